Background: an optimization exercise with open tools, aiming at small area. Do not read the settings as production practice.
RTL that was checked went through simulation tests only; none was proved equivalent to the original.
Runs are listed by start time; runs that overlapped did not see each other's results, and the first one shown may already differ from the original design.
Not every run is shown, and edits may drop behaviour that the tests do not exercise.
The RTL of run 5 was laid out without a check of its function.
In runs 11 and 12 the design's own scripts or RTL, not TritonCTS, make the clock network.
The flow treats the clock pin as an ideal source. Dropping or thinning the clock tree relies on that and would not hold on a real chip.
Power and IR drop assume default switching activity.

--- design.v ---
module simple_480p (
    input  wire logic clk_pix,    
    input  wire logic rst,        
    output      logic [9:0] sx,   
    output      logic [9:0] sy,   
    output      logic hsync,      
    output      logic vsync,      
    output      logic de          
    );
    parameter HA_END = 639;            
    parameter HS_STA = HA_END + 16;    
    parameter HS_END = HS_STA + 96;    
    parameter LINE   = 799;            
    parameter VA_END = 479;            
    parameter VS_STA = VA_END + 10;    
    parameter VS_END = VS_STA + 2;     
    parameter SCREEN = 524;            
    always_comb begin
        hsync = ~(sx >= HS_STA && sx < HS_END);   
        vsync = ~(sy >= VS_STA && sy < VS_END);   
        de = (sx <= HA_END && sy <= VA_END);
    end
    always_ff @(posedge clk_pix) begin
        if (sx == LINE) begin   
            sx <= 0;
            sy <= (sy == SCREEN) ? 0 : sy + 1;   
        end else begin
            sx <= sx + 1;
        end
        if (rst) begin
            sx <= 0;
            sy <= 0;
        end
    end
endmodule
`default_nettype none
`timescale 1ns / 1ps
module top_bounce #(parameter CORDW=10) (   
    input  wire logic clk_pix,          
    input  wire logic rst,              
    input  wire logic [CORDW-1:0] init_q1x,   
    input  wire logic [CORDW-1:0] init_q1y,
    input  wire logic [CORDW-1:0] init_q2x,   
    input  wire logic [CORDW-1:0] init_q2y,
    input  wire logic [CORDW-1:0] init_q3x,   
    input  wire logic [CORDW-1:0] init_q3y,
    input  wire logic [5:0] init_dir,   
    output      logic [CORDW-1:0] sx,   
    output      logic [CORDW-1:0] sy,   
    output      logic de,               
    output      logic [7:0] sdl_r,      
    output      logic [7:0] sdl_g,      
    output      logic [7:0] sdl_b       
    );
    simple_480p display_inst (
        .clk_pix,
        .rst,
        .sx,
        .sy,
        .hsync(),
        .vsync(),
        .de
    );
    localparam H_RES = 640;
    localparam V_RES = 480;
    logic animate;   
    always_comb animate = (sy == V_RES && sx == 0);
    localparam Q1_SIZE = 100;    
    localparam Q2_SIZE = 150;    
    localparam Q3_SIZE = 200;    
    logic [CORDW-1:0] q1x, q1y;  
    logic [CORDW-1:0] q2x, q2y;  
    logic [CORDW-1:0] q3x, q3y;  
    logic q1dx, q1dy;            
    logic q2dx, q2dy;            
    logic q3dx, q3dy;            
    localparam [CORDW-1:0] q1s = 2;   
    localparam [CORDW-1:0] q2s = 1;   
    localparam [CORDW-1:0] q3s = 1;   
    always_ff @(posedge clk_pix) begin
        if (animate) begin
            if (q1x >= H_RES - (Q1_SIZE + q1s)) begin   
                q1dx <= 1;
                q1x <= q1x - q1s;
            end else if (q1x < q1s) begin   
                q1dx <= 0;
                q1x <= q1x + q1s;
            end else q1x <= (q1dx) ? q1x - q1s : q1x + q1s;
            if (q1y >= V_RES - (Q1_SIZE + q1s)) begin   
                q1dy <= 1;
                q1y <= q1y - q1s;
            end else if (q1y < q1s) begin   
                q1dy <= 0;
                q1y <= q1y + q1s;
            end else q1y <= (q1dy) ? q1y - q1s : q1y + q1s;
            if (q2x >= H_RES - (Q2_SIZE + q2s)) begin
                q2dx <= 1;
                q2x <= q2x - q2s;
            end else if (q2x < q2s) begin
                q2dx <= 0;
                q2x <= q2x + q2s;
            end else q2x <= (q2dx) ? q2x - q2s : q2x + q2s;
            if (q2y >= V_RES - (Q2_SIZE + q2s)) begin
                q2dy <= 1;
                q2y <= q2y - q2s;
            end else if (q2y < q2s) begin
                q2dy <= 0;
                q2y <= q2y + q2s;
            end else q2y <= (q2dy) ? q2y - q2s : q2y + q2s;
            if (q3x >= H_RES - (Q3_SIZE + q3s)) begin
                q3dx <= 1;
                q3x <= q3x - q3s;
            end else if (q3x < q3s) begin
                q3dx <= 0;
                q3x <= q3x + q3s;
            end else q3x <= (q3dx) ? q3x - q3s : q3x + q3s;
            if (q3y >= V_RES - (Q3_SIZE + q3s)) begin
                q3dy <= 1;
                q3y <= q3y - q3s;
            end else if (q3y < q3s) begin
                q3dy <= 0;
                q3y <= q3y + q3s;
            end else q3y <= (q3dy) ? q3y - q3s : q3y + q3s;
        end
        if (rst) begin
            q1x <= init_q1x;
            q1y <= init_q1y;
            q2x <= init_q2x;
            q2y <= init_q2y;
            q3x <= init_q3x;
            q3y <= init_q3y;
            {q3dy, q3dx, q2dy, q2dx, q1dy, q1dx} <= init_dir;
        end
    end
    logic q1_draw, q2_draw, q3_draw;
    always_comb begin
        q1_draw = (sx >= q1x) && (sx < q1x + Q1_SIZE)
              && (sy >= q1y) && (sy < q1y + Q1_SIZE);
        q2_draw = (sx >= q2x) && (sx < q2x + Q2_SIZE)
              && (sy >= q2y) && (sy < q2y + Q2_SIZE);
        q3_draw = (sx >= q3x) && (sx < q3x + Q3_SIZE)
              && (sy >= q3y) && (sy < q3y + Q3_SIZE);
    end
    always_ff @(posedge clk_pix) begin
        sdl_r <= (de && q1_draw) ? 8'hFF : 8'h00;
        sdl_g <= (de && q2_draw) ? 8'hFF : 8'h00;
        sdl_b <= (de && q3_draw) ? 8'hFF : 8'h00;
    end
endmodule
--- run.sh ---
#!/bin/bash
# synth_recipe.tcl (not shown) runs the flow's synth.tcl, then flattens the netlist and writes it again
# the make line also repeats each setting of config.mk as NAME=value (left out here)
make -C /OpenROAD-flow-scripts/flow DESIGN_CONFIG=/design/flow/config.mk WORK_HOME=/design/flow/orfs CLKGATE_MAP_FILE= SYNTH_SCRIPT=/design/flow/synth_recipe.tcl finish
--- constraint.sdc ---
create_clock -name core_clock -period 10.0 [get_ports {clk_pix}]
set_input_delay 2.0000 -clock core_clock [delete_from_list [all_inputs] [get_ports {clk_pix}]]
set_output_delay 2.0000 -clock core_clock [all_outputs]
set_load 0.01 [all_outputs]
--- config.mk ---
export PLATFORM = sky130hd
export DESIGN_NAME = top_bounce
export DESIGN_NICKNAME = top_bounce
export VERILOG_FILES = /design/flow/design.v
export SDC_FILE = /design/flow/constraint.sdc
export NUM_CORES = 4
export LEC_CHECK = 0
export CAP_MARGIN = 20
export CORE_MARGIN = 2
export CORE_UTILIZATION = 40
export SLEW_MARGIN = 20
==> key figures, run 1 <==
Run status
  • Run status: finished clean

Final layout
  • Fraction of layout cells with a size suffix above 1: 0.03763
  • Layout Nets: 1322
  • Antenna Cells: 0
  • Most common cell after layout, fill and taps aside: ha_1
  • Most frequent cells in the layout: 143 x ha_1, 111 x clkdlybuf4s50_1, 103 x nand2_1
  • Fill count: 2236
  • Area delta synth->final: 15.89%

GRT
  • First-pass GRT wire length: 36450 µm
  • Initial antenna violation count: 0
  • Total GRT Usage: 0.1863
  • Pin count of the biggest net entering global routing: 92
  • Vias in the first global route: 7304
  • GR Overflow Total: 0

Pwr
  • Pwr Density: 103.8 nW/µm²
  • Pleak: 4.414 nW
  • Design Power: 1.097 mW
  • VDD IR max: 0.00007312 V

Clock network
  • Latest clock arrival within the worst-skew pair: 360 ps
  • Setup Buffers After CTS: 0
  • CTS Buf Count: 9
  • Clock Sinks: 89
  • Clk buf depth: 2
  • CTS root buffer: clkbuf_16
  • CTS tree: done
  • PostCTS Resize Cnt: 0
  • CTS Hold Bufs: 0
  • Clock slew seen by the registers of the worst setup and hold paths: 70 ps
  • Max H-tree Level: 3

Timing
  • RSZ-0062 raised after global routing: false
  • Minimum clock period: 4106 ps
  • Final hold violations: 0
  • Final Cycle Share: 0.4106
  • Total negative slack: 0 ps
  • Final setup viols: 0
  • Fmax: 243.6 MHz
  • Slew headroom: 0.4379
  • Clock Skew: 5.939 ps
  • Worst slew pin tran: 843.1 ps
  • Final count of pins violating max slew: 0

Detailed routing
  • Iteration-0 DRC Markers: 367
  • Vias: 7505
  • DR vias/cell: 5.357
  • Pre-antenna DRT Iters: 5
  • WL per Instance: 15.86 µm
  • Antenna Nets Post-Route: 0
  • # DRC: 0
  • Drt total wl: 22210 µm

Place
  • Port bufs: 112
  • Hpwl dp: 16730 µm
  • Routability cong.: 0.8228

Worst setup path
  • Crit path DAT: 2110 ps
  • Critical Path RT: 8000 ps
  • CP Capture Type: output port
  • CP Max Fanout: 13
  • R2R Setup Slk: 6700 ps
  • Critical path class: reg -> out
  • CP startpoint kind: flip-flop

Die
  • Die area: 24010 µm²
  • Core ar.: 22500 µm²
  • Die width: 155.0 µm
  • Starting Density: 0.4051
  • Core Rows: 55
  • Top Ports: 113
  • Die height: 155.0 µm

Synthesis
  • Post-synth EDFFs: 66
  • Largest family of logic cells by synthesized area: adder cells
  • Share of Yosys cell area claimed by the top area cell type: 0.2174
  • Syn. warnings: 2
  • Xor and xnor area share after synthesis: 0.09607
  • Mapped Nets: 1257
  • #FFs+latches synth: 89
  • Synth Flop Type: edfxtp_1
  • Mux cell area share after synthesis: 0.04708
  • Top post-synthesis cells by area: edfxtp_1 22%, ha_1 20%, xnor2_1 8.0%, dfxtp_1 5.1%, o21ai_0 5.0%
  • Seq/Total Area, Yosys: 0.2679
  • Simple-Gate Fraction of Synth Area: 0.1618
  • FFs w/ async S/R, synth: 0
  • Syn avg cell area: 8.715 µm²
  • Synth Area in Adders: 0.1963
  • Yosys top cell by area: edfxtp_1
  • Mapped Area: 9116 µm²
  • Synth Area in Compound Gates: 0.1647
  • Post-Synthesis Cells: 1046
  • Unique masters post-synth: 70

Min path
  • Min-Delay Path Class: reg -> reg

Job
  • Max-Cap Viols: 0
-- logic make-up after synthesis --
kind of cell | count (synthesis)
fa+ha+maj | 143
xor+xnor | 100
compound gates | 242
buf+inv | 134
flops | 89
mux | 42
simple gates | 296
-- flip-flops by register name (all words and copies together), names as in the netlist, 10 cells and up --
signal and cells:
display_inst.sx 10, q3y 10, q3x 10, q1y 10, q1x 10, q2y 10
q2x 10, display_inst.sy 10
-- metrics by stage --
stage                     cell area [µm²]  utilization  worst slack (ps)  cells  hold slack (ps)
after floorplan                      9116            -              5586   1046            487.8
after global placement              10280       0.4570              6042   1385            498.7
after detailed placement            10280       0.4570              6004   1385            502.3
after CTS                           10570       0.4695              5866   1401            522.0
after global routing                10570       0.4695              5737   1401            590.8
final                               10570       0.4695              5894   1401            510.9
-- where the power goes --
group | switching, mW | internal (mW)
Combinational | 0.147 | 0.139
Clock | 0.157 | 0.183
Sequential | 0.0426 | 0.429
-- synth_stat cells (all sizes together) (5+ instances only) --
cell type / count
a211oi: 7
a21o: 13
mux2: 7
nor4: 8
nand2b: 10
xnor2: 83
ha: 143
o21ai: 97
xor2: 17
dfxtp: 23
buf: 26
nor2b: 9
o21a: 13
nand2: 103
clkbuf: 34
edfxtp: 66
o211ai: 5
inv: 73
and3: 13
a21oi: 50
nand3: 26
or3: 8
o21bai: 9
mux2i: 35
a2111oi: 5
nor3: 21
a31oi: 10
nand4: 23
nor2: 46
-- routing by layer --
| metal | track usage | up-vias | routed length (µm) |
|---|---|---|---|
| met1 | 0.2461 | 3467 | 10700 |
| met4 | 0.04277 | 0 | 330 |
| met5 | 0 | - | 0 |
| met3 | 0.03398 | 24 | 844 |
| met2 | 0.3168 | 130 | 10340 |
| li1 | - | 3884 | - |
-- critical path, cell delays in order, from the launching register on --
cell             delay, ps
dfxtp_1                660
nand4_1                240
and3b_1                330
clkdlybuf4s50_1        510
-- worst paths after layout --
| check | cells after the start | end | start |
|---|---|---|---|
| worst max register to register | 6 | q2y[8] | display_inst.sx[6] |
| worst min register to register | 1 | display_inst.sx[0] | display_inst.sx[0] |
| worst min-delay path | 1 | display_inst.sx[0] | display_inst.sx[0] |
| worst max-delay path | 3 | de | display_inst.sy[5] |
-- layout make-up --
type                       instances  area (µm²)  share of cell area
clock buffer                      12       256.5             0.02428
clock inverter                     4       25.02            0.002369
inverter                          74       277.8             0.02629
multi-input combinational        823        6073              0.5748
sequential                        89        2442              0.2312
tap                              285       356.6             0.03375
timing repair buffer             114        1134              0.1073
==> inputs of run 2 (changes only) <==
==> design.v (replaced) <==
module simple_480p (
    input  wire logic clk_pix,    
    input  wire logic rst,        
    output      logic [9:0] sx,   
    output      logic [9:0] sy,   
    output      logic hsync,      
    output      logic vsync,      
    output      logic de          
    );
    parameter HA_END = 639;            
    parameter HS_STA = HA_END + 16;    
    parameter HS_END = HS_STA + 96;    
    parameter LINE   = 799;            
    parameter VA_END = 479;            
    parameter VS_STA = VA_END + 10;    
    parameter VS_END = VS_STA + 2;     
    parameter SCREEN = 524;            
    always_comb begin
        hsync = ~(sx >= HS_STA && sx < HS_END);   
        vsync = ~(sy >= VS_STA && sy < VS_END);   
        de = (sx <= HA_END && sy <= VA_END);
    end
    always_ff @(posedge clk_pix) begin
        if (sx == LINE) begin   
            sx <= 0;
            sy <= (sy == SCREEN) ? 0 : sy + 1;   
        end else begin
            sx <= sx + 1;
        end
        if (rst) begin
            sx <= 0;
            sy <= 0;
        end
    end
endmodule
`default_nettype none
`timescale 1ns / 1ps
module top_bounce #(parameter CORDW=10) (   
    input  wire logic clk_pix,          
    input  wire logic rst,              
    input  wire logic [CORDW-1:0] init_q1x,   
    input  wire logic [CORDW-1:0] init_q1y,
    input  wire logic [CORDW-1:0] init_q2x,   
    input  wire logic [CORDW-1:0] init_q2y,
    input  wire logic [CORDW-1:0] init_q3x,   
    input  wire logic [CORDW-1:0] init_q3y,
    input  wire logic [5:0] init_dir,   
    output      logic [CORDW-1:0] sx,   
    output      logic [CORDW-1:0] sy,   
    output      logic de,               
    output      logic [7:0] sdl_r,      
    output      logic [7:0] sdl_g,      
    output      logic [7:0] sdl_b       
    );
    logic last_x, last_y;
    always_comb begin
        last_x = (sx == 799);
        last_y = (sy == 524);
        de = (sx <= 639 && sy <= 479);
    end
    always_ff @(posedge clk_pix) begin
        if (last_x) begin
            sx <= 0;
            sy <= last_y ? 10'd0 : sy + 10'd1;
        end else begin
            sx <= sx + 10'd1;
        end
        if (rst) begin
            sx <= 0;
            sy <= 0;
        end
    end
    logic [9:0] c1x, c2x, c3x, c1y, c2y, c3y;
    logic q1dx, q1dy, q2dx, q2dy, q3dx, q3dy;
    logic eval;
    always_comb eval = last_y && (sx == 0);
    logic h1x, l1x, h2x, l2x, h3x, l3x, h1y, l1y, h2y, l2y, h3y, l3y;
    always_comb begin
        h1x = (c1x >= 538); l1x = (c1x < 2);
        h2x = (c2x >= 489); l2x = (c2x == 0);
        h3x = (c3x >= 439); l3x = (c3x == 0);
        h1y = (c1y >= 379); l1y = (c1y < 3);
        h2y = (c2y >= 330); l2y = (c2y < 2);
        h3y = (c3y >= 280); l3y = (c3y < 2);
    end
    logic hold1x, hold2x, hold3x, ext1y, ext2y, ext3y;
    always_comb begin
        hold1x = last_y && (q1dx ? (sx < 798) : (sx < 2));
        hold2x = last_y && (q2dx ? (sx < 799) : (sx < 1));
        hold3x = last_y && (q3dx ? (sx < 799) : (sx < 1));
        ext1y  = last_y && (q1dy ? (sx < 2) : (sx < 523));
        ext2y  = last_y && (q2dy ? (sx < 1) : (sx < 524));
        ext3y  = last_y && (q3dy ? (sx < 1) : (sx < 524));
    end
    function automatic [9:0] decx(input [9:0] c);
        decx = (c == 0) ? 10'd799 : c - 10'd1;
    endfunction
    function automatic [9:0] decy(input [9:0] c);
        decy = (c == 0) ? 10'd524 : c - 10'd1;
    endfunction
    always_ff @(posedge clk_pix) begin
        if (!hold1x) c1x <= decx(c1x);
        if (!hold2x) c2x <= decx(c2x);
        if (!hold3x) c3x <= decx(c3x);
        if (last_x || ext1y) c1y <= decy(c1y);
        if (last_x || ext2y) c2y <= decy(c2y);
        if (last_x || ext3y) c3y <= decy(c3y);
        if (eval) begin
            q1dx <= h1x | (~l1x & q1dx);
            q2dx <= h2x | (~l2x & q2dx);
            q3dx <= h3x | (~l3x & q3dx);
            q1dy <= h1y | (~l1y & q1dy);
            q2dy <= h2y | (~l2y & q2dy);
            q3dy <= h3y | (~l3y & q3dy);
        end
        if (rst) begin
            c1x <= init_q1x;
            c1y <= {1'b0, init_q1y[8:0]};
            c2x <= {1'b0, init_q2x[8:0]};
            c2y <= {1'b0, init_q2y[8:0]};
            c3x <= {1'b0, init_q3x[8:0]};
            c3y <= {1'b0, init_q3y[8:0]};
            {q3dy, q3dx, q2dy, q2dx, q1dy, q1dx} <= init_dir;
        end
    end
    logic q1_draw, q2_draw, q3_draw;
    always_comb begin
        q1_draw = (c1x == 0 || c1x >= 701) && (c1y == 0 || c1y >= 426);
        q2_draw = (c2x == 0 || c2x >= 651) && (c2y == 0 || c2y >= 376);
        q3_draw = (c3x == 0 || c3x >= 601) && (c3y == 0 || c3y >= 326);
    end
    logic r, g, b;
    always_ff @(posedge clk_pix) begin
        r <= de && q1_draw;
        g <= de && q2_draw;
        b <= de && q3_draw;
    end
    always_comb begin
        sdl_r = {8{r}};
        sdl_g = {8{g}};
        sdl_b = {8{b}};
    end
endmodule
==> run 2 against run 1 <==
Compared with the run above:
- clock power increased by 6.5%
- hold slack got worse by 7.3 ps
- fmax decreased by 13%
==> key figures, run 2 <==
Detailed routing
  • Met1 WL: 6231 µm (-42%)
  • Routed length on met3: 613 µm (-27%)
  • Drt total wl: 13400 µm (-40%)
  • Vias: 4638 (-38%)
  • DR vias/cell: 5.381 (+0.44%)
  • # DRC: 0 (unchanged)
  • Antenna Nets Post-Route: 0 (unchanged)
  • Top sig layer: met4
  • Met2 wire len: 6404 µm (-38%)
  • WL per Instance: 15.54 µm (-2.0%)
  • Iteration-0 DRC Markers: 257 (-30%)
  • Pre-antenna DRT Iters: 4 (-1)

Final layout
  • Fraction of layout cells with a size suffix above 1: 0.04985 (+0.01222)
  • Cell Count, Final, Fillers Out: 862 (-38%)
  • Post-layout instance area: 6965 µm² (-34%)
  • Fill count: 1279 (-43%)
  • Antenna Cells: 0 (unchanged)
  • Area delta synth->final: 23.63%
  • Final core occ: 0.5038 (+0.03425)
  • Most frequent cells in the layout: 106 x clkdlybuf4s50_1, 68 x nand2_1, 61 x edfxtp_1
  • Layout Nets: 765 (-42%)
  • Most common cell after layout, fill and taps aside: clkdlybuf4s50_1

Worst setup path
  • R2R Setup Slk: 7440 ps (+740 ps)
  • Worst path bufs/invs: 4 (+3)
  • CP Capture Type: flip-flop
  • CP Max Fanout: 95 (+82)
  • End of the worst register-to-register path: c2y[7]
  • Critical Path RT: 10060 ps (+2060 ps)
  • Top Family by Delay on Critical Path: buffers and inverters
  • Crit path max-delay cell type: clkinv_1
  • CP startpoint kind: input port
  • Worst-path cell chain: buf_2 -> buf_4 -> clkinv_1 -> o211ai_1 -> buf_4
  • CP max stage delay: 980 ps (+320 ps)
  • Crit path DAT: 4760 ps (+2650 ps)
  • Reg2Reg Depth: 6 (unchanged)
  • Crit Reg-Reg Startpoint: c2y[0]
  • Critical path class: in -> reg
  • Cell repeated most along the worst path: buf_4

Clock network
  • CTS Buf Count: 9 (unchanged)
  • Clock slew seen by the registers of the worst setup and hold paths: 70 ps (about the same)
  • Setup Buffers After CTS: 0 (unchanged)
  • Clk buf depth: 2 (unchanged)
  • Latest clock arrival within the worst-skew pair: 350 ps (about the same)
  • Max H-tree Level: 3 (unchanged)
  • CTS tree: done
  • PostCTS Resize Cnt: 0 (unchanged)
  • Clock Sinks: 89 (unchanged)
  • CTS Hold Bufs: 0 (unchanged)
  • CTS root buffer: clkbuf_16

Synthesis
  • Simple-Gate Fraction of Synth Area: 0.1925 (+0.03072)
  • Mapped Nets: 690 (-45%)
  • Top post-synthesis cells by area: edfxtp_1 33%, dfxtp_1 9.9%, nand2_1 4.5%, ha_1 4.4%, xnor2_1 4.0%
  • Synth Flop Type: edfxtp_1
  • FFs w/ async S/R, synth: 0 (unchanged)
  • Synth Area in Compound Gates: 0.1857 (+0.02095)
  • Largest family of logic cells by synthesized area: simple AND/OR/NAND/NOR gates
  • Synth cell count leaders: 68 x nand2_1, 61 x edfxtp_1, 54 x nor2_1
  • Top-count cell post-synth: nand2_1
  • Post-Synthesis Cells: 602 (-42%)
  • Unique masters post-synth: 65 (-7.1%)
  • Share of Yosys cell area claimed by the top area cell type: 0.3251 (+0.1077)
  • Mux cell area share after synthesis: 0 (-0.04708)
  • #FFs+latches synth: 89 (unchanged)
  • Xor and xnor area share after synthesis: 0.07773 (-0.01835)
  • Synth Area in Adders: 0.04441 (-0.1519)
  • Yosys top cell by area: edfxtp_1
  • Post-synth EDFFs: 61 (-7.6%)
  • Syn avg cell area: 9.359 µm² (+7.4%)
  • Mapped Area: 5634 µm² (-38%)
  • Seq/Total Area, Yosys: 0.4246 (+0.1567)
  • Syn. warnings: 1 (-1)

Timing
  • Slew headroom: 0.3654 (-0.07259)
  • Worst slew pin tran: 944.1 ps (+101.0 ps)
  • Final hold violations: 0 (unchanged)
  • RSZ-0062 raised after global routing: false
  • Total negative slack: 0 ps (unchanged)
  • Minimum clock period: 4698 ps (+592.2 ps)
  • Final setup viols: 0 (unchanged)
  • Clock Skew: 8.000 ps (+2.060 ps)
  • Final Cycle Share: 0.4698 (+0.05922)
  • Final count of pins violating max slew: 0 (unchanged)
  • Fmax: 212.9 MHz (-13%)

Die
  • Die width: 122.7 µm (-21%)
  • Die area: 15050 µm² (-37%)
  • Top Ports: 113 (unchanged)
  • Die height: 122.7 µm (-21%)
  • Core Rows: 43 (-22%)
  • Core ar.: 13830 µm² (-39%)
  • Starting Density: 0.4075 (+0.002359)

Pwr
  • Pleak: 2.497 nW (-43%)
  • Gate power share: 0.143 (-0.117)
  • VDD IR max: 0.0001120 V (+53%)
  • Switch Pwr: 238.5 µW (-31%)
  • Net Sw Frac: 0.2483 (-0.06756)
  • Pint: 722.3 µW (-3.7%)
  • Sequential power share: 0.482 (+0.052)
  • Pwr Density: 138.0 nW/µm² (+33%)
  • Clock share of power: 0.375 (+0.066)

Place
  • Hpwl dp: 9537 µm (-43%)
  • Routability cong.: 0.8406 (+2.2%)
  • Cell Area, Placed: 6626 µm² (-36%)
  • Placed Instances: 845 (-39%)
  • Port bufs: 107 (-4.5%)

Min path
  • Hold EP: sx[0]
  • Hold Startpoint: sx[0]
  • Min-Delay Path Class: reg -> reg
  • Hold Path Depth: 1 (unchanged)

GRT
  • First-pass GRT wire length: 21650 µm (-41%)
  • Vias in the first global route: 4489 (-39%)
  • Initial antenna violation count: 0 (unchanged)
  • GR Overflow Total: 0 (unchanged)
  • Total GRT Usage: 0.1824 (-0.003829)
  • Pin count of the biggest net entering global routing: 96 (+4.3%)

Job
  • Max-Cap Viols: 0 (unchanged)

Run status
  • Run status: finished clean
## run 2: cell families after synthesis
kind of cell / count (synthesis)
AOI/OAI and AO/OA: 150
xor gates and xnor gates: 50
adders and majority gates: 20
buffers and inverters: 74
DFF: 89
and+or+nand+nor: 219
## run 2: stage by stage
step	hold WS, ps	total power [mW]	worst slack (ps)
final	503.6	0.9609	5302
after global routing	545.9	1.005	4999
after CTS	503.1	0.9710	5186
after floorplan	486.6	0.5517	6732
after detailed placement	486.3	0.6070	4809
after global placement	480.5	0.6040	4902
## run 2: final cells by class
| type | instances | area [µm²] | area share |
|---|---|---|---|
| Inverter | 27 | 101.3 | 0.01455 |
| Tap cell | 180 | 225.2 | 0.03233 |
| Multi-Input combinational cell | 439 | 2825 | 0.4056 |
| Sequential cell | 89 | 2392 | 0.3435 |
| Clock buffer | 16 | 325.3 | 0.04670 |
| Timing Repair Buffer | 111 | 1096 | 0.1574 |
## run 2: per-layer routing
layer  vias to the layer above  global-route usage
met3                         9             0.04693
met4                         0             0.05101
li1                       2333                   -
met5                         -                   0
met1                      2199              0.2359
met2                        97              0.3015
## run 2: power by group through the flow
stage,Combinational [mW],Sequential [mW],Clock (mW)
floorplan,0.0931,0.459,0
global route,0.154,0.469,0.383
detailed placement,0.137,0.470,0
global placement,0.135,0.469,0
finish,0.137,0.463,0.361
CTS,0.139,0.462,0.370
## run 2: worst max-delay path by stage
stage | from | to | slack, ps | depth (start not counted)
floorplan | sy[7] | de | 6730 | 4
CTS | rst | c1x[7] | 5190 | 4
finish | rst | c1x[3] | 5300 | 5
global placement | rst | c1x[2] | 4900 | 4
global route | rst | c1x[3] | 5000 | 5
detailed placement | rst | c1x[2] | 4810 | 4
==> inputs of run 3 (changes only) <==
--- a/design.v
+++ b/design.v
@@ -59,12 +59,8 @@
         de = (sx <= 639 && sy <= 479);
     end
     always_ff @(posedge clk_pix) begin
-        if (last_x) begin
-            sx <= 0;
-            sy <= last_y ? 10'd0 : sy + 10'd1;
-        end else begin
-            sx <= sx + 10'd1;
-        end
+        sx <= last_x ? 10'd0 : sx + 10'd1;
+        sy <= (last_x && last_y) ? 10'd0 : sy + {9'd0, last_x};
         if (rst) begin
             sx <= 0;
             sy <= 0;
@@ -92,19 +88,24 @@
         ext2y  = last_y && (q2dy ? (sx < 1) : (sx < 524));
         ext3y  = last_y && (q3dy ? (sx < 1) : (sx < 524));
     end
-    function automatic [9:0] decx(input [9:0] c);
-        decx = (c == 0) ? 10'd799 : c - 10'd1;
+    function automatic [9:0] decx(input [9:0] c, input en);
+        decx = c - {9'd0, en};
+        if (en && c == 0) decx[7:5] = 3'b000;    
     endfunction
-    function automatic [9:0] decy(input [9:0] c);
-        decy = (c == 0) ? 10'd524 : c - 10'd1;
+    function automatic [9:0] decy(input [9:0] c, input en);
+        decy = c - {9'd0, en};
+        if (en && c == 0) begin                  
+            decy[8:4] = 5'b00000;
+            decy[1:0] = 2'b00;
+        end
     endfunction
     always_ff @(posedge clk_pix) begin
-        if (!hold1x) c1x <= decx(c1x);
-        if (!hold2x) c2x <= decx(c2x);
-        if (!hold3x) c3x <= decx(c3x);
-        if (last_x || ext1y) c1y <= decy(c1y);
-        if (last_x || ext2y) c2y <= decy(c2y);
-        if (last_x || ext3y) c3y <= decy(c3y);
+        c1x <= decx(c1x, !hold1x);
+        c2x <= decx(c2x, !hold2x);
+        c3x <= decx(c3x, !hold3x);
+        c1y <= decy(c1y, last_x || ext1y);
+        c2y <= decy(c2y, last_x || ext2y);
+        c3y <= decy(c3y, last_x || ext3y);
         if (eval) begin
             q1dx <= h1x | (~l1x & q1dx);
             q2dx <= h2x | (~l2x & q2dx);
==> run 3 against run 2 <==
Compared with the run above:
- critical endpoint is now de
- synthesized cell count decreased by 1.3%
- critical path depth decreased by 1
- clock-buffer cell count decreased by 2
- largest power group unchanged
- largest cell class unchanged
- sequential cell count unchanged
- highest routed layer unchanged
- still clean
- sequential power decreased by 7.1%
- critical path type is now reg -> out
- non-clock buffer count decreased by 3
- register-to-register slack got worse by 580 ps
- first-iteration DRC count decreased by 42%
- wire length decreased by 19%
==> key figures, run 3 <==
Final layout
  • Most common cell after layout, fill and taps aside: clkdlybuf4s50_1
  • Final core occ: 0.5217 (+0.01794)
  • Most frequent cells in the layout: 106 x clkdlybuf4s50_1, 83 x dfxtp_1, 73 x nor2_1
  • Fraction of layout cells with a size suffix above 1: 0.05325 (+0.003401)
  • Fill count: 1168 (-8.7%)
  • Area delta synth->final: 25.87%
  • Layout Nets: 757 (-1.0%)
  • Antenna Cells: 0 (unchanged)

Synthesis
  • Yosys top cell by area: dfxtp_1
  • Syn avg cell area: 8.451 µm² (-9.7%)
  • Top-count cell post-synth: dfxtp_1
  • Unique masters post-synth: 64 (-1.5%)
  • FFs w/ async S/R, synth: 0 (unchanged)
  • Synth cell count leaders: 83 x dfxtp_1, 73 x nor2_1, 59 x nand2_1
  • Post-Synthesis Cells: 594 (-1.3%)
  • #FFs+latches synth: 89 (unchanged)
  • Mapped Nets: 679 (-1.6%)
  • Synth Flop Type: dfxtp_1
  • Top post-synthesis cells by area: dfxtp_1 33%, xnor2_1 6.8%, nor2_1 5.5%, nand2_1 4.4%, ha_1 4.2%
  • Share of Yosys cell area claimed by the top area cell type: 0.3310 (+0.005890)
  • Syn. warnings: 1 (unchanged)
  • Seq/Total Area, Yosys: 0.3669 (-0.05771)
  • Post-synth EDFFs: 6 (-90%)
  • Mapped Area: 5020 µm² (-11%)

Pwr
  • Clock share of power: 0.353 (-0.022)
  • Net Sw Frac: 0.2657 (+0.01747)
  • Sequential power share: 0.485 (+0.003)
  • Pwr Density: 140.3 nW/µm² (+1.7%)
  • Switch Pwr: 235.6 µW (-1.2%)
  • Pint: 651.0 µW (-9.9%)
  • Pleak: 2.423 nW (-3.0%)
  • VDD IR max: 0.00007494 V (-33%)
  • Design Power: 886.6 µW (-7.7%)
  • Gate power share: 0.162 (+0.019)

GRT
  • Vias in the first global route: 3918 (-13%)
  • Pin count of the biggest net entering global routing: 87 (-9.4%)
  • Initial antenna violation count: 0 (unchanged)
  • First-pass GRT wire length: 17920 µm (-17%)
  • Total GRT Usage: 0.1668 (-0.01565)
  • GR Overflow Total: 0 (unchanged)

Detailed routing
  • Iteration-0 DRC Markers: 148 (-42%)
  • Pre-antenna DRT Iters: 4 (unchanged)
  • # DRC: 0 (unchanged)
  • DR vias/cell: 5.027 (-6.6%)
  • Antenna Nets Post-Route: 0 (unchanged)
  • Vias: 4243 (-8.5%)
  • WL per Instance: 12.80 µm (-18%)
  • Drt total wl: 10800 µm (-19%)

Clock network
  • Clock slew seen by the registers of the worst setup and hold paths: 60 ps (about the same)
  • Clk buf depth: 2 (unchanged)
  • PostCTS Resize Cnt: 0 (unchanged)
  • CTS root buffer: clkbuf_16
  • Latest clock arrival within the worst-skew pair: 350 ps (about the same)
  • CTS tree: done
  • Max H-tree Level: 3 (unchanged)
  • Clock Sinks: 89 (unchanged)
  • CTS Buf Count: 9 (unchanged)
  • Setup Buffers After CTS: 0 (unchanged)
  • CTS Hold Bufs: 0 (unchanged)

Min path
  • Min-Delay Path Class: reg -> reg

Die
  • Top Ports: 113 (unchanged)
  • Starting Density: 0.4145 (+0.006988)
  • Die width: 116.0 µm (-5.4%)
  • Core ar.: 12110 µm² (-12%)
  • Core Rows: 40 (-7.0%)
  • Die height: 116.0 µm (-5.4%)
  • Die area: 13460 µm² (-11%)

Job
  • Max-Cap Viols: 0 (unchanged)

Worst setup path
  • Critical path class: reg -> out
  • CP Capture Type: output port
  • CP startpoint kind: flip-flop
  • CP Max Fanout: 8 (-92%)
  • Critical Path RT: 8000 ps (-2060 ps)
  • Crit path DAT: 1880 ps (-2880 ps)

Timing
  • Final setup viols: 0 (unchanged)
  • Clock Skew: 11.38 ps (+3.377 ps)
  • Total negative slack: 0 ps (unchanged)
  • Worst slew pin tran: 894.2 ps (-49.89 ps)
  • Final hold violations: 0 (unchanged)
  • Fmax: 257.9 MHz (+21%)
  • RSZ-0062 raised after global routing: false
  • Minimum clock period: 3877 ps (-820.4 ps)
  • Final Cycle Share: 0.3877 (-0.08204)
  • Slew headroom: 0.4038 (+0.03850)
  • Final count of pins violating max slew: 0 (unchanged)

Place
  • Hpwl dp: 8090 µm (-15%)
  • Port bufs: 107 (unchanged)
  • Routability cong.: 0.8167 (-2.8%)

Run status
  • Run status: finished clean
[run 3: changes by cell type after synthesis, moves of 13 or more]
cell and change:
mux2i_1 +19, edfxtp_1 -55, o31ai_1 -18, nor2_1 +19
xnor2_1 +13, dfxtp_1 +55
[run 3: worst paths after layout]
check / cells after the start / end / from / slack (ps)
setup / recovery: 4 / de / sx[8] / 6120
hold / removal: 2 / sy[9] / sy[9] / 520
setup reg to reg: 11 / c2y[6] / sx[1] / 6860
hold reg to reg: 2 / sy[9] / sy[9] / 520
[run 3: power groups by stage]
stage | sequential (mW) | clock (mW) | combinational, mW
CTS | 0.430 | 0.321 | 0.145
finish | 0.430 | 0.313 | 0.143
detailed placement | 0.437 | 0 | 0.144
floorplan | 0.427 | 0 | 0.102
global placement | 0.437 | 0 | 0.142
global route | 0.436 | 0.335 | 0.162
[run 3: per-layer routing]
| metal | vias to the layer above | GRT usage | part of all wire |
|---|---|---|---|
| met4 | 0 | 0.07460 | 0.018 |
| met2 | 105 | 0.2698 | 0.44 |
| met5 | - | 0 | 0 |
| met3 | 11 | 0.02772 | 0.049 |
| met1 | 1925 | 0.2193 | 0.49 |
| li1 | 2202 | - | - |
[run 3: critical path: stages, from the launching register on]
cell and delay (ps):
dfxtp_1 390, o21ai_0 190, nand3b_1 250, inv_1 160, clkdlybuf4s50_1 550
[run 3: cell type report]
class                      count  area, µm²  area share
clock buffer                  14      264.0     0.04178
clock inverter                 1      5.005   0.0007921
timing repair buffer         108       1076      0.1703
tap                          168      210.2     0.03327
sequential                    89       1842      0.2915
inverter                      27      101.3     0.01604
multi-input combinational    437       2820      0.4463
[run 3: kinds of logic (layout without fill, tap and decap cells)]
group | after synthesis | count (layout) | synth area share
compound gates | 112 | 112 | 0.1510
xor+xnor | 62 | 62 | 0.1082
fa+ha+maj | 17 | 17 | 0.04237
buf+inv | 68 | 150 | 0.07128
flops | 89 | 89 | 0.3669
mux | 20 | 20 | 0.04013
simple gates | 226 | 226 | 0.2201
[run 3: per-stage QoR]
stage / std cells / setup WS (ps) / hold slack (ps) / instance area [µm²]
6_report: 844 / 6123 / 519.4 / 6319
5_1_grt: 844 / 6017 / 569.2 / 6319
4_1_cts: 844 / 6112 / 522.5 / 6319
3_5_place_dp: 829 / 6256 / 513.2 / 6050
3_3_place_gp: 829 / 6278 / 506.5 / 6050
2_1_floorplan: 594 / 6780 / 480.7 / 5020
==> inputs of run 4 (changes only) <==
--- a/config.mk
+++ b/config.mk
@@ -8,4 +8,5 @@
 export CAP_MARGIN = 20
 export CORE_MARGIN = 2
 export CORE_UTILIZATION = 40
+export CTS_BUF_LIST = sky130_fd_sc_hd__clkbuf_8
 export SLEW_MARGIN = 20
==> run 4 against run 3 <==
Compared with the run above:
- sequential cell count unchanged
- clock power down 29%
- core utilization down 0.84 points
- die area unchanged
- sequential power about the same
- combinational power about the same
- first-iteration DRC count up 10%
- total power down 10%
- synthesized area unchanged
- clock skew down 1.6 ps
- worst setup slack worse by 36 ps
- register-to-register slack worse by 20 ps
- critical path type unchanged
- critical endpoint unchanged
==> key figures, run 4 <==
Clock network
  • Latest clock arrival within the worst-skew pair: 370 ps (+20 ps)
  • Setup Buffers After CTS: 0 (unchanged)
  • PostCTS Resize Cnt: 0 (unchanged)
  • CTS root buffer: clkbuf_8
  • Clock slew seen by the registers of the worst setup and hold paths: 70 ps (about the same)
  • Max H-tree Level: 3 (unchanged)
  • Clk buf depth: 2 (unchanged)
  • CTS tree: done
  • Clock Sinks: 89 (unchanged)
  • CTS Hold Bufs: 0 (unchanged)
  • CTS Buf Count: 9 (unchanged)

Worst setup path
  • CP startpoint kind: flip-flop
  • Crit path max-delay cell type: clkdlybuf4s50_1
  • Crit Reg-Reg Startpoint: sx[1]
  • Critical Path RT: 8000 ps (about the same)
  • Crit path DAT: 1910 ps (+30 ps)
  • Worst path bufs/invs: 2 (unchanged)
  • CP Capture Type: output port
  • CP Max Fanout: 8 (unchanged)
  • Worst-path cell chain: o21ai_0 -> nand3b_1 -> inv_1 -> clkdlybuf4s50_1
  • End of the worst register-to-register path: c2y[6]
  • Reg2Reg Depth: 11 (unchanged)
  • Top Family by Delay on Critical Path: buffers and inverters
  • CP max stage delay: 550 ps (about the same)
  • Critical path class: reg -> out
  • R2R Setup Slk: 6840 ps (-20 ps)

Synthesis
  • Mapped Area: 5020 µm² (unchanged)
  • FFs w/ async S/R, synth: 0 (unchanged)
  • Share of Yosys cell area claimed by the top area cell type: 0.3310 (unchanged)
  • Syn. warnings: 1 (unchanged)
  • Mapped Nets: 679 (unchanged)
  • Top-count cell post-synth: dfxtp_1
  • Yosys top cell by area: dfxtp_1
  • Post-synth EDFFs: 6 (unchanged)
  • Synth cell count leaders: 83 x dfxtp_1, 73 x nor2_1, 59 x nand2_1
  • Top post-synthesis cells by area: dfxtp_1 33%, xnor2_1 6.8%, nor2_1 5.5%, nand2_1 4.4%, ha_1 4.2%
  • #FFs+latches synth: 89 (unchanged)
  • Unique masters post-synth: 64 (unchanged)
  • Seq/Total Area, Yosys: 0.3669 (unchanged)
  • Post-Synthesis Cells: 594 (unchanged)
  • Syn avg cell area: 8.451 µm² (unchanged)
  • Synth Flop Type: dfxtp_1

Final layout
  • Antenna Cells: 0 (unchanged)
  • Layout Nets: 757 (unchanged)
  • Most frequent cells in the layout: 106 x clkdlybuf4s50_1, 83 x dfxtp_1, 73 x nor2_1
  • Area delta synth->final: 23.85%
  • Fraction of layout cells with a size suffix above 1: 0.05325 (unchanged)
  • Most common cell after layout, fill and taps aside: clkdlybuf4s50_1

Timing
  • RSZ-0062 raised after global routing: false
  • Slew headroom: 0.4027 (-0.001168)
  • Final count of pins violating max slew: 0 (unchanged)
  • Final setup viols: 0 (unchanged)
  • Final Cycle Share: 0.3914 (+0.003640)
  • Clock Skew: 9.817 ps (-1.560 ps)
  • Minimum clock period: 3914 ps (+36.40 ps)
  • Final hold violations: 0 (unchanged)
  • Min Hold Slack: 522.2 ps (+2.712 ps)
  • Total negative slack: 0 ps (unchanged)
  • Worst slew pin tran: 896.0 ps (+1.753 ps)
  • Fmax: 255.5 MHz (-0.93%)

Detailed routing
  • # DRC: 0 (unchanged)
  • Pre-antenna DRT Iters: 4 (unchanged)
  • DR vias/cell: 5.036 (+0.16%)
  • Antenna Nets Post-Route: 0 (unchanged)
  • Drt total wl: 10800 µm (unchanged)
  • Vias: 4250 (+0.16%)
  • Iteration-0 DRC Markers: 163 (+10%)
  • WL per Instance: 12.80 µm (unchanged)

Min path
  • Hold EP: sy[9]
  • Hold Startpoint: sy[9]
  • Min-Delay Path Class: reg -> reg
  • Hold Path Depth: 2 (unchanged)

Pwr
  • Net Sw Frac: 0.2830 (+0.01731)
  • Pleak: 2.389 nW (-1.4%)
  • Pint: 569.5 µW (-13%)
  • VDD IR max: 0.00006876 V (-8.2%)
  • Sequential power share: 0.541 (+0.056)
  • Design Power: 794.4 µW (-10%)
  • Gate power share: 0.180 (+0.018)
  • Pwr Density: 127.8 nW/µm² (-8.9%)
  • Clock share of power: 0.279 (-0.074)
  • Switch Pwr: 224.8 µW (-4.6%)

Die
  • Die width: 116.0 µm (unchanged)
  • Core ar.: 12110 µm² (unchanged)
  • Top Ports: 113 (unchanged)
  • Die area: 13460 µm² (unchanged)
  • Starting Density: 0.4145 (unchanged)
  • Die height: 116.0 µm (unchanged)
  • Core Rows: 40 (unchanged)

Place
  • Routability cong.: 0.8167 (unchanged)
  • Port bufs: 107 (unchanged)
  • Hpwl dp: 8090 µm (unchanged)

GRT
  • Initial antenna violation count: 0 (unchanged)
  • GR Overflow Total: 0 (unchanged)
  • First-pass GRT wire length: 17850 µm (-0.39%)
  • Pin count of the biggest net entering global routing: 87 (unchanged)
  • Total GRT Usage: 0.1657 (-0.001116)
  • Vias in the first global route: 3907 (-0.28%)

Job
  • Max-Cap Viols: 0 (unchanged)

Run status
  • Run status: finished clean
[run 4: cell counts after synthesis]
No cell type changed its count.
[run 4: how the worst max path moves through the flow]
stage / startpoint / to / slack, ps / depth (start not counted)
after floorplan: rst / q3dy / 6780 / 4
after global placement: rst / c3y[1] / 6280 / 5
after detailed placement: rst / c3y[5] / 6260 / 5
after CTS: sx[8] / de / 6070 / 4
after global routing: sx[8] / de / 5980 / 4
final: sx[8] / de / 6090 / 4
[run 4: worst register-to-register path, stage by stage, from the launching register on]
cell and delay, ps:
dfxtp_1 520, ha_1 350, nand4_1 150, or3_4 400, inv_2 120, or2_2 150, ha_1 170, nor4b_1 650
nand2_1 140, xor2_1 170, o21ai_0 80, nor2b_1 160
[run 4: final cells by class]
| class | instances | area [µm²] |
|---|---|---|
| tap | 168 | 210.2 |
| sequential | 89 | 1842 |
| timing repair buffer | 108 | 1076 |
| clock inverter | 4 | 16.27 |
| multi-input combinational | 437 | 2820 |
| clock buffer | 11 | 151.4 |
| inverter | 27 | 101.3 |
| fill | 1183 | 5894 |
[run 4: power groups by stage]
stage / clock, mW / sequential, mW / combinational, mW
final: 0.222 / 0.429 / 0.143
after global routing: 0.243 / 0.436 / 0.161
after CTS: 0.231 / 0.429 / 0.145
after detailed placement: 0 / 0.437 / 0.144
after global placement: 0 / 0.437 / 0.142
after floorplan: 0 / 0.427 / 0.102
[run 4: logic make-up after synthesis]
family | count (synthesis) | synth area share
AO/OA/AOI/OAI | 112 | 0.1510
XOR/XNOR | 62 | 0.1082
adder cells (fa/ha/maj) | 17 | 0.04237
buffers and inverters | 68 | 0.07128
flip-flops | 89 | 0.3669
multiplexers | 20 | 0.04013
AND/OR/NAND/NOR | 226 | 0.2201
[run 4: per-layer routing]
| metal | GRT usage | share of wire | up-vias |
|---|---|---|---|
| li1 | - | - | 2199 |
| met1 | 0.2182 | 0.49 | 1939 |
| met2 | 0.2694 | 0.45 | 101 |
| met3 | 0.02615 | 0.049 | 11 |
| met4 | 0.07222 | 0.019 | 0 |
| met5 | 0 | 0 | - |
[run 4: per-stage QoR]
stage               instance area (µm²)  cells  setup slack [ps]    util
floorplan                          5020    594              6780       -
global placement                   6050    829              6278  0.4995
detailed placement                 6050    829              6256  0.4995
CTS                                6217    844              6075  0.5133
global route                       6217    844              5983  0.5133
finish                             6217    844              6086  0.5133
==> inputs of run 5 (changes only) <==
--- a/design.v
+++ b/design.v
@@ -54,9 +54,9 @@
     );
     logic last_x, last_y;
     always_comb begin
-        last_x = (sx == 799);
-        last_y = (sy == 524);
-        de = (sx <= 639 && sy <= 479);
+        last_x = sx[9] & sx[8] & (&sx[4:0]);               
+        last_y = sy[9] & sy[3] & sy[2];                    
+        de = ~(sx[9] & (sx[8] | sx[7])) & ~(sy[9] | (&sy[8:5]));
     end
     always_ff @(posedge clk_pix) begin
         sx <= last_x ? 10'd0 : sx + 10'd1;
@@ -70,14 +70,25 @@
     logic q1dx, q1dy, q2dx, q2dy, q3dx, q3dy;
     logic eval;
     always_comb eval = last_y && (sx == 0);
+    logic z1x, z2x, z3x, z1y, z2y, z3y;
+    always_comb begin
+        z1x = (c1x == 0); z2x = (c2x == 0); z3x = (c3x == 0);
+        z1y = (c1y == 0); z2y = (c2y == 0); z3y = (c3y == 0);
+    end
     logic h1x, l1x, h2x, l2x, h3x, l3x, h1y, l1y, h2y, l2y, h3y, l3y;
     always_comb begin
-        h1x = (c1x >= 538); l1x = (c1x < 2);
-        h2x = (c2x >= 489); l2x = (c2x == 0);
-        h3x = (c3x >= 439); l3x = (c3x == 0);
-        h1y = (c1y >= 379); l1y = (c1y < 3);
-        h2y = (c2y >= 330); l2y = (c2y < 2);
-        h3y = (c3y >= 280); l3y = (c3y < 2);
+        h1x = c1x[9] & c1x[4] & c1x[3] & (c1x[2] | c1x[1]);           
+        l1x = ~|c1x[9:1];                                              
+        h2x = (&c2x[8:5]) & c2x[3] & (c2x[1] | c2x[0]);                
+        l2x = z2x;                                                     
+        h3x = c3x[8] & c3x[7] & c3x[5] & c3x[4] & (c3x[3] | (&c3x[2:0]));  
+        l3x = z3x;                                                     
+        h1y = c1y[8] & c1y[6] & c1y[5] & c1y[4] & c1y[3] & (c1y[2] | (c1y[1] & c1y[0]));  
+        l1y = ~|c1y[8:2] & ~(c1y[1] & c1y[0]);                         
+        h2y = c2y[8] & c2y[6] & c2y[3] & c2y[1];                       
+        l2y = ~|c2y[8:1];                                              
+        h3y = c3y[8] & c3y[4] & c3y[3];                                
+        l3y = ~|c3y[8:1];                                              
     end
     logic hold1x, hold2x, hold3x, ext1y, ext2y, ext3y;
     always_comb begin
@@ -126,9 +137,9 @@
     end
     logic q1_draw, q2_draw, q3_draw;
     always_comb begin
-        q1_draw = (c1x == 0 || c1x >= 701) && (c1y == 0 || c1y >= 426);
-        q2_draw = (c2x == 0 || c2x >= 651) && (c2y == 0 || c2y >= 376);
-        q3_draw = (c3x == 0 || c3x >= 601) && (c3y == 0 || c3y >= 326);
+        q1_draw = (z1x || c1x >= 701) && (z1y || c1y >= 426);
+        q2_draw = (z2x || c2x >= 651) && (z2y || c2y >= 376);
+        q3_draw = (z3x || c3x >= 601) && (z3y || c3y >= 326);
     end
     logic r, g, b;
     always_ff @(posedge clk_pix) begin
==> flow/run.sh (new file) <==
#!/bin/bash
set -euo pipefail
W=$PWD
export FLOW_WORK=$W
bash standard.sh \
  SYNTH_SCRIPT=$W/flow/synth_area.tcl \
  MY_ABC_SCRIPT=$W/flow/area.abc \
  FLOW_WORK=$W \
  ADDER_MAP_FILE= \
  "BUFFER_PORTS_ARGS=-buffer_cell sky130_fd_sc_hd__buf_1" \
  finish > $W/standard.log 2>&1
==> flow/area.abc (new file) <==
strash
dc2
balance
rewrite
refactor
balance
rewrite
rewrite -z
balance
refactor -z
rewrite -z
balance
strash
dc2
balance
rewrite
refactor
balance
rewrite
rewrite -z
balance
refactor -z
rewrite -z
balance
&get -n
&st
&synch2
&nf -R 1000
&put
==> flow/synth_area.tcl (new file) <==
proc abc {args} {
  set i [lsearch $args -script]
  if {$i >= 0 && [info exists ::env(MY_ABC_SCRIPT)]} {
    lset args [expr {$i + 1}] $::env(MY_ABC_SCRIPT)
  }
  yosys abc {*}$args
}
source $::env(FLOW_WORK)/synth_recipe.tcl
==> standard.sh (new file) <==
#!/bin/bash
# synth_recipe.tcl (not shown) runs the flow's synth.tcl, then flattens the netlist and writes it again
# the make line also repeats each setting of config.mk as NAME=value (left out here)
make -C /OpenROAD-flow-scripts/flow DESIGN_CONFIG=/design/flow/config.mk WORK_HOME=/design/flow/orfs CLKGATE_MAP_FILE= SYNTH_SCRIPT=/design/flow/synth_recipe.tcl "${@:-finish}"
removed: run.sh
==> run 5 against run 4 <==
Compared with the run above:
- synthesized area down 14%
- non-clock buffer count unchanged
- clock power up 45%
- sequential cell count unchanged
- critical path type unchanged
- critical endpoint unchanged
==> key figures, run 5 <==
Synthesis
  • Mapped Nets: 588 (-13%)
  • Synth cell count leaders: 83 x dfxtp_1, 73 x nand2_1, 71 x o21ai_0
  • FFs w/ async S/R, synth: 0 (unchanged)
  • Unique masters post-synth: 38 (-41%)
  • Top post-synthesis cells by area: dfxtp_1 39%, o21ai_0 8.3%, nand2_1 6.4%, xnor2_1 5.3%, buf_4 4.2%
  • Seq/Total Area, Yosys: 0.4285 (+0.06163)
  • Yosys top cell by area: dfxtp_1
  • #FFs+latches synth: 89 (unchanged)
  • Post-Synthesis Cells: 520 (-12%)
  • Mapped Area: 4298 µm² (-14%)
  • Syn avg cell area: 8.265 µm² (-2.2%)
  • Share of Yosys cell area claimed by the top area cell type: 0.3866 (+0.05560)
  • Top-count cell post-synth: dfxtp_1
  • Syn. warnings: 1 (unchanged)
  • Post-synth EDFFs: 6 (unchanged)
  • Synth Flop Type: dfxtp_1

Timing
  • Total negative slack: 0 ps (unchanged)
  • Final Cycle Share: 0.3908 (-0.0005830)
  • Worst slew pin tran: 846.2 ps (-49.80 ps)
  • Fmax: 255.9 MHz (+0.15%)
  • Slew headroom: 0.4359 (+0.03320)
  • RSZ-0062 raised after global routing: false
  • Final setup viols: 0 (unchanged)
  • Minimum clock period: 3908 ps (-5.830 ps)
  • Final count of pins violating max slew: 0 (unchanged)
  • Clock Skew: 8.920 ps (-0.8969 ps)
  • Final hold violations: 0 (unchanged)

Final layout
  • Most common cell after layout, fill and taps aside: buf_1
  • Final core occ: 0.4786 (-0.03468)
  • Fraction of layout cells with a size suffix above 1: 0.02746 (-0.02579)
  • Area delta synth->final: 15.49%
  • Most frequent cells in the layout: 106 x buf_1, 83 x dfxtp_1, 73 x nand2_1
  • Antenna Cells: 0 (unchanged)
  • Layout Nets: 683 (-9.8%)

Detailed routing
  • Drt total wl: 9832 µm (-9.0%)
  • WL per Instance: 13.02 µm (+1.8%)
  • # DRC: 0 (unchanged)
  • Vias: 3830 (-9.9%)
  • Iteration-0 DRC Markers: 152 (-6.7%)
  • Pre-antenna DRT Iters: 5 (+1)
  • DR vias/cell: 5.073 (+0.74%)
  • Antenna Nets Post-Route: 0 (unchanged)

Die
  • Starting Density: 0.4145 (about the same)
  • Die width: 107.7 µm (-7.2%)
  • Core Rows: 37 (-7.5%)
  • Die height: 107.7 µm (-7.2%)
  • Core ar.: 10370 µm² (-14%)
  • Die area: 11590 µm² (-14%)
  • Top Ports: 113 (unchanged)

Worst setup path
  • CP startpoint kind: flip-flop
  • CP Capture Type: output port
  • CP Max Fanout: 6 (-2)
  • Critical path class: reg -> out
  • Critical Path RT: 8000 ps (about the same)
  • Crit path DAT: 1910 ps (about the same)
  • Crit. Startpoint: sx[8]
  • Crit Reg-Reg Startpoint: sx[8]
  • R2R Setup Slk: 6800 ps (-40 ps)

Clock network
  • CTS Hold Bufs: 0 (unchanged)
  • CTS tree: done
  • CTS Buf Count: 9 (unchanged)
  • Max H-tree Level: 3 (unchanged)
  • Setup Buffers After CTS: 0 (unchanged)
  • Clock Sinks: 89 (unchanged)
  • CTS root buffer: clkbuf_8
  • Clock slew seen by the registers of the worst setup and hold paths: 90 ps (+20 ps)
  • PostCTS Resize Cnt: 0 (unchanged)
  • Clk buf depth: 2 (unchanged)
  • Latest clock arrival within the worst-skew pair: 360 ps (about the same)

GRT
  • Pin count of the biggest net entering global routing: 97 (+11%)
  • Total GRT Usage: 0.1748 (+0.009174)
  • First-pass GRT wire length: 16130 µm (-9.7%)
  • GR Overflow Total: 0 (unchanged)
  • Initial antenna violation count: 0 (unchanged)
  • Vias in the first global route: 3482 (-11%)

Pwr
  • Pwr Density: 168.3 nW/µm² (+32%)
  • VDD IR max: 0.00008130 V (+18%)
  • Pleak: 1.768 nW (-26%)

Run status
  • Run status: finished clean

Place
  • Routability cong.: 0.8502 (+4.1%)
  • Port bufs: 107 (unchanged)
  • Hpwl dp: 7037 µm (-13%)

Min path
  • Hold Startpoint: c3x[8]
  • Min-Delay Path Class: reg -> reg

Job
  • Max-Cap Viols: 0 (unchanged)
-- run 5: cell type report --
class / instances / area, µm²
fillers: 1095 / 5406
clock inverters: 5 / 127.6
repair buffers: 108 / 410.4
inverters: 5 / 18.77
flip-flops and latches: 89 / 1842
clock buffers: 10 / 137.6
well taps: 136 / 170.2
multi-input cells: 402 / 2257
-- run 5: final timing paths --
check | end | depth (start not counted)
min | c3x[8] | 2
max reg2reg | c1y[6] | 10
max | de | 3
min reg2reg | c3x[8] | 2
-- run 5: kinds of logic (layout without fill, tap and decap cells) --
group | Yosys count | count (layout) | synth area share
and+or+nand+nor | 213 | 213 | 0.2376
AOI/OAI and AO/OA | 144 | 144 | 0.1959
DFF | 89 | 89 | 0.4285
xor gates and xnor gates | 45 | 45 | 0.09170
buffers and inverters | 29 | 128 | 0.04629
-- run 5: report_power, final --
group	switching (mW)	internal, mW
logic	0.0484	0.0450
registers	0.0322	0.387
clock network	0.126	0.197
-- run 5: critical path, stage by stage (launching register included) --
cell and delay [ps]:
dfxtp_1 370, or2_0 280, a211oi_1 670, buf_1 220
-- run 5: stage by stage --
stage | hold WS (ps) | power, mW | cells | setup WS (ps) | area [µm²]
finish | 514.5 | 0.8354 | 755 | 6092 | 4964
global route | 536.4 | 0.8798 | 755 | 5940 | 4964
CTS | 512.7 | 0.8455 | 755 | 6019 | 4964
detailed placement | 491.7 | 0.5206 | 740 | 6438 | 4698
global placement | 478.0 | 0.5181 | 740 | 6434 | 4698
floorplan | 465.5 | 0.4866 | 520 | 6867 | 4298
-- run 5: per-layer routing --
layer,wire length (µm),vias to the layer above,global-route usage
met5,0,-,0
met4,150,0,0.05952
met3,547,12,0.05327
met2,4484,85,0.2767
met1,4650,1720,0.2263
li1,-,2013,-
==> inputs of run 6 (changes only) <==
--- a/design.v
+++ b/design.v
@@ -52,11 +52,13 @@
     output      logic [7:0] sdl_g,      
     output      logic [7:0] sdl_b       
     );
-    logic last_x, last_y;
+    logic last_x, last_y, act_x, act_y;
     always_comb begin
         last_x = sx[9] & sx[8] & (&sx[4:0]);               
         last_y = sy[9] & sy[3] & sy[2];                    
-        de = ~(sx[9] & (sx[8] | sx[7])) & ~(sy[9] | (&sy[8:5]));
+        act_x = ~(sx[9] & (sx[8] | sx[7]));                
+        act_y = ~(sy[9] | (&sy[8:5]));                     
+        de = act_x & act_y;
     end
     always_ff @(posedge clk_pix) begin
         sx <= last_x ? 10'd0 : sx + 10'd1;
@@ -66,7 +68,8 @@
             sy <= 0;
         end
     end
-    logic [9:0] c1x, c2x, c3x, c1y, c2y, c3y;
+    logic [9:0] c1x, c2x, c3x;
+    logic [8:0] c1y, c2y, c3y;
     logic q1dx, q1dy, q2dx, q2dy, q3dx, q3dy;
     logic eval;
     always_comb eval = last_y && (sx == 0);
@@ -83,63 +86,60 @@
         l2x = z2x;                                                     
         h3x = c3x[8] & c3x[7] & c3x[5] & c3x[4] & (c3x[3] | (&c3x[2:0]));  
         l3x = z3x;                                                     
-        h1y = c1y[8] & c1y[6] & c1y[5] & c1y[4] & c1y[3] & (c1y[2] | (c1y[1] & c1y[0]));  
-        l1y = ~|c1y[8:2] & ~(c1y[1] & c1y[0]);                         
-        h2y = c2y[8] & c2y[6] & c2y[3] & c2y[1];                       
-        l2y = ~|c2y[8:1];                                              
-        h3y = c3y[8] & c3y[4] & c3y[3];                                
-        l3y = ~|c3y[8:1];                                              
+        h1y = c1y[8] & c1y[6] & c1y[5] & c1y[4] & c1y[3] & (c1y[2] | c1y[1]);  
+        l1y = ~|c1y[8:1];                                              
+        h2y = c2y[8] & c2y[6] & c2y[3] & (c2y[1] | c2y[0]);            
+        l2y = z2y;                                                     
+        h3y = c3y[8] & c3y[4] & (c3y[3] | (&c3y[2:0]));                
+        l3y = z3y;                                                     
     end
     logic hold1x, hold2x, hold3x, ext1y, ext2y, ext3y;
     always_comb begin
         hold1x = last_y && (q1dx ? (sx < 798) : (sx < 2));
         hold2x = last_y && (q2dx ? (sx < 799) : (sx < 1));
         hold3x = last_y && (q3dx ? (sx < 799) : (sx < 1));
-        ext1y  = last_y && (q1dy ? (sx < 2) : (sx < 523));
-        ext2y  = last_y && (q2dy ? (sx < 1) : (sx < 524));
-        ext3y  = last_y && (q3dy ? (sx < 1) : (sx < 524));
+        ext1y  = last_y && (q1dy ? (sx < 2) : (sx < 478));
+        ext2y  = last_y && (q2dy ? (sx < 1) : (sx < 479));
+        ext3y  = last_y && (q3dy ? (sx < 1) : (sx < 479));
     end
     function automatic [9:0] decx(input [9:0] c, input en);
         decx = c - {9'd0, en};
         if (en && c == 0) decx[7:5] = 3'b000;    
     endfunction
-    function automatic [9:0] decy(input [9:0] c, input en);
-        decy = c - {9'd0, en};
-        if (en && c == 0) begin                  
-            decy[8:4] = 5'b00000;
-            decy[1:0] = 2'b00;
-        end
+    function automatic [8:0] decy(input [8:0] c, input en);
+        decy = c - {8'd0, en};
+        if (en && c == 0) decy[5] = 1'b0;        
     endfunction
+    logic stepy;
+    always_comb stepy = last_x & act_y;
     always_ff @(posedge clk_pix) begin
         c1x <= decx(c1x, !hold1x);
         c2x <= decx(c2x, !hold2x);
         c3x <= decx(c3x, !hold3x);
-        c1y <= decy(c1y, last_x || ext1y);
-        c2y <= decy(c2y, last_x || ext2y);
-        c3y <= decy(c3y, last_x || ext3y);
-        if (eval) begin
-            q1dx <= h1x | (~l1x & q1dx);
-            q2dx <= h2x | (~l2x & q2dx);
-            q3dx <= h3x | (~l3x & q3dx);
-            q1dy <= h1y | (~l1y & q1dy);
-            q2dy <= h2y | (~l2y & q2dy);
-            q3dy <= h3y | (~l3y & q3dy);
-        end
+        c1y <= decy(c1y, stepy || ext1y);
+        c2y <= decy(c2y, stepy || ext2y);
+        c3y <= decy(c3y, stepy || ext3y);
+        q1dx <= (eval & h1x) | (q1dx & ~(eval & l1x));
+        q2dx <= (eval & h2x) | (q2dx & ~(eval & l2x));
+        q3dx <= (eval & h3x) | (q3dx & ~(eval & l3x));
+        q1dy <= (eval & h1y) | (q1dy & ~(eval & l1y));
+        q2dy <= (eval & h2y) | (q2dy & ~(eval & l2y));
+        q3dy <= (eval & h3y) | (q3dy & ~(eval & l3y));
         if (rst) begin
             c1x <= init_q1x;
-            c1y <= {1'b0, init_q1y[8:0]};
+            c1y <= init_q1y[8:0];
             c2x <= {1'b0, init_q2x[8:0]};
-            c2y <= {1'b0, init_q2y[8:0]};
+            c2y <= init_q2y[8:0];
             c3x <= {1'b0, init_q3x[8:0]};
-            c3y <= {1'b0, init_q3y[8:0]};
+            c3y <= init_q3y[8:0];
             {q3dy, q3dx, q2dy, q2dx, q1dy, q1dx} <= init_dir;
         end
     end
     logic q1_draw, q2_draw, q3_draw;
     always_comb begin
-        q1_draw = (z1x || c1x >= 701) && (z1y || c1y >= 426);
-        q2_draw = (z2x || c2x >= 651) && (z2y || c2y >= 376);
-        q3_draw = (z3x || c3x >= 601) && (z3y || c3y >= 326);
+        q1_draw = (z1x || c1x >= 701) && (z1y || c1y >= 381);
+        q2_draw = (z2x || c2x >= 651) && (z2y || c2y >= 331);
+        q3_draw = (z3x || c3x >= 601) && (z3y || c3y >= 281);
     end
     logic r, g, b;
     always_ff @(posedge clk_pix) begin
==> run 6 against run 5 <==
Compared with the run above:
- sequential power decreased by 3%
- critical endpoint unchanged
- synthesized area decreased by 4.1%
- worst setup slack improved by 380 ps
- critical path type unchanged
- clock skew increased by 4.0 ps
- fmax increased by 11%
- largest power group unchanged
- clock-buffer cell count increased by 1
==> key figures, run 6 <==
Run status
  • Run status: finished clean

Detailed routing
  • # DRC: 0 (unchanged)
  • Drt total wl: 9033 µm (-8.1%)
  • Antenna Nets Post-Route: 0 (unchanged)
  • WL per Instance: 12.09 µm (-7.1%)
  • DR vias/cell: 4.932 (-2.8%)
  • Pre-antenna DRT Iters: 5 (unchanged)
  • Vias: 3684 (-3.8%)
  • Iteration-0 DRC Markers: 182 (+20%)

Final layout
  • Fill count: 1057 (-3.5%)
  • Layout Nets: 674 (-1.3%)
  • Area delta synth->final: 14.87%
  • Antenna Cells: 0 (unchanged)
  • Reg area: 1722 µm² (-6.5%)
  • Fraction of layout cells with a size suffix above 1: 0.02782 (+0.0003596)
  • Most frequent cells in the layout: 106 x buf_1, 86 x dfxtp_1, 78 x nand2_1
  • Most common cell after layout, fill and taps aside: buf_1
  • Multi-input logic area: 2206 µm² (-2.3%)
  • Final core occ: 0.4650 (-0.01366)

Worst setup path
  • Critical Path RT: 8000 ps (about the same)
  • Critical path class: reg -> out
  • CP startpoint kind: flip-flop
  • CP Max Fanout: 4 (-2)
  • Crit path max-delay cell type: dfxtp_1
  • Worst-path cell chain: and4_1 -> nor2_1 -> nand2_1 -> clkinv_1 -> buf_1
  • CP Capture Type: output port
  • CP max stage delay: 330 ps (-340 ps)
  • Crit path DAT: 1520 ps (-390 ps)

GRT
  • GR Overflow Total: 0 (unchanged)
  • First-pass GRT wire length: 15360 µm (-4.8%)
  • Initial antenna violation count: 0 (unchanged)
  • Total GRT Usage: 0.1682 (-0.006644)
  • Vias in the first global route: 3369 (-3.2%)
  • Pin count of the biggest net entering global routing: 66 (-32%)

Die
  • Core Rows: 37 (unchanged)
  • Core ar.: 10180 µm² (-1.8%)
  • Top Ports: 113 (unchanged)
  • Die width: 105.5 µm (-2.0%)
  • Die height: 105.5 µm (-2.0%)
  • Starting Density: 0.4048 (-0.009663)
  • Die area: 11130 µm² (-3.9%)

Synthesis
  • Mapped Nets: 579 (-1.5%)
  • Top post-synthesis cells by area: dfxtp_1 42%, o21ai_0 8.6%, nand2_1 7.1%, xor2_1 4.9%, nor2_1 4.6%
  • Top-count cell post-synth: dfxtp_1
  • FFs w/ async S/R, synth: 0 (unchanged)
  • Unique masters post-synth: 37 (-2.6%)
  • Mapped Area: 4123 µm² (-4.1%)
  • Synth cell count leaders: 86 x dfxtp_1, 78 x nand2_1, 71 x o21ai_0
  • Post-Synthesis Cells: 511 (-1.7%)
  • Post-synth EDFFs: 0 (-6)
  • Seq/Total Area, Yosys: 0.4176 (-0.01093)
  • Syn. warnings: 1 (unchanged)
  • Yosys top cell by area: dfxtp_1
  • Syn avg cell area: 8.068 µm² (-2.4%)
  • Share of Yosys cell area claimed by the top area cell type: 0.4176 (+0.03099)
  • #FFs+latches synth: 86 (-3.4%)
  • Synth Flop Type: dfxtp_1

Clock network
  • CTS Hold Bufs: 0 (unchanged)
  • Latest clock arrival within the worst-skew pair: 350 ps (about the same)
  • Clk buf depth: 2 (unchanged)
  • CTS root buffer: clkbuf_8
  • CTS Buf Count: 9 (unchanged)
  • Clock Sinks: 86 (-3.4%)
  • Max H-tree Level: 3 (unchanged)
  • CTS tree: done
  • Clock slew seen by the registers of the worst setup and hold paths: 70 ps (-20 ps)
  • Setup Buffers After CTS: 0 (unchanged)
  • PostCTS Resize Cnt: 0 (unchanged)

Pwr
  • Gate power share: 0.121 (+0.009)
  • VDD IR max: 0.00008578 V (+5.5%)
  • Pwr Density: 157.7 nW/µm² (-6.3%)
  • Pleak: 1.683 nW (-4.8%)
  • Pint: 545.2 µW (-13%)
  • Switch Pwr: 201.8 µW (-2.3%)
  • Net Sw Frac: 0.2701 (+0.02297)
  • Clock share of power: 0.337 (-0.049)
  • Sequential power share: 0.542 (+0.040)

Timing
  • RSZ-0062 raised after global routing: false
  • Total negative slack: 0 ps (unchanged)
  • Fmax: 283.7 MHz (+11%)
  • Final hold violations: 0 (unchanged)
  • Slew headroom: 0.5176 (+0.08172)
  • Worst slew pin tran: 719.3 ps (-126.9 ps)
  • Clock Skew: 12.94 ps (+4.022 ps)
  • Final setup viols: 0 (unchanged)
  • Final Cycle Share: 0.3525 (-0.03830)
  • Final count of pins violating max slew: 0 (unchanged)
  • Minimum clock period: 3525 ps (-383.0 ps)
  • Min Hold Slack: 521.1 ps (+6.597 ps)

Place
  • Routability cong.: 0.8383 (-1.4%)
  • Hpwl dp: 6702 µm (-4.8%)
  • Port bufs: 107 (unchanged)

Min path
  • Min-Delay Path Class: reg -> reg

Job
  • Max-Cap Viols: 0 (unchanged)
==> run 6: cells by family after synthesis <==
| family | synth area share |
|---|---|
| simple gates | 0.2346 |
| flops | 0.4176 |
| compound gates | 0.1933 |
| buf+inv | 0.04734 |
| mux | 0.01366 |
| xor+xnor | 0.09348 |
==> run 6: critical path, delay by kind of cell, from the launching register on <==
| kind | cells | cell delay [ps] |
|---|---|---|
| buf+inv | 2 | 210 |
| flops | 1 | 330 |
| simple gates | 3 | 630 |
==> run 6: stage by stage <==
step | instance area, µm² | power (mW) | instances | worst slack [ps]
global route | 4736 | 0.7902 | 747 | 6214
detailed placement | 4526 | 0.5031 | 731 | 6242
CTS | 4736 | 0.7566 | 747 | 6447
finish | 4736 | 0.7470 | 747 | 6475
floorplan | 4123 | 0.4706 | 511 | 7111
global placement | 4526 | 0.5002 | 731 | 6256
==> run 6: metal layers <==
metal | vias to the layer above | routed length, µm | global-route usage
li1 | 1976 | - | -
met1 | 1627 | 4553 | 0.2264
met2 | 70 | 3984 | 0.2682
met3 | 11 | 351 | 0.03278
met4 | 0 | 143 | 0.06109
met5 | - | 0 | 0
==> run 6: worst paths after layout <==
path              start     end  slack, ps  cells after the start
setup / recovery  sy[6]      de       6480                      5
hold / removal    sy[6]   sy[6]        520                      2
setup reg to reg  sx[0]  c2y[8]       6680                     12
hold reg to reg   sy[6]   sy[6]        520                      2
==> run 6: power groups by stage <==
stage	registers (mW)	logic, mW	clock network [mW]
2_1_floorplan	0.405	0.0654	0
3_3_place_gp	0.412	0.0886	0
3_5_place_dp	0.412	0.0908	0
4_1_cts	0.405	0.0913	0.260
5_1_grt	0.411	0.105	0.274
6_report	0.405	0.0902	0.252
==> run 6: layout make-up <==
class | instances | share of cell area
inverters | 4 | 0.003170
multi-input cells | 397 | 0.4658
well taps | 136 | 0.03593
clock buffers | 11 | 0.03197
flip-flops and latches | 86 | 0.3635
clock inverters | 5 | 0.01242
repair buffers | 108 | 0.08719
==> inputs of run 7 (changes only) <==
--- a/config.mk
+++ b/config.mk
@@ -9,4 +9,6 @@
 export CORE_MARGIN = 2
 export CORE_UTILIZATION = 40
 export CTS_BUF_LIST = sky130_fd_sc_hd__clkbuf_8
+export CTS_CLUSTER_DIAMETER = 100
+export CTS_CLUSTER_SIZE = 30
 export SLEW_MARGIN = 20
==> run 7 against run 6 <==
Compared with the run above:
- cell count unchanged
- critical path depth unchanged
- total power unchanged
- hold slack unchanged
- worst setup slack unchanged
- clock skew unchanged
- combinational power about the same
- clock-buffer cell count unchanged
==> key figures, run 7 <==
Run status
  • Run status: finished clean

Synthesis
  • Seq/Total Area, Yosys: 0.4176 (unchanged)
  • Syn avg cell area: 8.068 µm² (unchanged)
  • Mapped Area: 4123 µm² (unchanged)
  • #FFs+latches synth: 86 (unchanged)
  • Unique masters post-synth: 37 (unchanged)
  • Top post-synthesis cells by area: dfxtp_1 42%, o21ai_0 8.6%, nand2_1 7.1%, xor2_1 4.9%, nor2_1 4.6%
  • Top-count cell post-synth: dfxtp_1
  • Mapped Nets: 579 (unchanged)
  • Share of Yosys cell area claimed by the top area cell type: 0.4176 (unchanged)
  • Yosys top cell by area: dfxtp_1
  • Synth Flop Type: dfxtp_1
  • Post-Synthesis Cells: 511 (unchanged)
  • FFs w/ async S/R, synth: 0 (unchanged)
  • Post-synth EDFFs: 0 (unchanged)
  • Synth cell count leaders: 86 x dfxtp_1, 78 x nand2_1, 71 x o21ai_0
  • Syn. warnings: 1 (unchanged)

Worst setup path
  • Crit path max-delay cell type: dfxtp_1
  • CP startpoint kind: flip-flop
  • Critical path class: reg -> out
  • CP Max Fanout: 4 (unchanged)
  • Reg2Reg Depth: 12 (unchanged)
  • Crit path DAT: 1520 ps (about the same)
  • Worst-path cell chain: and4_1 -> nor2_1 -> nand2_1 -> clkinv_1 -> buf_1
  • CP Capture Type: output port
  • Critical Path RT: 8000 ps (about the same)
  • CP max stage delay: 330 ps (about the same)

Place
  • DP Worst Slack: 6242 ps (unchanged)
  • Port bufs: 107 (unchanged)
  • Routability cong.: 0.8383 (unchanged)
  • Placed Instances: 731 (unchanged)
  • Hpwl dp: 6702 µm (unchanged)

Timing
  • Setup WS post-layout: 6475 ps (unchanged)
  • Slew headroom: 0.5176 (unchanged)
  • Total negative slack: 0 ps (unchanged)
  • Clock Skew: 12.94 ps (unchanged)
  • Minimum clock period: 3525 ps (unchanged)
  • Final hold violations: 0 (unchanged)
  • Final count of pins violating max slew: 0 (unchanged)
  • Final setup viols: 0 (unchanged)
  • Fmax: 283.7 MHz (unchanged)
  • RSZ-0062 raised after global routing: false
  • Worst slew pin tran: 719.3 ps (unchanged)
  • Final Cycle Share: 0.3525 (unchanged)

Die
  • Core Rows: 37 (unchanged)
  • Starting Density: 0.4048 (unchanged)
  • Die area: 11130 µm² (unchanged)
  • Core ar.: 10180 µm² (unchanged)
  • Top Ports: 113 (unchanged)
  • Die width: 105.5 µm (unchanged)
  • Die height: 105.5 µm (unchanged)

Final layout
  • Most frequent cells in the layout: 106 x buf_1, 86 x dfxtp_1, 78 x nand2_1
  • Cell Count, Final, Fillers Out: 747 (unchanged)
  • Layout Nets: 674 (unchanged)
  • Area delta synth->final: 14.87% (unchanged)
  • Antenna Cells: 0 (unchanged)
  • Fraction of layout cells with a size suffix above 1: 0.02782 (unchanged)
  • Most common cell after layout, fill and taps aside: buf_1

Clock network
  • Clock Sinks: 86 (unchanged)
  • CTS Buf Count: 9 (unchanged)
  • CTS tree: done
  • PostCTS Resize Cnt: 0 (unchanged)
  • Setup Buffers After CTS: 0 (unchanged)
  • Max H-tree Level: 3 (unchanged)
  • Clock slew seen by the registers of the worst setup and hold paths: 70 ps (about the same)
  • Clk buf depth: 2 (unchanged)
  • Latest clock arrival within the worst-skew pair: 350 ps (about the same)
  • CTS Hold Bufs: 0 (unchanged)
  • CTS root buffer: clkbuf_8

Detailed routing
  • # DRC: 0 (unchanged)
  • Vias: 3684 (unchanged)
  • Antenna Nets Post-Route: 0 (unchanged)
  • DR vias/cell: 4.932 (unchanged)
  • Pre-antenna DRT Iters: 5 (unchanged)
  • WL per Instance: 12.09 µm (unchanged)
  • Iteration-0 DRC Markers: 182 (unchanged)
  • Drt total wl: 9033 µm (unchanged)

Pwr
  • Pwr Density: 157.7 nW/µm² (unchanged)
  • VDD IR max: 0.00008578 V (unchanged)
  • Pleak: 1.683 nW (unchanged)
  • Design Power: 747.0 µW (unchanged)

GRT
  • Total GRT Usage: 0.1682 (unchanged)
  • Vias in the first global route: 3369 (unchanged)
  • Met3 GRT Util: 0.03278 (unchanged)
  • GR Overflow Total: 0 (unchanged)
  • First-pass GRT wire length: 15360 µm (unchanged)
  • Initial antenna violation count: 0 (unchanged)
  • GR peak layer: met2
  • Met2 Use GR: 0.2682 (unchanged)
  • Pin count of the biggest net entering global routing: 66 (unchanged)
  • Met1 Usage GRT: 0.2264 (unchanged)

Job
  • Max-Cap Viols: 0 (unchanged)

Min path
  • Hold Path Depth: 2 (unchanged)
  • Min-Delay Path Class: reg -> reg
-- run 7: cell counts in the layout (fill, tap and decap cells not counted) --
No cell type changed its count.
-- run 7: metal layers --
layer,routed length [µm],up-vias
met5,0,-
met1,4553,1627
met2,3984,70
met3,351,11
met4,143,0
li1,-,1976
-- run 7: worst paths after layout --
| kind | slack (ps) | start | endpoint |
|---|---|---|---|
| worst min register to register | 520 | sy[6] | sy[6] |
| worst max-delay path | 6480 | sy[6] | de |
| worst min-delay path | 520 | sy[6] | sy[6] |
| worst max register to register | 6680 | sx[0] | c2y[8] |
-- run 7: cells by family after synthesis --
| family | share of synthesized area |
|---|---|
| AO/OA/AOI/OAI | 0.1933 |
| multiplexers | 0.01366 |
| flip-flops | 0.4176 |
| AND/OR/NAND/NOR | 0.2346 |
| buffers and inverters | 0.04734 |
| XOR/XNOR | 0.09348 |
-- run 7: area by class of cell --
class                      instances  area (µm²)
sequential                        86        1722
clock buffer                      11       151.4
inverter                           4       15.01
tap                              136       170.2
fill                            1057        5449
multi-input combinational        397        2206
clock inverter                     5       58.81
timing repair buffer             108       412.9
-- run 7: where the power goes --
part / switching, mW / internal (mW) / total [mW]
clock: 0.123 / 0.129 / 0.252
sequential: 0.0337 / 0.371 / 0.405
combinational: 0.0455 / 0.0447 / 0.0902
-- run 7: critical path: cells and delay by family (launching register included) --
kind,cells,cell delay [ps]
flops,1,330
buf+inv,2,210
simple gates,3,630
-- run 7: stage by stage --
| stage | hold WS [ps] | util | cell area, µm² |
|---|---|---|---|
| final | 521.1 | 0.4650 | 4736 |
| after global routing | 565.8 | 0.4650 | 4736 |
| after CTS | 521.5 | 0.4650 | 4736 |
| after detailed placement | 509.0 | 0.4443 | 4526 |
| after global placement | 504.3 | 0.4443 | 4526 |
| after floorplan | 481.5 | - | 4123 |
==> inputs of run 8 (changes only) <==
--- a/flow/run.sh
+++ b/flow/run.sh
@@ -1,4 +1,9 @@
 #!/bin/bash
+# Standard ORFS layout (standard.sh) with three changes:
+#  - synthesis: the reference script, but abc maps with an area script
+#    (flow/area.abc) and Yosys's adder cell mapping is skipped;
+#  - every port still gets its own buffer, but the smallest one (buf_1);
+#  - clock tree: CTS with larger sink clusters and no dummy loads.
 set -euo pipefail
 W=$PWD
 export FLOW_WORK=$W
@@ -8,4 +13,5 @@
   FLOW_WORK=$W \
   ADDER_MAP_FILE= \
   "BUFFER_PORTS_ARGS=-buffer_cell sky130_fd_sc_hd__buf_1" \
+  "CTS_ARGS=-sink_clustering_enable -repair_clock_nets -dont_use_dummy_load -buf_list sky130_fd_sc_hd__clkbuf_16 -sink_clustering_size 50 -sink_clustering_max_diameter 150" \
   finish > $W/standard.log 2>&1
--- a/config.mk
+++ b/config.mk
@@ -9,6 +9,4 @@
 export CORE_MARGIN = 2
 export CORE_UTILIZATION = 40
 export CTS_BUF_LIST = sky130_fd_sc_hd__clkbuf_8
-export CTS_CLUSTER_DIAMETER = 100
-export CTS_CLUSTER_SIZE = 30
 export SLEW_MARGIN = 20
==> run 8 against run 7 <==
Compared with the run above:
- hold slack lost 4.1 ps
- synthesized cell count is the same
- clock power grew 8.7%
- fmax grew 0.89%
- synthesized area is the same
- via count is essentially flat
- cell count shrank 0.94%
- combinational power is essentially flat
- still clean on timing, DRC and antenna
- clock skew grew 4.7 ps
- clock-buffer cell count shrank 2
- highest routed layer unchanged
==> key figures, run 8 <==
Run status
  • Run status: finished clean

Worst setup path
  • R2R Setup Slk: 6690 ps (about the same)
  • CP startpoint kind: flip-flop
  • Crit Reg-Reg Startpoint: sx[0]
  • Critical Path RT: 8000 ps (about the same)
  • Critical path class: reg -> out
  • CP Capture Type: output port
  • Reg2Reg Depth: 12 (unchanged)
  • Crit path DAT: 1490 ps (-30 ps)
  • End of the worst register-to-register path: c2y[8]
  • CP Max Fanout: 4 (unchanged)

Timing
  • RSZ-0062 raised after global routing: false
  • Minimum clock period: 3494 ps (-31.18 ps)
  • Worst slew pin tran: 711.5 ps (-7.734 ps)
  • Final hold violations: 0 (unchanged)
  • Clock Skew: 17.62 ps (+4.680 ps)
  • Total negative slack: 0 ps (unchanged)
  • Min Hold Slack: 516.9 ps (-4.142 ps)
  • Slew headroom: 0.5228 (+0.005187)
  • Final setup viols: 0 (unchanged)
  • Final Cycle Share: 0.3494 (-0.003118)
  • Final count of pins violating max slew: 0 (unchanged)
  • Fmax: 286.2 MHz (+0.89%)

Final layout
  • Area delta synth->final: 15.24%
  • Layout Nets: 674 (unchanged)
  • Final core occ: 0.4665 (+0.001474)
  • Fraction of layout cells with a size suffix above 1: 0.01821 (-0.009611)
  • Most common cell after layout, fill and taps aside: buf_1
  • Most frequent cells in the layout: 106 x buf_1, 86 x dfxtp_1, 78 x nand2_1
  • Antenna Cells: 0 (unchanged)

Pwr
  • Clock share of power: 0.356 (+0.019)
  • Design Power: 770.4 µW (+3.1%)
  • VDD IR max: 0.00007329 V (-15%)
  • Gate power share: 0.117 (-0.004)
  • Net Sw Frac: 0.2537 (-0.01643)
  • Pint: 574.9 µW (+5.5%)
  • Pleak: 1.687 nW (+0.24%)
  • Pwr Density: 162.2 nW/µm² (+2.8%)
  • Sequential power share: 0.527 (-0.015)
  • Switch Pwr: 195.4 µW (-3.1%)

GRT
  • First-pass GRT wire length: 15370 µm (about the same)
  • Pin count of the biggest net entering global routing: 66 (unchanged)
  • Initial antenna violation count: 0 (unchanged)
  • Vias in the first global route: 3371 (+0.059%)
  • GR Overflow Total: 0 (unchanged)
  • Total GRT Usage: 0.1683 (about the same)

Detailed routing
  • DR vias/cell: 4.981 (+1.0%)
  • WL per Instance: 12.18 µm (+0.72%)
  • Pre-antenna DRT Iters: 4 (-1)
  • Antenna Nets Post-Route: 0 (unchanged)
  • Drt total wl: 9013 µm (-0.22%)
  • Vias: 3686 (+0.054%)
  • # DRC: 0 (unchanged)
  • Iteration-0 DRC Markers: 177 (-2.7%)

Clock network
  • Latest clock arrival within the worst-skew pair: 330 ps (-20 ps)
  • Setup Buffers After CTS: 0 (unchanged)
  • Clock Sinks: 86 (unchanged)
  • CTS Hold Bufs: 0 (unchanged)
  • Max H-tree Level: 3 (unchanged)
  • Clk buf depth: 2 (unchanged)
  • Clock slew seen by the registers of the worst setup and hold paths: 50 ps (-20 ps)
  • CTS Buf Count: 9 (unchanged)
  • CTS root buffer: clkbuf_16
  • PostCTS Resize Cnt: 0 (unchanged)
  • CTS tree: done

Synthesis
  • Mapped Nets: 579 (unchanged)
  • FFs w/ async S/R, synth: 0 (unchanged)
  • Share of Yosys cell area claimed by the top area cell type: 0.4176 (unchanged)
  • Mapped Area: 4123 µm² (unchanged)
  • Syn avg cell area: 8.068 µm² (unchanged)
  • Post-synth EDFFs: 0 (unchanged)
  • Unique masters post-synth: 37 (unchanged)
  • Seq/Total Area, Yosys: 0.4176 (unchanged)
  • #FFs+latches synth: 86 (unchanged)
  • Syn. warnings: 1 (unchanged)
  • Top post-synthesis cells by area: dfxtp_1 42%, o21ai_0 8.6%, nand2_1 7.1%, xor2_1 4.9%, nor2_1 4.6%
  • Post-Synthesis Cells: 511 (unchanged)
  • Yosys top cell by area: dfxtp_1
  • Top-count cell post-synth: dfxtp_1
  • Synth Flop Type: dfxtp_1
  • Synth cell count leaders: 86 x dfxtp_1, 78 x nand2_1, 71 x o21ai_0

Die
  • Core Rows: 37 (unchanged)
  • Top Ports: 113 (unchanged)
  • Die area: 11130 µm² (unchanged)
  • Starting Density: 0.4048 (unchanged)
  • Die width: 105.5 µm (unchanged)
  • Die height: 105.5 µm (unchanged)
  • Core ar.: 10180 µm² (unchanged)

Min path
  • Hold EP: sy[6]
  • Min-Delay Path Class: reg -> reg
  • Hold Path Depth: 2 (unchanged)
  • Hold Startpoint: sy[6]

Place
  • Routability cong.: 0.8383 (unchanged)
  • Hpwl dp: 6702 µm (unchanged)
  • Port bufs: 107 (unchanged)

Job
  • Max-Cap Viols: 0 (unchanged)
[run 8: worst max-delay path: stages (launching register included)]
cell      delay (ps)
dfxtp_1          320
and4_1           210
nor2_1           210
nand2_1          220
clkinv_1          70
buf_1            140
[run 8: power groups by stage]
stage | Combinational [mW] | Clock, mW | Sequential, mW
5_1_grt | 0.105 | 0.297 | 0.411
2_1_floorplan | 0.0654 | 0 | 0.405
4_1_cts | 0.0913 | 0.283 | 0.406
3_5_place_dp | 0.0908 | 0 | 0.412
3_3_place_gp | 0.0886 | 0 | 0.412
6_report | 0.0901 | 0.274 | 0.406
[run 8: how the worst max path moves through the flow]
stage / endpoint / startpoint / cells after the start
2_1_floorplan: de / sy[7] / 4
3_3_place_gp: sy[7] / rst / 5
3_5_place_dp: sy[7] / rst / 5
4_1_cts: de / sy[6] / 5
5_1_grt: c2y[8] / sx[0] / 12
6_report: de / sy[6] / 5
[run 8: area by class of cell]
| type | count | area [µm²] |
|---|---|---|
| clock buffers | 9 | 225.2 |
| multi-input cells | 397 | 2206 |
| flip-flops and latches | 86 | 1722 |
| well taps | 136 | 170.2 |
| fillers | 1047 | 5434 |
| inverters | 4 | 15.01 |
| repair buffers | 108 | 412.9 |
[run 8: per-layer routing]
metal | GRT usage | vias to the layer above | share of wire
met4 | 0.05827 | 0 | 0.016
li1 | - | 1975 | -
met1 | 0.2268 | 1627 | 0.51
met2 | 0.2682 | 73 | 0.44
met5 | 0 | - | 0
met3 | 0.03463 | 11 | 0.038
[run 8: logic make-up (layout without fill, tap and decap cells)]
logic type             count (synthesis)  in the layout  share of synthesized area
multiplexers                           5              5                    0.01366
AND/OR/NAND/NOR                      212            212                     0.2346
AO/OA/AOI/OAI                        136            136                     0.1933
buffers and inverters                 28            121                    0.04734
XOR/XNOR                              44             44                    0.09348
flip-flops                            86             86                     0.4176
[run 8: through the flow]
stage / area, µm² / cells / worst slack [ps]
finish: 4751 / 740 / 6506
floorplan: 4123 / 511 / 7111
global route: 4751 / 740 / 6216
CTS: 4751 / 740 / 6491
detailed placement: 4526 / 731 / 6242
global placement: 4526 / 731 / 6256
==> inputs of run 9 (changes only) <==
--- a/design.v
+++ b/design.v
@@ -71,8 +71,13 @@
     logic [9:0] c1x, c2x, c3x;
     logic [8:0] c1y, c2y, c3y;
     logic q1dx, q1dy, q2dx, q2dy, q3dx, q3dy;
-    logic eval;
-    always_comb eval = last_y && (sx == 0);
+    logic sx0, sx01, sx_act, eval;
+    always_comb begin
+        sx0 = ~|sx;                                        
+        sx01 = ~|sx[9:1];                                  
+        sx_act = ~(sx[9] | (&sx[8:5]));                    
+        eval = sy[9] & sy[3] & sy[1] & sy[0] & sx0;        
+    end
     logic z1x, z2x, z3x, z1y, z2y, z3y;
     always_comb begin
         z1x = (c1x == 0); z2x = (c2x == 0); z3x = (c3x == 0);
@@ -95,12 +100,12 @@
     end
     logic hold1x, hold2x, hold3x, ext1y, ext2y, ext3y;
     always_comb begin
-        hold1x = last_y && (q1dx ? (sx < 798) : (sx < 2));
-        hold2x = last_y && (q2dx ? (sx < 799) : (sx < 1));
-        hold3x = last_y && (q3dx ? (sx < 799) : (sx < 1));
-        ext1y  = last_y && (q1dy ? (sx < 2) : (sx < 478));
-        ext2y  = last_y && (q2dy ? (sx < 1) : (sx < 479));
-        ext3y  = last_y && (q3dy ? (sx < 1) : (sx < 479));
+        hold1x = last_y & (q1dx ^ sx01);
+        hold2x = last_y & (q2dx ^ sx0);
+        hold3x = last_y & (q3dx ^ sx0);
+        ext1y  = last_y & sx_act & ~(q1dy ^ sx01);
+        ext2y  = last_y & sx_act & ~(q2dy ^ sx0);
+        ext3y  = last_y & sx_act & ~(q3dy ^ sx0);
     end
     function automatic [9:0] decx(input [9:0] c, input en);
         decx = c - {9'd0, en};
==> flow/run.sh (replaced) <==
#!/bin/bash
# Standard ORFS layout (standard.sh) with three changes:
#  - synthesis: the reference script, but abc maps with an area script
#    (flow/area.abc) and Yosys's adder cell mapping is skipped;
#  - every port still gets its own buffer, but the smallest one (buf_1);
#  - clock tree: CTS with clkbuf_8 only and no dummy loads.
set -euo pipefail
W=$PWD
export FLOW_WORK=$W
bash standard.sh \
  SYNTH_SCRIPT=$W/flow/synth_area.tcl \
  MY_ABC_SCRIPT=$W/flow/area.abc \
  FLOW_WORK=$W \
  ADDER_MAP_FILE= \
  "BUFFER_PORTS_ARGS=-buffer_cell sky130_fd_sc_hd__buf_1" \
  "CTS_ARGS=-sink_clustering_enable -repair_clock_nets -dont_use_dummy_load -buf_list sky130_fd_sc_hd__clkbuf_8" \
  finish > $W/standard.log 2>&1
--- a/flow/area.abc
+++ b/flow/area.abc
@@ -24,6 +24,6 @@
 balance
 &get -n
 &st
-&synch2
-&nf -R 1000
+&dch -f
+&nf -R 1000 -p
 &put
--- a/config.mk
+++ b/config.mk
@@ -8,5 +8,4 @@
 export CAP_MARGIN = 20
 export CORE_MARGIN = 2
 export CORE_UTILIZATION = 40
-export CTS_BUF_LIST = sky130_fd_sc_hd__clkbuf_8
 export SLEW_MARGIN = 20
==> run 9 against run 8 <==
Compared with the run above:
- worst setup slack got worse by 130 ps
- clock power decreased by 31%
- cell count down 2.2%
- hold slack worse by 27 ps
- clock-buffer cell count is the same
- register-to-register slack worse by 310 ps
- critical path type is now reg -> reg
- sequential power down 1%
- sequential cell count unchanged
- core utilization fell by 0.12 points
- synthesized area fell by 1.8%
- clock skew up 1.1 ps
- synthesized cell count decreased by 2.5%
==> key figures, run 9 <==
GRT
  • Met3 GRT Util: 0.05365 (+0.01902)
  • Pin count of the biggest net entering global routing: 100 (+52%)
  • GR Overflow Total: 0 (unchanged)
  • Initial antenna violation count: 0 (unchanged)
  • First-pass GRT wire length: 16020 µm (+4.2%)
  • Vias in the first global route: 3458 (+2.6%)
  • Total GRT Usage: 0.1778 (+0.009483)
  • Met2 Use GR: 0.2843 (+0.01611)
  • GR peak layer: met2
  • Met1 Usage GRT: 0.2351 (+0.008289)

Final layout
  • Fraction of layout cells with a size suffix above 1: 0.01861 (+0.0004006)
  • Layout Nets: 661 (-1.9%)
  • Post-layout instance area: 4568 µm² (-3.8%)
  • Area delta synth->final: 12.86%
  • Most frequent cells in the layout: 106 x buf_1, 86 x dfxtp_1, 74 x o21ai_0
  • Fill count: 1009 (-3.6%)
  • Antenna Cells: 0 (unchanged)
  • Multi-input logic area: 2120 µm² (-3.9%)
  • Reg area: 1722 µm² (unchanged)
  • Most common cell after layout, fill and taps aside: buf_1

Worst setup path
  • Critical Path RT: 10280 ps (+2280 ps)
  • CP startpoint kind: flip-flop
  • Crit path DAT: 3900 ps (+2410 ps)
  • CP Capture Type: flip-flop
  • CP max stage delay: 560 ps (+240 ps)
  • Crit path max-delay cell type: nor2_1
  • Worst-path cell chain: nor4_1 -> nand3_1 -> nor2_1 -> xnor2_1 -> nor2_1 -> or3_1 -> or3_1 -> nor3_1 -> nand2b_1 -> nor3_1 -> o21ai_0 -> a21oi_1
  • CP Max Fanout: 7 (+3)
  • Critical path class: reg -> reg

Timing
  • Worst slew pin tran: 880.9 ps (+169.3 ps)
  • Total negative slack: 0 ps (unchanged)
  • Final hold violations: 0 (unchanged)
  • Final setup viols: 0 (unchanged)
  • Final Cycle Share: 0.3621 (+0.01272)
  • Slew headroom: 0.4128 (-0.1100)
  • Fmax: 276.2 MHz (-3.5%)
  • Clock Skew: 18.69 ps (+1.072 ps)
  • Minimum clock period: 3621 ps (+127.3 ps)
  • Final count of pins violating max slew: 0 (unchanged)
  • RSZ-0062 raised after global routing: false

Place
  • Routability cong.: 0.8228 (-1.8%)
  • Port bufs: 107 (unchanged)
  • Cell Area, Placed: 4444 µm² (-1.8%)
  • Hpwl dp: 6665 µm (-0.54%)

Synthesis
  • Synth Flop Type: dfxtp_1
  • Post-synth EDFFs: 0 (unchanged)
  • Seq/Total Area, Yosys: 0.4253 (+0.007745)
  • Mapped Nets: 566 (-2.2%)
  • Yosys top cell by area: dfxtp_1
  • Top post-synthesis cells by area: dfxtp_1 43%, o21ai_0 9.3%, nand2_1 5.7%, xnor2_1 5.6%, buf_4 4.5%
  • Unique masters post-synth: 36 (-2.7%)
  • Post-Synthesis Cells: 498 (-2.5%)
  • Syn. warnings: 1 (unchanged)
  • FFs w/ async S/R, synth: 0 (unchanged)
  • Share of Yosys cell area claimed by the top area cell type: 0.4253 (+0.007745)
  • Top-count cell post-synth: dfxtp_1
  • #FFs+latches synth: 86 (unchanged)
  • Synth cell count leaders: 86 x dfxtp_1, 75 x o21ai_0, 61 x nand2_1
  • Mapped Area: 4048 µm² (-1.8%)
  • Syn avg cell area: 8.128 µm² (+0.74%)

Detailed routing
  • Vias: 3700 (+0.38%)
  • DR vias/cell: 5.110 (+2.6%)
  • Antenna Nets Post-Route: 0 (unchanged)
  • # DRC: 0 (unchanged)
  • Drt total wl: 9301 µm (+3.2%)
  • Pre-antenna DRT Iters: 4 (unchanged)
  • WL per Instance: 12.85 µm (+5.5%)
  • Iteration-0 DRC Markers: 167 (-5.6%)

Pwr
  • VDD IR max: 0.00007714 V (+5.3%)
  • Pleak: 1.656 nW (-1.8%)
  • Pwr Density: 149.7 nW/µm² (-7.7%)

Clock network
  • Clock Sinks: 86 (unchanged)
  • Clock slew seen by the registers of the worst setup and hold paths: 80 ps (+30 ps)
  • Latest clock arrival within the worst-skew pair: 340 ps (about the same)
  • CTS Hold Bufs: 0 (unchanged)
  • CTS tree: done
  • Setup Buffers After CTS: 0 (unchanged)
  • CTS root buffer: clkbuf_8
  • Max H-tree Level: 3 (unchanged)
  • PostCTS Resize Cnt: 0 (unchanged)
  • CTS Buf Count: 9 (unchanged)
  • Clk buf depth: 2 (unchanged)

Die
  • Die width: 104.6 µm (-0.88%)
  • Die area: 10940 µm² (-1.7%)
  • Die height: 104.6 µm (-0.88%)
  • Starting Density: 0.4122 (+0.007416)
  • Core Rows: 36 (-2.7%)
  • Top Ports: 113 (unchanged)
  • Core ar.: 9819 µm² (-3.6%)

Run status
  • Run status: finished clean

Job
  • Max-Cap Viols: 0 (unchanged)

Min path
  • Min-Delay Path Class: reg -> reg
## run 9: cell types whose count changed in the layout (fill, tap and decap cells not counted), sizes merged, moves of 4 or more
cell and change:
nor2 -4, xnor2 +5, mux2 -5, nand2 -17
a21oi +11, xor2 -7, o21a -4, a211oi -7
o21ai +4, a2bb2oi +8, a22o +4
## run 9: metrics by stage
stage / util / hold slack, ps / std cells / setup WS, ps / total power, mW
6_report: 0.4652 / 489.7 / 724 / 6379 / 0.6838
5_1_grt: 0.4652 / 528.4 / 724 / 5965 / 0.7303
4_1_cts: 0.4652 / 494.9 / 724 / 6318 / 0.6943
3_5_place_dp: 0.4526 / 471.4 / 715 / 6327 / 0.5035
3_3_place_gp: 0.4526 / 466.8 / 715 / 6323 / 0.5014
2_1_floorplan: - / 442.8 / 498 / 6930 / 0.4713
## run 9: report_power, final
| part | switching (mW) | internal, mW | total [mW] |
|---|---|---|---|
| sequential | 0.0314 | 0.371 | 0.402 |
| combinational | 0.0474 | 0.0458 | 0.0932 |
| clock | 0.108 | 0.0807 | 0.188 |
## run 9: cell families after synthesis
group	count (synthesis)	synth area share
AND/OR/NAND/NOR	190	0.2161
AO/OA/AOI/OAI	149	0.2167
flip-flops	86	0.4253
XOR/XNOR	42	0.09088
buffers and inverters	31	0.05101
## run 9: per-layer routing
metal,vias up,share of wire
met5,-,0
met4,0,0.0092
met3,6,0.052
met2,93,0.45
met1,1667,0.48
li1,1934,-
## run 9: worst paths after layout
kind | end | cells after the start | start | slack, ps
setup / recovery | c2x[9] | 12 | sx[9] | 6380
hold / removal | c2y[8] | 2 | c2y[8] | 490
setup reg to reg | c2x[9] | 12 | sx[9] | 6380
hold reg to reg | c2y[8] | 2 | c2y[8] | 490
## run 9: layout make-up
type / count / share of cell area
clock buffer: 9 / 0.02712
timing repair buffer: 108 / 0.08984
sequential: 86 / 0.3769
multi-input combinational: 381 / 0.4640
tap: 133 / 0.03643
inverter: 7 / 0.005752
## run 9: worst max-delay path, delay by kind of cell, from the launching register on
kind	cells	cell delay [ps]
simple gates	9	2730
xor+xnor	1	190
compound gates	2	250
flops	1	390
==> inputs of run 10 (changes only) <==
==> flow/area.abc (replaced) <==
&get -n
&st
&deepsyn -T 60
&dch -f
&nf -R 1000 -p
&put
==> run 10 against run 9 <==
Compared with the run above:
- first-iteration DRC count down 28%
- clock power about the same
- register-to-register slack worse by 50 ps
- via count up 0.86%
- global-route usage up 0.069 points
- sequential power about the same
- final area down 0.63%
- synthesized cell count down 2.6%
- sequential cell count unchanged
- total power up 1.2%
- wire length up 3.5%
- still clean on timing, DRC and antenna
- clock-buffer cell count unchanged
==> key figures, run 10 <==
Detailed routing
  • Pre-antenna DRT Iters: 6 (+2)
  • Antenna Nets Post-Route: 0 (unchanged)
  • WL per Instance: 13.53 µm (+5.3%)
  • DR vias/cell: 5.249 (+2.7%)
  • Vias: 3732 (+0.86%)
  • Iteration-0 DRC Markers: 121 (-28%)
  • Drt total wl: 9622 µm (+3.5%)
  • # DRC: 0 (unchanged)

Pwr
  • Net Sw Frac: 0.2769 (+0.004388)
  • Clock share of power: 0.273 (-0.002)
  • Design Power: 692.0 µW (+1.2%)
  • Switch Pwr: 191.6 µW (+2.8%)
  • VDD IR max: 0.00007094 V (-8.0%)
  • Pleak: 1.638 nW (-1.1%)
  • Sequential power share: 0.584 (-0.004)
  • Gate power share: 0.143 (+0.007)
  • Pwr Density: 152.4 nW/µm² (+1.8%)
  • Pint: 500.4 µW (+0.59%)

Final layout
  • Cell Count, Final, Fillers Out: 711 (-1.8%)
  • Most common cell after layout, fill and taps aside: buf_1
  • Most frequent cells in the layout: 106 x buf_1, 86 x dfxtp_1, 56 x o21ai_0
  • Antenna Cells: 0 (unchanged)
  • Layout Nets: 648 (-2.0%)
  • Reg area: 1722 µm² (unchanged)
  • Post-layout instance area: 4539 µm² (-0.63%)
  • Area delta synth->final: 12.95% (about the same)
  • Multi-input logic area: 2091 µm² (-1.4%)
  • Final core occ: 0.4644 (-0.0008000)
  • Fill count: 1027 (+1.8%)
  • Fraction of layout cells with a size suffix above 1: 0.01903 (+0.0004186)

Synthesis
  • Unique masters post-synth: 40 (+11%)
  • Share of Yosys cell area claimed by the top area cell type: 0.4284 (+0.003046)
  • Post-Synthesis Cells: 485 (-2.6%)
  • Mapped Area: 4019 µm² (-0.71%)
  • Synth Flop Type: dfxtp_1
  • #FFs+latches synth: 86 (unchanged)
  • Mapped Nets: 553 (-2.3%)
  • Seq/Total Area, Yosys: 0.4284 (+0.003046)
  • FFs w/ async S/R, synth: 0 (unchanged)
  • Synth cell count leaders: 86 x dfxtp_1, 57 x o21ai_0, 54 x nand2_1
  • Syn. warnings: 1 (unchanged)
  • Yosys top cell by area: dfxtp_1
  • Top post-synthesis cells by area: dfxtp_1 43%, o21ai_0 7.1%, nand2_1 5.0%, nor2_1 4.6%, buf_4 4.5%
  • Syn avg cell area: 8.286 µm² (+2.0%)
  • Top-count cell post-synth: dfxtp_1
  • Post-synth EDFFs: 0 (unchanged)

GRT
  • GR Overflow Total: 0 (unchanged)
  • Total GRT Usage: 0.1785 (+0.0006868)
  • First-pass GRT wire length: 15800 µm (-1.4%)
  • Pin count of the biggest net entering global routing: 91 (-9.0%)
  • Vias in the first global route: 3363 (-2.7%)
  • Initial antenna violation count: 0 (unchanged)

Worst setup path
  • CP startpoint kind: input port
  • Critical Path RT: 10190 ps (-90 ps)
  • CP max stage delay: 990 ps (+430 ps)
  • CP Max Fanout: 90 (+83)
  • Crit path DAT: 4620 ps (+720 ps)
  • Crit path max-delay cell type: clkinv_1
  • End of the worst register-to-register path: c2x[7]
  • Critical path class: in -> reg
  • Crit Reg-Reg Startpoint: sx[9]
  • R2R Setup Slk: 6330 ps (-50 ps)
  • Reg2Reg Depth: 10 (-2)
  • Top Family by Delay on Critical Path: buffers and inverters
  • CP Capture Type: flip-flop
  • Worst path bufs/invs: 3 (+3)
  • Worst-path cell chain: clkbuf_2 -> buf_4 -> clkinv_1 -> o21ai_1 -> nor3_1

Timing
  • Minimum clock period: 4422 ps (+800.9 ps)
  • Clock Skew: 25.78 ps (+7.083 ps)
  • Setup WS post-layout: 5578 ps (-800.9 ps)
  • Final hold violations: 0 (unchanged)
  • Final Cycle Share: 0.4422 (+0.08009)
  • Final count of pins violating max slew: 0 (unchanged)
  • Fmax: 226.1 MHz (-18%)
  • Final setup viols: 0 (unchanged)
  • Total negative slack: 0 ps (unchanged)
  • RSZ-0062 raised after global routing: false
  • Slew headroom: 0.3890 (-0.02375)
  • Worst slew pin tran: 910.9 ps (+30.00 ps)
  • Min Hold Slack: 485.2 ps (-4.457 ps)

Place
  • Routability cong.: 0.7779 (-5.5%)
  • Hpwl dp: 6792 µm (+1.9%)
  • DP Worst Slack: 5125 ps (-1202 ps)
  • Cell Area, Placed: 4415 µm² (-0.65%)
  • Port bufs: 107 (unchanged)
  • Placed Instances: 702 (-1.8%)

Min path
  • Hold Startpoint: c2y[0]
  • Hold Path Depth: 2 (unchanged)
  • Min-Delay Path Class: reg -> reg
  • Hold EP: c2y[0]

Die
  • Die area: 10860 µm² (-0.69%)
  • Die width: 104.2 µm (-0.34%)
  • Die height: 104.2 µm (-0.34%)
  • Starting Density: 0.4112 (-0.001045)
  • Top Ports: 113 (unchanged)
  • Core Rows: 36 (unchanged)
  • Core ar.: 9774 µm² (-0.46%)

Job
  • Max-Cap Viols: 0 (unchanged)

Clock network
  • Max H-tree Level: 3 (unchanged)
  • Clock slew seen by the registers of the worst setup and hold paths: 70 ps (about the same)
  • Clk buf depth: 2 (unchanged)
  • CTS Hold Bufs: 0 (unchanged)
  • PostCTS Resize Cnt: 0 (unchanged)
  • CTS root buffer: clkbuf_8
  • CTS Buf Count: 9 (unchanged)
  • Setup Buffers After CTS: 0 (unchanged)
  • Clock Sinks: 86 (unchanged)
  • CTS tree: done
  • Latest clock arrival within the worst-skew pair: 350 ps (about the same)

Run status
  • Run status: finished clean
-- run 10: cell types whose count changed in the layout (fill, tap and decap cells not counted), moves of 5 or more --
cell | before | now
xnor2_1 | 26 | 20
or3_1 | 4 | 9
nand2_1 | 61 | 54
nor3_1 | 31 | 26
o21ai_0 | 74 | 56
a21oi_1 | 31 | 25
-- run 10: logic make-up (layout without fill, tap and decap cells) --
family                    Yosys count  in the layout  synth area share
DFF                                86             86            0.4284
and+or+nand+nor                   189            189            0.2195
AOI/OAI and AO/OA                 140            140            0.2158
xor gates and xnor gates           39             39           0.08499
buffers and inverters              31            124           0.05137
-- run 10: worst max path at each step --
stage,from,endpoint,depth (start not counted)
final,rst,sy[3],5
after global routing,rst,sy[2],5
after CTS,rst,sy[3],5
after detailed placement,rst,sy[3],5
after global placement,rst,sy[1],5
after floorplan,rst,sy[0],3
-- run 10: routing by layer --
| layer | part of all wire | vias to the layer above | GRT usage |
|---|---|---|---|
| met5 | 0 | - | 0 |
| met4 | 0.0098 | 0 | 0.04826 |
| met3 | 0.062 | 8 | 0.06391 |
| met2 | 0.46 | 108 | 0.2852 |
| met1 | 0.47 | 1705 | 0.2283 |
| li1 | - | 1911 | - |
-- run 10: cell type report --
type                    count  share of cell area
repair buffers            108             0.09041
flip-flops and latches     86              0.3793
multi-input cells         368              0.4606
well taps                 133             0.03666
inverters                   7            0.005788
clock buffers               9             0.02729
-- run 10: worst register-to-register path: stages (launching register included) --
cell     delay, ps
dfxtp_1        380
nor4_1         300
nand3_1        250
nor2_1         630
xnor2_1        220
o21ai_0        200
or3_1          450
or2_0          300
or3_1          380
o21ai_0        300
o21ai_0        130
-- run 10: power by group through the flow --
stage	clock network [mW]	logic [mW]	registers, mW
after floorplan	0	0.0719	0.404
after global routing	0.211	0.113	0.409
after CTS	0.197	0.100	0.403
after detailed placement	0	0.0992	0.411
final	0.189	0.0988	0.404
after global placement	0	0.0972	0.410
==> inputs of run 11 (changes only) <==
--- a/flow/run.sh
+++ b/flow/run.sh
@@ -3,7 +3,8 @@
 #  - synthesis: the reference script, but abc maps with an area script
 #    (flow/area.abc) and Yosys's adder cell mapping is skipped;
 #  - every port still gets its own buffer, but the smallest one (buf_1);
-#  - clock tree: CTS with clkbuf_8 only and no dummy loads.
+#  - clock tree: CTS, then rebuilt as four clkbuf_16 leaf buffers fed by
+#    the clock port, each driving a k-means cluster of flip-flops.
 set -euo pipefail
 W=$PWD
 export FLOW_WORK=$W
@@ -14,4 +15,6 @@
   ADDER_MAP_FILE= \
   "BUFFER_PORTS_ARGS=-buffer_cell sky130_fd_sc_hd__buf_1" \
   "CTS_ARGS=-sink_clustering_enable -repair_clock_nets -dont_use_dummy_load -buf_list sky130_fd_sc_hd__clkbuf_8" \
+  POST_CTS_TCL=$W/flow/post_cts.tcl \
+  CLOCK_LEAVES=4 CLOCK_LEAF_CELL=sky130_fd_sc_hd__clkbuf_16 \
   finish > $W/standard.log 2>&1
==> flow/clocktree.tcl (new file) <==
# Rebuild the clock tree as a single level: the clock port drives
# CLOCK_LEAVES leaf buffers (CLOCK_LEAF_CELL), each driving one cluster
# of nearby flip-flops. Replaces the buffers CTS inserted.
set block [ord::get_db_block]
set db [ord::get_db]
set nleaves [expr {[info exists ::env(CLOCK_LEAVES)] ? $::env(CLOCK_LEAVES) : 3}]
set leafcell [expr {[info exists ::env(CLOCK_LEAF_CELL)] ? $::env(CLOCK_LEAF_CELL) : "sky130_fd_sc_hd__clkbuf_8"}]
set port_net [[$block findBTerm clk_pix] getNet]

set sinks {}
set tree_insts {}
set tree_nets {}
set ok 1
proc walk {net} {
  upvar sinks sinks tree_insts tree_insts tree_nets tree_nets ok ok
  foreach it [$net getITerms] {
    if {![$it isInputSignal]} { continue }
    set inst [$it getInst]
    set m [[$inst getMaster] getName]
    if {[regexp {__(clkbuf|buf)_\d+$} $m]} {
      lappend tree_insts $inst
      set out [[$inst findITerm X] getNet]
      lappend tree_nets $out
      walk $out
    } elseif {[$it getMTerm] ne "" && [[$it getMTerm] getName] eq "CLK"} {
      lappend sinks $it
    } else {
      puts "clocktree: unexpected load [$inst getName] ($m); leaving the tree as it is"
      set ok 0
    }
  }
}
walk $port_net
puts "clocktree: [llength $sinks] sinks, [llength $tree_insts] tree buffers"

if {$ok && [llength $sinks] > 0} {
  # sink locations
  set pts {}
  foreach it $sinks {
    set b [[$it getInst] getBBox]
    lappend pts [list [expr {([$b xMin] + [$b xMax]) / 2.0}] [expr {([$b yMin] + [$b yMax]) / 2.0}]]
  }
  # k-means, seeded along the longer axis
  set n [llength $pts]
  set xs [lsort -real [lmap p $pts {lindex $p 0}]]
  set ys [lsort -real [lmap p $pts {lindex $p 1}]]
  set cent {}
  for {set k 0} {$k < $nleaves} {incr k} {
    set i [expr {int(($k + 0.5) * $n / $nleaves)}]
    lappend cent [list [lindex $xs $i] [lindex $ys $i]]
  }
  for {set iter 0} {$iter < 50} {incr iter} {
    set assign {}
    foreach p $pts {
      set best 0; set bd 1e30
      for {set k 0} {$k < $nleaves} {incr k} {
        set c [lindex $cent $k]
        set d [expr {abs([lindex $p 0] - [lindex $c 0]) + abs([lindex $p 1] - [lindex $c 1])}]
        if {$d < $bd} { set bd $d; set best $k }
      }
      lappend assign $best
    }
    set newc {}
    for {set k 0} {$k < $nleaves} {incr k} {
      set sx 0; set sy 0; set cnt 0
      foreach p $pts a $assign { if {$a == $k} { set sx [expr {$sx + [lindex $p 0]}]; set sy [expr {$sy + [lindex $p 1]}]; incr cnt } }
      if {$cnt > 0} { lappend newc [list [expr {$sx / $cnt}] [expr {$sy / $cnt}]] } else { lappend newc [lindex $cent $k] }
    }
    set cent $newc
  }
  # take the old tree apart
  foreach it $sinks { $it disconnect }
  foreach inst $tree_insts { odb::dbInst_destroy $inst }
  foreach net $tree_nets { if {[$net getITermCount] == 0 && [$net getBTermCount] == 0} { odb::dbNet_destroy $net } }
  # build the new one
  set master [$db findMaster $leafcell]
  for {set k 0} {$k < $nleaves} {incr k} {
    set inst [odb::dbInst_create $block $master "clkleaf_$k"]
    set net [odb::dbNet_create $block "clknet_leaf_$k"]
    $net setSigType CLOCK
    [$inst findITerm A] connect $port_net
    [$inst findITerm X] connect $net
    set c [lindex $cent $k]
    $inst setLocation [expr {int([lindex $c 0])}] [expr {int([lindex $c 1])}]
    $inst setPlacementStatus PLACED
    set cnt 0
    foreach it $sinks a $assign { if {$a == $k} { $it connect $net; incr cnt } }
    puts "clocktree: leaf $k drives $cnt sinks"
  }
}
==> flow/post_cts.tcl (new file) <==
# After CTS: replace the H-tree by one level of leaf buffers, then redo
# legalisation and the timing repair that cts.tcl ran before this hook.
source $::env(FLOW_WORK)/flow/clocktree.tcl
detailed_placement
estimate_parasitics -placement
repair_timing_helper
detailed_placement
check_placement -verbose
estimate_parasitics -placement
==> run 11 against run 10 <==
Compared with the run above:
- still clean on timing, DRC and antenna
- combinational power about the same
- synthesized area is the same
- wire length is 0.92% lower
- sequential share of layout area up 0.20 points
- critical path depth unchanged
- clock power is 15% lower
- clock skew fell by 17 ps
- hold slack gained 2.9 ps
- die area is the same
- critical path type unchanged
- critical endpoint is now sy[2]
- largest power group unchanged
==> key figures, run 11 <==
Run status
  • Run status: finished clean

Detailed routing
  • Vias: 3690 (-1.1%)
  • DR vias/cell: 5.227 (-0.43%)
  • WL per Instance: 13.50 µm (-0.22%)
  • # DRC: 0 (unchanged)
  • Antenna Nets Post-Route: 0 (unchanged)
  • Pre-antenna DRT Iters: 4 (-2)
  • Iteration-0 DRC Markers: 154 (+27%)
  • Drt total wl: 9533 µm (-0.92%)

Die
  • Core ar.: 9774 µm² (unchanged)
  • Die height: 104.2 µm (unchanged)
  • Die area: 10860 µm² (unchanged)
  • Top Ports: 113 (unchanged)
  • Die width: 104.2 µm (unchanged)
  • Core Rows: 36 (unchanged)
  • Starting Density: 0.4112 (unchanged)

Synthesis
  • FFs w/ async S/R, synth: 0 (unchanged)
  • Mapped Area: 4019 µm² (unchanged)
  • Yosys top cell by area: dfxtp_1
  • Post-Synthesis Cells: 485 (unchanged)
  • Top post-synthesis cells by area: dfxtp_1 43%, o21ai_0 7.1%, nand2_1 5.0%, nor2_1 4.6%, buf_4 4.5%
  • Seq/Total Area, Yosys: 0.4284 (unchanged)
  • Syn. warnings: 1 (unchanged)
  • Synth cell count leaders: 86 x dfxtp_1, 57 x o21ai_0, 54 x nand2_1
  • #FFs+latches synth: 86 (unchanged)
  • Top-count cell post-synth: dfxtp_1
  • Share of Yosys cell area claimed by the top area cell type: 0.4284 (unchanged)
  • Mapped Nets: 553 (unchanged)
  • Synth Flop Type: dfxtp_1
  • Syn avg cell area: 8.286 µm² (unchanged)
  • Post-synth EDFFs: 0 (unchanged)
  • Unique masters post-synth: 40 (unchanged)

Final layout
  • Most frequent cells in the layout: 106 x buf_1, 86 x dfxtp_1, 56 x o21ai_0
  • Layout Nets: 643 (-0.77%)
  • Fraction of layout cells with a size suffix above 1: 0.01047 (-0.008560)
  • Most common cell after layout, fill and taps aside: buf_1
  • Antenna Cells: 0 (unchanged)
  • Area delta synth->final: 12.36%

Pwr
  • Pleak: 1.622 nW (-0.94%)
  • Pwr Density: 147.1 nW/µm² (-3.5%)
  • Gate power share: 0.149 (+0.006)
  • Sequential power share: 0.608 (+0.024)
  • VDD IR max: 0.00008696 V (+23%)
  • Pint: 492.6 µW (-1.6%)
  • Switch Pwr: 171.7 µW (-10%)
  • Net Sw Frac: 0.2585 (-0.01841)
  • Clock share of power: 0.243 (-0.030)

Worst setup path
  • Crit path max-delay cell type: clkinv_1
  • CP max stage delay: 1000 ps (about the same)
  • CP startpoint kind: input port
  • CP Max Fanout: 90 (unchanged)
  • R2R Setup Slk: 6390 ps (+60 ps)
  • Critical path class: in -> reg
  • CP Capture Type: flip-flop
  • Critical Path RT: 10020 ps (-170 ps)
  • Crit path DAT: 4640 ps (+20 ps)
  • Worst-path cell chain: clkbuf_2 -> buf_4 -> clkinv_1 -> o21ai_1 -> nor3_1
  • End of the worst register-to-register path: c2x[7]
  • Crit Reg-Reg Startpoint: sx[9]
  • Reg2Reg Depth: 10 (unchanged)

GRT
  • Total GRT Usage: 0.1733 (-0.005172)
  • Pin count of the biggest net entering global routing: 91 (unchanged)
  • First-pass GRT wire length: 15620 µm (-1.1%)
  • Initial antenna violation count: 0 (unchanged)
  • GR Overflow Total: 0 (unchanged)
  • Vias in the first global route: 3304 (-1.8%)

Job
  • Max-Cap Viols: 0 (unchanged)

Timing
  • Final hold violations: 0 (unchanged)
  • Final count of pins violating max slew: 0 (unchanged)
  • Total negative slack: 0 ps (unchanged)
  • Setup WS post-layout: 5377 ps (-201.0 ps)
  • RSZ-0062 raised after global routing: false
  • Minimum clock period: 4623 ps (+201.0 ps)
  • Fmax: 216.3 MHz (-4.3%)
  • Clock Skew: 8.707 ps (-17.07 ps)
  • Final Cycle Share: 0.4623 (+0.02010)
  • Worst slew pin tran: 922.4 ps (+11.52 ps)
  • Min Hold Slack: 488.1 ps (+2.905 ps)
  • Final setup viols: 0 (unchanged)
  • Slew headroom: 0.3813 (-0.007728)

Min path
  • Hold Startpoint: c2y[0]
  • Min-Delay Path Class: reg -> reg
  • Hold EP: c2y[0]
  • Hold Path Depth: 2 (unchanged)

Clock network
  • Clock Sinks: 86 (unchanged)
  • Latest clock arrival within the worst-skew pair: 150 ps (-200 ps)
  • Clock slew seen by the registers of the worst setup and hold paths: 90 ps (+20 ps)

Place
  • DP Worst Slack: 5125 ps (unchanged)
  • Port bufs: 107 (unchanged)
  • Hpwl dp: 6792 µm (unchanged)
  • Routability cong.: 0.7779 (unchanged)
==> run 11: cell count changes in the layout (fill, tap and decap cells not counted) <==
cell       previous run  this run
clkbuf_16             0         4
clkbuf_8              9         0
==> run 11: kinds of logic after synthesis <==
kind of cell	count (synthesis)	synth area share
AOI/OAI and AO/OA	140	0.2158
xor gates and xnor gates	39	0.08499
buffers and inverters	31	0.05137
and+or+nand+nor	189	0.2195
DFF	86	0.4284
==> run 11: cell type report <==
class,instances,area (µm²)
plain buffers,4,100.1
flip-flops and latches,86,1722
well taps,133,166.4
repair buffers,108,410.4
inverters,7,26.28
multi-input cells,368,2091
fillers,1029,5259
==> run 11: layer usage <==
layer / global-route usage / share of wire / vias up
met5: 0 / 0 / -
met4: 0.03958 / 0.0078 / 0
met3: 0.04449 / 0.060 / 7
met2: 0.2791 / 0.46 / 90
met1: 0.2338 / 0.47 / 1687
li1: - / - / 1906
==> run 11: worst max path at each step <==
| stage | end | slack (ps) | start | cells after the start |
|---|---|---|---|---|
| 2_1_floorplan | sy[0] | 6920 | rst | 3 |
| 3_3_place_gp | sy[1] | 5140 | rst | 5 |
| 3_5_place_dp | sy[3] | 5130 | rst | 5 |
| 5_1_grt | sy[2] | 5030 | rst | 5 |
| 6_report | sy[2] | 5380 | rst | 5 |
==> run 11: power groups by stage <==
stage | combinational, mW | clock [mW] | sequential (mW)
after global routing | 0.113 | 0.179 | 0.409
after detailed placement | 0.0992 | 0 | 0.411
after floorplan | 0.0719 | 0 | 0.404
final | 0.0990 | 0.161 | 0.404
after global placement | 0.0972 | 0 | 0.410
==> run 11: metrics by stage <==
| step | cell area (µm²) | std cells | util | power (mW) |
|---|---|---|---|---|
| 6_report | 4516 | 706 | 0.4620 | 0.6643 |
| 3_3_place_gp | 4415 | 702 | 0.4517 | 0.5069 |
| 2_1_floorplan | 4019 | 485 | - | 0.4762 |
| 3_5_place_dp | 4415 | 702 | 0.4517 | 0.5102 |
| 5_1_grt | 4516 | 706 | 0.4620 | 0.7013 |
==> run 11: worst max-delay path, delay by kind of cell <==
| family | cells | cell delay, ps |
|---|---|---|
| simple gates | 1 | 110 |
| buf+inv | 3 | 1700 |
| compound gates | 1 | 770 |
==> inputs of run 12 (changes only) <==
--- a/flow/run.sh
+++ b/flow/run.sh
@@ -3,7 +3,7 @@
 #  - synthesis: the reference script, but abc maps with an area script
 #    (flow/area.abc) and Yosys's adder cell mapping is skipped;
 #  - every port still gets its own buffer, but the smallest one (buf_1);
-#  - clock tree: CTS, then rebuilt as four clkbuf_16 leaf buffers fed by
+#  - clock tree: CTS, then rebuilt as three clkbuf_16 leaf buffers fed by
 #    the clock port, each driving a k-means cluster of flip-flops.
 set -euo pipefail
 W=$PWD
@@ -16,5 +16,5 @@
   "BUFFER_PORTS_ARGS=-buffer_cell sky130_fd_sc_hd__buf_1" \
   "CTS_ARGS=-sink_clustering_enable -repair_clock_nets -dont_use_dummy_load -buf_list sky130_fd_sc_hd__clkbuf_8" \
   POST_CTS_TCL=$W/flow/post_cts.tcl \
-  CLOCK_LEAVES=4 CLOCK_LEAF_CELL=sky130_fd_sc_hd__clkbuf_16 \
+  CLOCK_LEAVES=3 CLOCK_LEAF_CELL=sky130_fd_sc_hd__clkbuf_16 \
   finish > $W/standard.log 2>&1
==> run 12 against run 11 <==
Compared with the run above:
- sequential power barely moved
- wire length down 0.71%
- fmax grew 0.85%
- final area is 0.55% lower
- hold slack better by 3.3 ps
- global-route usage fell by 0.23 points
- cell count fell by 0.14%
- sequential cell count unchanged
- worst setup slack better by 39 ps
==> key figures, run 12 <==
Final layout
  • Antenna Cells: 0 (unchanged)
  • Cell Count, Final, Fillers Out: 705 (-0.14%)
  • Fraction of layout cells with a size suffix above 1: 0.008741 (-0.001730)
  • Final core occ: 0.4594 (-0.002561)
  • Area delta synth->final: 11.74%
  • Most common cell after layout, fill and taps aside: buf_1
  • Layout Nets: 642 (-0.16%)
  • Most frequent cells in the layout: 106 x buf_1, 86 x dfxtp_1, 56 x o21ai_0
  • Post-layout instance area: 4491 µm² (-0.55%)

Die
  • Core ar.: 9774 µm² (unchanged)
  • Die area: 10860 µm² (unchanged)
  • Starting Density: 0.4112 (unchanged)
  • Die width: 104.2 µm (unchanged)
  • Die height: 104.2 µm (unchanged)
  • Top Ports: 113 (unchanged)
  • Core Rows: 36 (unchanged)

Detailed routing
  • Drt total wl: 9465 µm (-0.71%)
  • DR vias/cell: 5.233 (+0.11%)
  • Vias: 3689 (-0.027%)
  • # DRC: 0 (unchanged)
  • Pre-antenna DRT Iters: 4 (unchanged)
  • WL per Instance: 13.43 µm (-0.57%)
  • Iteration-0 DRC Markers: 170 (+10%)
  • Antenna Nets Post-Route: 0 (unchanged)

Worst setup path
  • Crit path max-delay cell type: clkinv_1
  • CP Max Fanout: 90 (unchanged)
  • Critical Path RT: 10030 ps (about the same)
  • CP max stage delay: 990 ps (about the same)
  • Crit path DAT: 4620 ps (-20 ps)
  • Worst-path cell chain: clkbuf_2 -> buf_4 -> clkinv_1 -> o21ai_1 -> nor3_1
  • CP Capture Type: flip-flop
  • Critical path class: in -> reg
  • Reg2Reg Depth: 10 (unchanged)
  • CP startpoint kind: input port

Place
  • Hpwl dp: 6792 µm (unchanged)
  • Cell Area, Placed: 4415 µm² (unchanged)
  • Placed Instances: 702 (unchanged)
  • Routability cong.: 0.7779 (unchanged)
  • DP Worst Slack: 5125 ps (unchanged)
  • Port bufs: 107 (unchanged)

Synthesis
  • Unique masters post-synth: 40 (unchanged)
  • FFs w/ async S/R, synth: 0 (unchanged)
  • Synth cell count leaders: 86 x dfxtp_1, 57 x o21ai_0, 54 x nand2_1
  • Top post-synthesis cells by area: dfxtp_1 43%, o21ai_0 7.1%, nand2_1 5.0%, nor2_1 4.6%, buf_4 4.5%
  • Top-count cell post-synth: dfxtp_1
  • Share of Yosys cell area claimed by the top area cell type: 0.4284 (unchanged)
  • Yosys top cell by area: dfxtp_1
  • Mapped Area: 4019 µm² (unchanged)
  • Synth Flop Type: dfxtp_1
  • Seq/Total Area, Yosys: 0.4284 (unchanged)
  • Post-synth EDFFs: 0 (unchanged)
  • Mapped Nets: 553 (unchanged)
  • #FFs+latches synth: 86 (unchanged)
  • Syn avg cell area: 8.286 µm² (unchanged)
  • Post-Synthesis Cells: 485 (unchanged)
  • Syn. warnings: 1 (unchanged)

Timing
  • Final setup viols: 0 (unchanged)
  • Final Cycle Share: 0.4584 (-0.003882)
  • Total negative slack: 0 ps (unchanged)
  • Setup WS post-layout: 5416 ps (+38.82 ps)
  • RSZ-0062 raised after global routing: false
  • Final count of pins violating max slew: 0 (unchanged)
  • Min Hold Slack: 491.4 ps (+3.274 ps)
  • Final hold violations: 0 (unchanged)
  • Clock Skew: 11.67 ps (+2.960 ps)
  • Worst slew pin tran: 907.2 ps (-15.20 ps)
  • Fmax: 218.1 MHz (+0.85%)
  • Minimum clock period: 4584 ps (-38.82 ps)
  • Slew headroom: 0.3915 (+0.01020)

Clock network
  • Clock Sinks: 86 (unchanged)
  • Clock slew seen by the registers of the worst setup and hold paths: 110 ps (+20 ps)
  • Latest clock arrival within the worst-skew pair: 170 ps (+20 ps)

Pwr
  • Pleak: 1.610 nW (-0.76%)
  • VDD IR max: 0.00009401 V (+8.1%)
  • Pwr Density: 143.9 nW/µm² (-2.2%)
  • Design Power: 646.2 µW (-2.7%)

Job
  • Max-Cap Viols: 0 (unchanged)

GRT
  • GR Overflow Total: 0 (unchanged)
  • Total GRT Usage: 0.1711 (-0.002254)
  • Vias in the first global route: 3310 (+0.18%)
  • First-pass GRT wire length: 15580 µm (-0.26%)
  • Initial antenna violation count: 0 (unchanged)
  • Pin count of the biggest net entering global routing: 91 (unchanged)

Run status
  • Run status: finished clean

Min path
  • Min-Delay Path Class: reg -> reg
  • Hold Path Depth: 2 (unchanged)
-- run 12: worst paths after layout --
| path | from | end | slack [ps] |
|---|---|---|---|
| max | rst | sy[2] | 5420 |
| min | c2y[0] | c2y[0] | 490 |
| max reg2reg | sx[9] | c2x[5] | 6350 |
| min reg2reg | c2y[0] | c2y[0] | 490 |
-- run 12: report_power, final --
part           switching, mW  internal [mW]  leakage (nW)
clock network         0.0877         0.0558        0.0370
logic                 0.0514         0.0474         0.857
registers             0.0317          0.372         0.716
total                  0.171          0.475          1.61
-- run 12: worst max-delay path: cells and delay by family --
family,cells,cell delay (ps)
AOI/OAI and AO/OA,1,760
buffers and inverters,3,1680
and+or+nand+nor,1,110
-- run 12: metal layers --
| metal | vias up | share of wire | GRT usage |
|---|---|---|---|
| li1 | 1904 | - | - |
| met1 | 1685 | 0.47 | 0.2303 |
| met2 | 92 | 0.46 | 0.2815 |
| met3 | 8 | 0.056 | 0.03697 |
| met4 | 0 | 0.012 | 0.03861 |
| met5 | - | 0 | 0 |
-- run 12: final cells by class --
| type | count | area (µm²) |
|---|---|---|
| Fill cell | 1033 | 5284 |
| Multi-Input combinational cell | 368 | 2091 |
| Sequential cell | 86 | 1722 |
| Timing Repair Buffer | 108 | 410.4 |
| Tap cell | 133 | 166.4 |
| Buffer | 3 | 75.07 |
| Inverter | 7 | 26.28 |
-- run 12: cells by family after synthesis --
| group | synth area share |
|---|---|
| buffers and inverters | 0.05137 |
| and+or+nand+nor | 0.2195 |
| AOI/OAI and AO/OA | 0.2158 |
| xor gates and xnor gates | 0.08499 |
| DFF | 0.4284 |

port drivers added, routing unchanged:
How much do the figures lean on ideal ports? The routed layouts below were timed once more, with nothing changed but the port constraints. Step 1 assumes that a clkbuf_16 drives the clock port and a buf_2 every other input. Step 2 moves the port delays by t, midway between the first and last clock arrival at a register: inputs arrive t later, outputs are due t later. That takes back most of the time a late clock gives input paths. Three values: no drivers, after step 1, after step 2; two values: the first two.
| run | shift t [ns] | slack for setup (ns) | slew at the worst register clock pin (ns) | worst slew at a driven data input, ns | cell pins on the clock port's net |
|---|---|---|---|---|---|
| run 1 | 0.399 | 5.894 / 5.848 / 6.049 | 0.07 / 0.07 | 0.04 | 1 |
| run 2 | 0.384 | 5.302 / 5.320 / 4.936 | 0.07 / 0.07 | 0.04 | 1 |
| run 3 | 0.384 | 6.123 / 6.083 / 6.235 | 0.07 / 0.07 | 0.04 | 1 |
| run 4 | 0.404 | 6.086 / 6.051 / 6.233 | 0.09 / 0.09 | 0.04 | 1 |
| run 5 | 0.393 | 6.092 / 6.059 / 6.452 | 0.09 / 0.09 | 0.04 | 1 |
| run 6 | 0.374 | 6.475 / 6.443 / 6.267 | 0.09 / 0.09 | 0.05 | 1 |
| run 7 | 0.374 | 6.475 / 6.443 / 6.267 | 0.09 / 0.09 | 0.05 | 1 |
| run 8 | 0.355 | 6.506 / 6.470 / 6.257 | 0.07 / 0.07 | 0.05 | 1 |
| run 9 | 0.369 | 6.379 / 6.379 / 6.379 | 0.08 / 0.08 | 0.06 | 1 |
| run 10 | 0.373 | 5.578 / 5.590 / 5.217 | 0.09 / 0.09 | 0.04 | 1 |
| run 11 | 0.228 | 5.377 / 5.432 / 5.204 | 0.09 / 0.09 | 0.04 | 4 |
| run 12 | 0.233 | 5.416 / 5.459 / 5.226 | 0.11 / 0.11 | 0.04 | 3 |
After both steps setup and hold are still met in every run listed. For run 2, which loses most, drivers alone change the setup slack by +0.018 ns; drivers and shift together by -0.366 ns.
